What follows belongs to an exercise in optimizing a design on an open flow for small area; a production flow would make more cautious choices.
RTL that was checked went through simulation tests only; none was proved equivalent to the original.
The runs stand in the order in which they began. Some may have run side by side, so a run need not build on the results above it, and the first need not be the original design.
Some runs may be left out. An edit can pass the tests and still lose a function that they never use.
Only the layout flow was run in runs 2 to 5; the RTL was not checked for function there.
Power and IR drop assume default switching activity.

`design/flow/config.mk`:
```
export PLATFORM = sky130hd
export DESIGN_NAME = icache_intc_top
export DESIGN_NICKNAME = icache_intc_top
export VERILOG_FILES = /design/flow/design.v
export SDC_FILE = /design/flow/constraint.sdc
export NUM_CORES = 8
export LEC_CHECK = 0
export CAP_MARGIN = 20
export CELL_PAD_IN_SITES_DETAIL_PLACEMENT = 2
export CELL_PAD_IN_SITES_GLOBAL_PLACEMENT = 4
export CORE_AREA = 10 10 650 650
export DIE_AREA = 0 0 660 660
export PLACE_DENSITY = 0.3
export SLEW_MARGIN = 20
```
`design/flow/constraint.sdc`:
```
create_clock -name core_clock -period 10.0 [get_ports {clk_i}]
set_input_delay 2.0000 -clock core_clock [delete_from_list [all_inputs] [get_ports {clk_i}]]
set_output_delay 2.0000 -clock core_clock [all_outputs]
set_load 0.01 [all_outputs]
```
`design/flow/design.v`:
```
module Req_Arb_Node_icache_intc
#(
   parameter ADDRESS_WIDTH = 32, 
   parameter UID_WIDTH     = 16
)
(
   input  logic                     request_ch0_i,
   input  logic [ADDRESS_WIDTH-1:0] address_ch0_i,
   input  logic [UID_WIDTH-1:0]     UID_ch0_i,
   output logic                     grant_ch0_o,
   input  logic                     request_ch1_i,
   input  logic [ADDRESS_WIDTH-1:0] address_ch1_i,
   input  logic [UID_WIDTH-1:0]     UID_ch1_i,
   output logic                     grant_ch1_o,
   output logic [ADDRESS_WIDTH-1:0] address_o,
   output logic                     request_o,
   output logic [UID_WIDTH-1:0]     UID_o,
   input  logic                     grant_i,
   input logic                      Flag_i
);
   logic      ch_selector;   
   always_comb
   begin
      request_o   =  request_ch0_i |   request_ch1_i;
      ch_selector = ~request_ch0_i | ( Flag_i & request_ch1_i );
      grant_ch0_o = (( request_ch0_i & ~request_ch1_i) | ( request_ch0_i & ~Flag_i)) & grant_i;
      grant_ch1_o = ((~request_ch0_i &  request_ch1_i) | ( request_ch1_i &  Flag_i)) & grant_i;    
      case(ch_selector)
         1'b1: begin address_o   = address_ch1_i; UID_o    = UID_ch1_i; end
         1'b0: begin address_o   = address_ch0_i; UID_o    = UID_ch0_i; end
      endcase
   end
endmodule
module Resp_Arb_Node_icache_intc #( parameter DATA_WIDTH = 32 )
(
    input  logic                  response_ch0_i,
    input  logic [DATA_WIDTH-1:0] read_data_ch0_i,
    input  logic                  response_ch1_i,
    input  logic [DATA_WIDTH-1:0] read_data_ch1_i,
    output logic [DATA_WIDTH-1:0] read_data_o,
    output logic                  response_o
);
    assign response_o  = response_ch0_i | response_ch1_i;
    assign read_data_o = (response_ch1_i) ? read_data_ch1_i : read_data_ch0_i;
endmodule
module DistributedArbitrationNetwork_Req_icache_intc
#(
    parameter N_CORES       = 16,
    parameter ADDRESS_WIDTH = 32,
    parameter UID_WIDTH     = 20
) 
(
   input  logic                                   clk_i,
   input  logic                                   rst_ni,
   input  logic [N_CORES-1:0]                     request_i,
   input  logic [N_CORES-1:0][ADDRESS_WIDTH-1:0]  address_i,
   input  logic [N_CORES-1:0][UID_WIDTH-1:0]      UID_i,
   output logic [N_CORES-1:0]                     grant_o,
   output logic                                   request_o,
   output logic [ADDRESS_WIDTH-1:0]               address_o,
   output logic [UID_WIDTH-1:0]                   UID_o,
   input  logic                                   grant_i
);
   logic [$clog2(N_CORES)-1:0]                    arb_FLAG_o;
   genvar j,k;
   generate
      if(N_CORES == 2)
      begin : DUAL_MASTER
          Req_Arb_Node_icache_intc 
          #( 
                  .ADDRESS_WIDTH ( ADDRESS_WIDTH ), 
                  .UID_WIDTH     ( UID_WIDTH     )
          )
          Req_Arb_Node_icache_intc_i
          (
            .request_ch0_i   ( request_i [0] ),
            .address_ch0_i   ( address_i [0] ),
            .UID_ch0_i       ( UID_i     [0] ),
            .grant_ch0_o     ( grant_o   [0] ),
            .request_ch1_i   ( request_i [1] ),
            .address_ch1_i   ( address_i [1] ),    
            .UID_ch1_i       ( UID_i     [1] ),
            .grant_ch1_o     ( grant_o   [1] ),
            .request_o       ( request_o     ),
            .address_o       ( address_o     ),
            .UID_o           ( UID_o         ),
            .grant_i         ( grant_i       ),
            .Flag_i          ( arb_FLAG_o    )
         );
      end 
      else
      begin : MULTI_MASTER
          logic [ADDRESS_WIDTH-1:0]   address_int  [N_CORES-3:0];
          logic                       request_int  [N_CORES-3:0];
          logic [UID_WIDTH-1:0]       UID_int      [N_CORES-3:0];
          logic                       grant_int    [N_CORES-3:0];
            for(j=0; j < $clog2(N_CORES); j++)
            begin : HORIZONTAL_INDEX
              for(k=0; k<2**j; k=k+1)
                begin : VERTICAL_INDEX
                  if (j == 0 )
                  begin : OUT_NODE
                    Req_Arb_Node_icache_intc 
                    #( 
                        .ADDRESS_WIDTH ( ADDRESS_WIDTH ), 
                        .UID_WIDTH     ( UID_WIDTH     )
                    )
                    Req_Arb_Node_icache_intc_i
                    (
                        .request_ch0_i   ( request_int [2*k]                ),
                        .address_ch0_i   ( address_int [2*k]                ),
                        .UID_ch0_i       ( UID_int     [2*k]                ),
                        .grant_ch0_o     ( grant_int   [2*k]                ),
                        .request_ch1_i   ( request_int [2*k+1]              ),
                        .address_ch1_i   ( address_int [2*k+1]              ),    
                        .UID_ch1_i       ( UID_int     [2*k+1]              ),
                        .grant_ch1_o     ( grant_int   [2*k+1]              ),
                        .request_o       ( request_o                        ),
                        .address_o       ( address_o                        ),
                        .UID_o           ( UID_o                            ),
                        .grant_i         ( grant_i                          ),
                        .Flag_i          ( arb_FLAG_o[$clog2(N_CORES)-j-1]  )
                    );
                  end 
                  else if ( j < $clog2(N_CORES) - 1 )
                        begin : INTERNAL_NODES
                          Req_Arb_Node_icache_intc 
                          #( 
                              .ADDRESS_WIDTH ( ADDRESS_WIDTH ), 
                              .UID_WIDTH     ( UID_WIDTH     )
                          )
                          Req_Arb_Node_icache_intc_i 
                          (
                              .request_ch0_i   ( request_int [((2**j)*2-2) + 2*k]    ),
                              .address_ch0_i   ( address_int [((2**j)*2-2) + 2*k]    ),
                              .UID_ch0_i       ( UID_int     [((2**j)*2-2) + 2*k]    ),
                              .grant_ch0_o     ( grant_int   [((2**j)*2-2) + 2*k]    ),
                              .request_ch1_i   ( request_int [((2**j)*2-2) + 2*k+1]  ),
                              .address_ch1_i   ( address_int [((2**j)*2-2) + 2*k+1]  ),    
                              .UID_ch1_i       ( UID_int     [((2**j)*2-2) + 2*k+1]  ),
                              .grant_ch1_o     ( grant_int   [((2**j)*2-2) + 2*k+1]  ),
                              .request_o       ( request_int [((2**(j-1))*2-2) + k]  ),
                              .address_o       ( address_int [((2**(j-1))*2-2) + k]  ),
                              .UID_o           ( UID_int     [((2**(j-1))*2-2) + k]  ),
                              .grant_i         ( grant_int   [((2**(j-1))*2-2) + k]  ),
                              .Flag_i          ( arb_FLAG_o  [$clog2(N_CORES)-j-1]   )   
                          );
                        end 
                     else
                        begin : INPUT_NODES
                             Req_Arb_Node_icache_intc 
                             #( 
                                 .ADDRESS_WIDTH ( ADDRESS_WIDTH ), 
                                 .UID_WIDTH     ( UID_WIDTH     )
                             )
                             Req_Arb_Node_icache_intc_i
                             (
                                 .request_ch0_i   ( request_i   [2*k]                   ),
                                 .address_ch0_i   ( address_i   [2*k]                   ),
                                 .UID_ch0_i       ( UID_i       [2*k]                   ),
                                 .grant_ch0_o     ( grant_o     [2*k]                   ),
                                 .request_ch1_i   ( request_i   [2*k+1]                 ),
                                 .address_ch1_i   ( address_i   [2*k+1]                 ),    
                                 .UID_ch1_i       ( UID_i       [2*k+1]                 ),
                                 .grant_ch1_o     ( grant_o     [2*k+1]                 ),
                                 .request_o       ( request_int [((2**(j-1))*2-2) + k]  ),
                                 .address_o       ( address_int [((2**(j-1))*2-2) + k]  ),
                                 .UID_o           ( UID_int     [((2**(j-1))*2-2) + k]  ),
                                 .grant_i         ( grant_int   [((2**(j-1))*2-2) + k]  ),
                                 .Flag_i          ( arb_FLAG_o[$clog2(N_CORES)-j-1]  )
                             );
                        end
                end
            end
    end
    endgenerate
    always_ff @(posedge clk_i or negedge rst_ni)
    begin
        if(rst_ni == 1'b0)
           arb_FLAG_o <= '0;
        else
            if( request_o  & grant_i )
            begin
                    arb_FLAG_o <= arb_FLAG_o + 1'b1;
            end
    end
endmodule
module DistributedArbitrationNetwork_Resp_icache_intc #( parameter N_CACHE_BANKS = 16, parameter DATA_WIDTH    = 32 ) 
(
   input logic [N_CACHE_BANKS-1:0]                 response_i,
   input logic [N_CACHE_BANKS-1:0][DATA_WIDTH-1:0] read_data_i,
   output logic                                    response_o,
   output logic [DATA_WIDTH-1:0]                   read_data_o
);
   genvar j,k;
   generate
      case(N_CACHE_BANKS)
        1: begin
          assign read_data_o = read_data_i;
          assign response_o  = response_i;
        end  
        2:       
        begin : DUAL_CACHE_BANKS
           Resp_Arb_Node_icache_intc 
           #(
              .DATA_WIDTH(DATA_WIDTH)
           )
           Resp_Arb_Node_icache_intc_i
           (
              .response_ch0_i  ( response_i    [0] ),
              .read_data_ch0_i ( read_data_i   [0] ),
              .response_ch1_i  ( response_i    [1] ),
              .read_data_ch1_i ( read_data_i   [1] ),
              .response_o      ( response_o        ),
              .read_data_o     ( read_data_o       )
           );
        end  
        default:
        begin : MULTI_CHACHE_BANKS   
              logic                               response_int   [N_CACHE_BANKS-3:0];
              logic [DATA_WIDTH-1:0]              read_data_int  [N_CACHE_BANKS-3:0];
                for(j=0; j < $clog2(N_CACHE_BANKS); j++)
                  begin : HORIZ_INCR
                    for(k=0; k<2**j; k=k+1)
                      begin : VERT_INCR
                        if (j == 0 )
                        begin : OUT_NODE
                           Resp_Arb_Node_icache_intc 
                           #(
                              .DATA_WIDTH      ( DATA_WIDTH        )
                           )
                           Resp_Arb_Node_icache_intc_i
                           (
                              .response_ch0_i  ( response_int  [2*k]   ),
                              .read_data_ch0_i ( read_data_int [2*k]   ),
                              .response_ch1_i  ( response_int  [2*k+1] ),
                              .read_data_ch1_i ( read_data_int [2*k+1] ),
                              .response_o      ( response_o            ),
                              .read_data_o     ( read_data_o           )
                           );                        
                        end 
                        else    if ( j < $clog2(N_CACHE_BANKS) - 1)
                                begin : INTERNAL_NODES 
                                   Resp_Arb_Node_icache_intc 
                                   #(
                                      .DATA_WIDTH      ( DATA_WIDTH        )
                                   )
                                   Resp_Arb_Node_icache_intc_i
                                   (
                                      .response_ch0_i  ( response_int  [((2**j)*2-2) + 2*k]    ),
                                      .read_data_ch0_i ( read_data_int [((2**j)*2-2) + 2*k]    ),
                                      .response_ch1_i  ( response_int  [((2**j)*2-2) + 2*k +1] ),
                                      .read_data_ch1_i ( read_data_int [((2**j)*2-2) + 2*k +1] ),
                                      .response_o      ( response_int  [((2**(j-1))*2-2) + k]  ),
                                      .read_data_o     ( read_data_int [((2**(j-1))*2-2) + k]  )
                                   );  
                                end
                                else
                                begin : INPUT_NODES
                                   Resp_Arb_Node_icache_intc 
                                   #(
                                      .DATA_WIDTH      ( DATA_WIDTH        )
                                   )
                                   Resp_Arb_Node_icache_intc_i
                                   (
                                      .response_ch0_i  ( response_i    [2*k]                  ),
                                      .read_data_ch0_i ( read_data_i   [2*k]                  ),
                                      .response_ch1_i  ( response_i    [2*k+1]                ),
                                      .read_data_ch1_i ( read_data_i   [2*k+1]                ),
                                      .response_o      ( response_int  [((2**(j-1))*2-2) + k] ),
                                      .read_data_o     ( read_data_int [((2**(j-1))*2-2) + k] )
                                   );
                                end
                      end
                  end
        end  
      endcase  
   endgenerate
endmodule
module RoutingBlock_Req_icache_intc
#(
    parameter int unsigned ADDRESS_WIDTH = 32,
    parameter int unsigned N_CORES       = 16,
    parameter int unsigned UID_WIDTH     = N_CORES,
    parameter int unsigned N_CACHE_BANKS = 8,
    parameter int unsigned DATA_WIDTH    = 32
)
(
    input  logic                                   clk_i,
    input  logic                                   rst_ni,
    output logic                                   request_o,
    output logic [ADDRESS_WIDTH-1:0]               address_o,
    output logic [UID_WIDTH-1:0]                   UID_o,
    input  logic                                   grant_i,
    input  logic [N_CORES-1:0]                     request_i,
    input  logic [N_CORES-1:0][ADDRESS_WIDTH-1:0]  address_i,
    input  logic [N_CORES-1:0][UID_WIDTH-1:0]      UID_i,
    output logic [N_CORES-1:0]                     grant_o,
    input   logic                                  response_i,
    input   logic [UID_WIDTH-1:0]                  response_UID_i,
    output  logic [N_CORES-1:0]                    response_o
);
   assign response_o = {UID_WIDTH{response_i}} & response_UID_i;
   generate
      if(N_CORES > 1)
      begin : MULTI_CORE
         DistributedArbitrationNetwork_Req_icache_intc #( .ADDRESS_WIDTH (ADDRESS_WIDTH), .UID_WIDTH(UID_WIDTH), .N_CORES(N_CORES) )  DistributedArbitrationNetwork_Req_icache_intc_i
         (
            .clk_i        ( clk_i       ),
            .rst_ni       ( rst_ni      ),
            .request_i    ( request_i   ),
            .address_i    ( address_i   ),
            .UID_i        ( UID_i       ),
            .grant_o      ( grant_o     ),
            .request_o    ( request_o   ),
            .address_o    ( address_o   ),
            .UID_o        ( UID_o       ),
            .grant_i      ( grant_i     )
         );
      end
      else
      begin : SINGLE_CORE
         assign request_o   = request_i;
         assign address_o   = address_i;
         assign UID_o       = UID_i;
         assign grant_o     = grant_i;
      end
   endgenerate
endmodule
module RoutingBlock_Resp_icache_intc
#(
   parameter int unsigned UID_WIDTH       = 8,
   parameter int unsigned UID             = 1,
   parameter int unsigned N_CACHE_BANKS   = 16,
   parameter int unsigned DATA_WIDTH      = 32,
   parameter int unsigned DEST_WIDTH      = 1
)
(
   input logic [N_CACHE_BANKS-1:0]                 response_i,
   input logic [N_CACHE_BANKS-1:0][DATA_WIDTH-1:0] read_data_i,
   output logic                                    response_o,
   output logic [DATA_WIDTH-1:0]                   read_data_o,
   input logic                                     request_i,
   input logic [DEST_WIDTH-1:0]                    destination_i,
   output logic                                    grant_o,
   output logic [N_CACHE_BANKS-1:0]                request_o,
   input  logic [N_CACHE_BANKS-1:0]                grant_i,
   output logic [UID_WIDTH-1:0]                    UID_o    
);
   typedef logic [UID_WIDTH-1:0] logic_uid_type;
   DistributedArbitrationNetwork_Resp_icache_intc  #( .N_CACHE_BANKS(N_CACHE_BANKS), .DATA_WIDTH(DATA_WIDTH) )  DistributedArbitrationNetwork_Resp_icache_intc_i
   (
      .response_i  ( response_i  ),
      .read_data_i ( read_data_i ),
      .response_o  ( response_o  ),
      .read_data_o ( read_data_o )
   );
      always @(*)
      begin
         request_o = '0;
         request_o [destination_i] = request_i;
         grant_o                    = grant_i[destination_i];
         UID_o                      = logic_uid_type'(UID);
      end
endmodule
module icache_intc 
#(
    parameter ADDRESS_WIDTH  = 32,
    parameter N_CORES        = 8,
    parameter N_AUX_CHANNEL  = 0,
    parameter UID_WIDTH      = N_CORES+N_AUX_CHANNEL,
    parameter DATA_WIDTH     = 32,
    parameter N_CACHE_BANKS  = 16,
    parameter OFFSET         = $clog2(DATA_WIDTH)-3
)
(
   input  logic                                                      clk_i,
   input  logic                                                      rst_ni,
   input  logic [N_CORES+N_AUX_CHANNEL-1:0]                          request_i,
   input  logic [N_CORES+N_AUX_CHANNEL-1:0][ADDRESS_WIDTH-1:0]       address_i,
   output logic [N_CORES+N_AUX_CHANNEL-1:0]                          grant_o,
   output logic [N_CORES+N_AUX_CHANNEL-1:0]                          response_o,
   output logic [N_CORES+N_AUX_CHANNEL-1:0][DATA_WIDTH-1:0]          read_data_o,
   output logic [N_CACHE_BANKS-1:0]                                  request_o,
   output logic [N_CACHE_BANKS-1:0][ADDRESS_WIDTH-1:0]               address_o,
   output logic [N_CACHE_BANKS-1:0][UID_WIDTH-1:0]                   UID_o,
   input  logic [N_CACHE_BANKS-1:0]                                  grant_i,
   input  logic [N_CACHE_BANKS-1:0][DATA_WIDTH-1:0]                  read_data_i,
   input  logic [N_CACHE_BANKS-1:0]                                  response_i,
   input  logic [N_CACHE_BANKS-1:0][UID_WIDTH-1:0]                   response_UID_i
);
   localparam DEST_WIDTH  = (N_CACHE_BANKS == 1) ? 1'b1 : $clog2(N_CACHE_BANKS);
   logic [N_CORES+N_AUX_CHANNEL-1:0][UID_WIDTH-1:0]   UID_int;
   logic [N_CORES+N_AUX_CHANNEL-1:0]                  grant_from_CB     [N_CACHE_BANKS-1:0];
   logic [N_CACHE_BANKS-1:0]                          request_from_CORE [N_CORES+N_AUX_CHANNEL-1:0];
   logic [N_CORES+N_AUX_CHANNEL-1:0]                  response_from_CB  [N_CACHE_BANKS-1:0];
   logic [N_CACHE_BANKS-1:0]                          response_to_CORE  [N_CORES+N_AUX_CHANNEL-1:0];
   logic [N_CORES+N_AUX_CHANNEL-1:0]                  request_to_CB     [N_CACHE_BANKS-1:0];
   logic [N_CACHE_BANKS-1:0]                          grant_to_CORE     [N_CORES+N_AUX_CHANNEL-1:0];
   logic [N_CORES+N_AUX_CHANNEL-1:0][DEST_WIDTH-1:0]  destination;
   genvar j,k;
   generate
      for (k=0; k<N_CORES+N_AUX_CHANNEL; k++)
      begin : Destination_blk
         if(N_CACHE_BANKS == 1)
            assign destination[k] = 1'b0;
         else
            assign destination[k] = address_i[k][OFFSET+$clog2(N_CACHE_BANKS)-1:OFFSET];
         for (j=0; j<N_CACHE_BANKS; j++)
         begin : Swapping
            assign response_to_CORE[k][j] = response_from_CB[j][k];
            assign request_to_CB[j][k]    = request_from_CORE[k][j];
            assign grant_to_CORE[k][j]    = grant_from_CB[j][k];
         end
      end
      for (j=0; j<N_CACHE_BANKS; j++)
      begin : RoutingRequestNetwork
         if(N_AUX_CHANNEL == 0)
         begin : NO_AUX_CHANNEL
            RoutingBlock_Req_icache_intc #( .ADDRESS_WIDTH(ADDRESS_WIDTH), .N_CORES(N_CORES), .UID_WIDTH(UID_WIDTH), .N_CACHE_BANKS(N_CACHE_BANKS), .DATA_WIDTH(DATA_WIDTH)) RoutingBlock_Req_icache_intc_i
            (
               .clk_i          ( clk_i                ),
               .rst_ni         ( rst_ni               ),
               .request_o      ( request_o        [j] ),
               .address_o      ( address_o        [j] ),
               .UID_o          ( UID_o            [j] ),
               .grant_i        ( grant_i          [j] ),
               .request_i      ( request_to_CB    [j] ),
               .address_i      ( address_i            ),
               .UID_i          ( UID_int              ),
               .grant_o        ( grant_from_CB    [j] ),
               .response_i     ( response_i       [j] ),
               .response_UID_i ( response_UID_i   [j] ),
               .response_o     ( response_from_CB [j] )
            );
         end
         else
         begin : WITH_AUX_CH
               RoutingBlock_2ch_Req_icache_intc #( .ADDRESS_WIDTH(ADDRESS_WIDTH), .N_CORES(N_CORES), .N_AUX_CHANNEL(N_AUX_CHANNEL), .UID_WIDTH(UID_WIDTH), .N_CACHE_BANKS(N_CACHE_BANKS), .DATA_WIDTH(DATA_WIDTH)) RoutingBlock_Req_icache_intc_i
               (
                  .clk_i          ( clk_i                ),
                  .rst_ni         ( rst_ni               ),
                  .request_o      ( request_o        [j] ),
                  .address_o      ( address_o        [j] ),
                  .UID_o          ( UID_o            [j] ),
                  .grant_i        ( grant_i          [j] ),
                  .request_i      ( request_to_CB    [j] ),
                  .address_i      ( address_i            ),
                  .UID_i          ( UID_int              ),
                  .grant_o        ( grant_from_CB    [j] ),
                  .response_i     ( response_i       [j] ),
                  .response_UID_i ( response_UID_i   [j] ),
                  .response_o     ( response_from_CB [j] )
               );
         end
      end
      for (j=0; j<  N_CORES+N_AUX_CHANNEL; j++)
      begin : RoutingResponsetNetwork
         RoutingBlock_Resp_icache_intc #( .UID(2**j), .DEST_WIDTH(DEST_WIDTH), .N_CACHE_BANKS(N_CACHE_BANKS), .DATA_WIDTH(DATA_WIDTH), .UID_WIDTH(UID_WIDTH) ) RoutingBlock_Resp_icache_intc_i
         (
            .response_i    ( response_to_CORE  [j] ),
            .read_data_i   ( read_data_i           ),
            .response_o    ( response_o        [j] ),
            .read_data_o   ( read_data_o       [j] ),
            .request_i     ( request_i         [j] ),
            .destination_i ( destination       [j] ),
            .grant_o       ( grant_o           [j] ),
            .request_o     ( request_from_CORE [j] ),
            .grant_i       ( grant_to_CORE     [j] ),
            .UID_o         ( UID_int           [j] )
         );
      end
    endgenerate
endmodule
module icache_intc_top (
   input  logic          clk_i,
   input  logic          rst_ni,
   input  logic [7:0]    request_i,
   input  logic [255:0]  address_i,
   output logic [7:0]    grant_o,
   output logic [7:0]    response_o,
   output logic [255:0]  read_data_o,
   output logic [15:0]   request_o,
   output logic [511:0]  address_o,
   output logic [127:0]  UID_o,
   input  logic [15:0]   grant_i,
   input  logic [511:0]  read_data_i,
   input  logic [15:0]   response_i,
   input  logic [127:0]  response_UID_i
);
   icache_intc #(
      .ADDRESS_WIDTH ( 32 ),
      .N_CORES       ( 8  ),
      .N_AUX_CHANNEL ( 0  ),
      .DATA_WIDTH    ( 32 ),
      .N_CACHE_BANKS ( 16 )
   ) i_icache_intc (
      .clk_i          ( clk_i          ),
      .rst_ni         ( rst_ni         ),
      .request_i      ( request_i      ),
      .address_i      ( address_i      ),
      .grant_o        ( grant_o        ),
      .response_o     ( response_o     ),
      .read_data_o    ( read_data_o    ),
      .request_o      ( request_o      ),
      .address_o      ( address_o      ),
      .UID_o          ( UID_o          ),
      .grant_i        ( grant_i        ),
      .read_data_i    ( read_data_i    ),
      .response_i     ( response_i     ),
      .response_UID_i ( response_UID_i )
   );
endmodule
```
`design/flow/run.sh`:
```
#!/bin/bash
# synth_recipe.tcl (not shown) runs the flow's synth.tcl, then flattens the netlist and writes it again
# the make line also repeats each setting of config.mk as NAME=value (left out here)
make -C /OpenROAD-flow-scripts/flow DESIGN_CONFIG=/design/flow/config.mk WORK_HOME=/design/flow/orfs CLKGATE_MAP_FILE= SYNTH_SCRIPT=/design/flow/synth_recipe.tcl finish
```
==> results.txt, run 1 <==
DR DRC count=0; drt first pass iters=14; Total Negative Setup Slacks=0 ps; register bit count reported by yosys=48; vias per std cell=7.08; die area=0.436 mm²; post-cts sizing count=0; Area growth syn-to-layout=38.3%; Hold Path Class=register to register; max-slew violations=0; Max clock buf depth=2; commonest non-fill, non-tap cell in the layout=nand2_1; synth unique cells=131; met2 usage=68.2%; Rows=234; unrepaired setup endpoints after global routing=no; remaining antenna violation count=0; FMAX=0.103 GHz; wire per inst=58.8 µm; ys flop type=dfrtp_1; clk sink count=48; Leak Pwr=36.7 nW; drt initial violations=26100; Worst Path Buf+Inv=5; met3 GRT Util=18.3%; core area=0.407 mm²; CTS tree=done; Die Span X=660 µm; PnR worst setup slack=286 ps; Final Hold Vio Count=0; met1 usage=59.2%; largest net degree at the start of global routing=85; number of global-route vias before repair=125000; total CTS buffers=5; crit-path cells=clkdlybuf4s50_1 -> inv_1 -> ha_1 -> or4bb_1 -> a21oi_1 -> nor2b_1 -> nor2_4 -> buf_4 -> a21oi_1 -> a221oi_1 -> buf_4 -> mux2i_1 -> clkdlybuf4s50_1; Crit Path Category=input port to primary output; VDD IR max=0.000162 V; asr flop ratio synth=100%; starting density of the core=18.5%; share of layout cells above drive strength 1=14.4%; Hold WS=506 ps; critical path fanouts, max=25; Worst Skew=16.7 ps; Crit-path slowest cell=clkdlybuf4s50_1; commonest non-fill, non-tap cells in the layout=1943 x nand2_1, 1798 x clkdlybuf4s50_1, 1414 x a21oi_1; fin crit share=97.1%; die height=660 µm; initial antenna violation count=351; Sequential cell area=0.00120 mm²; Multi-input gate area=0.0666 mm²; synthesized area=0.0753 mm²; Vias=134000; fillcell total=48100; Post-synth EDFFs=0; total congestion overflow=0; clk slew on worst S/H paths=110 ps; status=finished clean; Port-buffer cells=1865; crit end category=primary output; Slew Limit Headroom=9.21%; clk root buf=clkbuf_16; Post-Route WL=1120000 µm; CP Data Arrival Time=7710 ps; P per Cell Area=99.6 mW/mm²; sequential share of the synthesized area=1.59%; Top Family by Delay on Critical Path=buffers and inverters; Final Critical Period=9710 ps; worst skew pair latency=360 ps; Max-Cap Viols=0; Mapped Avg Cell Area=5.98 µm²; DP Wirelength=842000 µm; Mapped Cells=12600; GRT busiest layer=met2; first-pass GRT wire length=1410000 µm; H-tree depth=2; boundary pin count=1866; Worst Path Required=8000 ps; RD Place Congestion=1.05; Syn. warnings=27; GRT Overall Usage=47.8%; Setup WS pre-CTS=571 ps; critical path launch point type=input port; final setup fails=0; Slew @ Worst Pin=1360 ps; hold buffers post-CTS=0; setup bufs post-CTS=0; Final nets=14300; slowest cell delay on critical path=630 ps
## cell families after synthesis
logic type / synth area share (%)
AO/OA/AOI/OAI: 47.3
AND/OR/NAND/NOR: 25.8
buffers and inverters: 12.3
multiplexers: 12.1
flip-flops: 1.59
XOR/XNOR: 0.508
adder cells (fa/ha/maj): 0.399
## path summary, 6_finish.rpt
check                                    start             end  slack, ps  depth (start not counted)
worst max-delay path            address_i[162]  address_o[212]        290                         13
worst min-delay path                  register        register        510                          1
worst max register to register        register        register       8250                          2
worst min register to register        register        register        510                          1
max in group asynchronous               rst_ni       async pin       7550                          2
min in group asynchronous               rst_ni       async pin       1780                          2
## worst reg2reg max path, stage by stage, from the launching register on
cell	delay, ps
dfrtp_1	1020
ha_1	370
mux2_2	260
## layout make-up
| class | instances | share of cell area [%] |
|---|---|---|
| multi-input combinational | 10300 | 63.9 |
| timing repair buffer | 2964 | 27.6 |
| tap | 5428 | 6.52 |
| sequential | 48 | 1.15 |
| antenna | 195 | 0.468 |
| inverter | 61 | 0.220 |
| clock buffer | 5 | 0.120 |
| clock inverter | 3 | 0.0660 |
## through the flow
| step | power, mW | cell area [µm²] | util, % | cells |
|---|---|---|---|---|
| 6_report | 10.4 | 104000 | 25.6 | 19000 |
| 4_1_cts | 9.85 | 104000 | 25.4 | 18800 |
| 2_1_floorplan | 3.78 | 75300 | - | 12600 |
| 5_1_grt | 10.3 | 104000 | 25.6 | 18900 |
| 3_3_place_gp | 9.43 | 103000 | 25.4 | 18800 |
| 3_5_place_dp | 9.55 | 103000 | 25.4 | 18800 |
## report_power, final
part / internal (mW) / switching [mW]
logic: 2.94 / 6.43
registers: 0.283 / 0.453
clock network: 0.146 / 0.132
total: 3.37 / 7.02
## synthesized netlist by cell type (all sizes together) (21+ instances only)
cell	number	area, µm²
nand2	1983	7450
clkbuf	1612	6200
a21oi	1468	7430
nor2	982	3700
nand3	647	3240
buf	609	2820
a311oi	579	5080
a211oi	520	3920
a222oi	513	5130
mux2i	492	4920
mux2	367	4170
o21ai	353	1790
a31oi	319	2040
a221oi	293	2580
a22oi	264	1980
nor3	221	1160
and2	207	1290
a221o	183	1830
a22o	146	1280
and3	109	682
inv	59	221
o22ai	52	352
dfrtp	48	1200
nand2b	46	298
xnor2	37	324
nor2b	31	194
o211ai	30	225
ha	24	300
nor3b	24	185
a21o	21	158
o21a	21	159
or2	21	134
## per-layer routing
layer  wire (µm)  share of wire, %  vias up
li1            -                 -    49700
met1      433000                39    70500
met2      447000                40    11400
met3      142000                13     2541
met4       91700               8.2      106
met5         847             0.076        -
==> run 2, diff against run 1 <==
==> design/flow/design.v (replaced) <==
module icache_intc_top (
   input  logic          clk_i,
   input  logic          rst_ni,
   input  logic [7:0]    request_i,
   input  logic [255:0]  address_i,
   output logic [7:0]    grant_o,
   output logic [7:0]    response_o,
   output logic [255:0]  read_data_o,
   output logic [15:0]   request_o,
   output logic [511:0]  address_o,
   output logic [127:0]  UID_o,
   input  logic [15:0]   grant_i,
   input  logic [511:0]  read_data_i,
   input  logic [15:0]   response_i,
   input  logic [127:0]  response_UID_i
);
   logic [15:0][7:0] r;       
   logic [15:0][7:0] win;     
   logic [15:0][2:0] flag_q;  
   for (genvar k = 0; k < 8; k++) begin : g_dec
      for (genvar j = 0; j < 16; j++) begin : g_bank
         assign r[j][k] = request_i[k] & (address_i[32*k+2 +: 4] == j);
      end
   end
   for (genvar j = 0; j < 16; j++) begin : g_req
      logic [3:0] l_req, l_sel;
      logic [1:0] m_req, m_sel;
      logic       t_sel;
      for (genvar p = 0; p < 4; p++) begin : g_leaf
         assign l_req[p] = r[j][2*p] | r[j][2*p+1];
         assign l_sel[p] = ~r[j][2*p] | (flag_q[j][0] & r[j][2*p+1]);
      end
      for (genvar q = 0; q < 2; q++) begin : g_mid
         assign m_req[q] = l_req[2*q] | l_req[2*q+1];
         assign m_sel[q] = ~l_req[2*q] | (flag_q[j][1] & l_req[2*q+1]);
      end
      assign t_sel = ~m_req[0] | (flag_q[j][2] & m_req[1]);
      for (genvar k = 0; k < 8; k++) begin : g_win
         assign win[j][k] = (t_sel == k[2]) & (m_sel[k/4] == k[1]) & (l_sel[k/2] == k[0]);
      end
      assign request_o[j]   = m_req[0] | m_req[1];
      assign UID_o[8*j +: 8] = win[j];
      for (genvar i = 0; i < 32; i++) begin : g_abit
         if (i >= 2 && i < 6) begin : g_const
            assign address_o[32*j+i] = j[i-2];
         end else begin : g_sel
            logic [7:0] d;
            for (genvar k = 0; k < 8; k++) begin : g_d
               assign d[k] = address_i[32*k+i];
            end
            icache_intc_aosel8 i_sel (.s_i(win[j]), .d_i(d), .y_o(address_o[32*j+i]));
         end
      end
      always_ff @(posedge clk_i or negedge rst_ni) begin
         if (!rst_ni)
            flag_q[j] <= '0;
         else if (request_o[j] & grant_i[j])
            flag_q[j] <= flag_q[j] + 3'd1;
      end
   end
   for (genvar k = 0; k < 8; k++) begin : g_core
      logic [15:0] sel;
      logic [15:0] gnt;
      for (genvar j = 0; j < 16; j++) begin : g_bank
         assign sel[j] = response_i[j] & response_UID_i[8*j+k];
         assign gnt[j] = r[j][k] & win[j][k] & grant_i[j];
      end
      assign grant_o[k]    = |gnt;
      assign response_o[k] = |sel;
      for (genvar i = 0; i < 32; i++) begin : g_dbit
         logic [15:0] d;
         for (genvar j = 0; j < 16; j++) begin : g_d
            assign d[j] = read_data_i[32*j+i];
         end
         icache_intc_aosel16 i_sel (.s_i(sel), .d_i(d), .y_o(read_data_o[32*k+i]));
      end
   end
endmodule
module icache_intc_aosel8 (
   input  logic [7:0] s_i,
   input  logic [7:0] d_i,
   output logic       y_o
);
   logic [2:0] n;
   icache_intc_aoi222 i_a (.a_i(s_i[2:0]), .b_i(d_i[2:0]), .y_o(n[0]));
   icache_intc_aoi222 i_b (.a_i(s_i[5:3]), .b_i(d_i[5:3]), .y_o(n[1]));
   icache_intc_aoi22  i_c (.a_i(s_i[7:6]), .b_i(d_i[7:6]), .y_o(n[2]));
   icache_intc_nand3  i_o (.a_i(n), .y_o(y_o));
endmodule
module icache_intc_aosel16 (
   input  logic [15:0] s_i,
   input  logic [15:0] d_i,
   output logic        y_o
);
   logic [4:0] n;
   logic [1:0] m;
   for (genvar g = 0; g < 5; g++) begin : g_aoi
      icache_intc_aoi222 i_a (.a_i(s_i[3*g +: 3]), .b_i(d_i[3*g +: 3]), .y_o(n[g]));
   end
   icache_intc_nand3 i_m0 (.a_i(n[2:0]), .y_o(m[0]));
   icache_intc_nand2 i_m1 (.a_i(n[4:3]), .y_o(m[1]));
   icache_intc_ao211 i_o (.a_i({s_i[15], d_i[15]}), .b_i(m[0]), .c_i(m[1]), .y_o(y_o));
endmodule
module icache_intc_aoi222 (
   input  logic [2:0] a_i,
   input  logic [2:0] b_i,
   output logic       y_o
);
   assign y_o = ~((a_i[0] & b_i[0]) | (a_i[1] & b_i[1]) | (a_i[2] & b_i[2]));
endmodule
module icache_intc_aoi22 (
   input  logic [1:0] a_i,
   input  logic [1:0] b_i,
   output logic       y_o
);
   assign y_o = ~((a_i[0] & b_i[0]) | (a_i[1] & b_i[1]));
endmodule
module icache_intc_nand3 (
   input  logic [2:0] a_i,
   output logic       y_o
);
   assign y_o = ~&a_i;
endmodule
module icache_intc_nand2 (
   input  logic [1:0] a_i,
   output logic       y_o
);
   assign y_o = ~&a_i;
endmodule
module icache_intc_ao211 (
   input  logic [1:0] a_i,
   input  logic       b_i,
   input  logic       c_i,
   output logic       y_o
);
   assign y_o = (&a_i) | b_i | c_i;
endmodule
==> design/flow/flow/run.sh (new file) <==
#!/bin/bash
# Standard ORFS layout, with two changes to how it is made:
#  - port buffers are buf_1 (buffer_ports otherwise picks a 10 um^2 delay buffer),
#  - IO pins may sit on adjacent routing tracks, so a smaller die still has room for all ports.
set -euo pipefail
bash standard.sh \
  "BUFFER_PORTS_ARGS=-buffer_cell sky130_fd_sc_hd__buf_1" \
  "PLACE_PINS_ARGS=-min_distance 1 -min_distance_in_tracks" \
  finish > make_finish.log 2>&1
==> design/flow/standard.sh (new file) <==
#!/bin/bash
# synth_recipe.tcl (not shown) runs the flow's synth.tcl, then flattens the netlist and writes it again
# the make line also repeats each setting of config.mk as NAME=value (left out here)
make -C /OpenROAD-flow-scripts/flow DESIGN_CONFIG=/design/flow/config.mk WORK_HOME=/design/flow/orfs CLKGATE_MAP_FILE= SYNTH_SCRIPT=/design/flow/synth_recipe.tcl "${@:-finish}"
==> design/flow/config.mk (replaced) <==
export PLATFORM = sky130hd
export DESIGN_NAME = icache_intc_top
export DESIGN_NICKNAME = icache_intc_top
export VERILOG_FILES = /design/flow/design.v
export SDC_FILE = /design/flow/constraint.sdc
export NUM_CORES = 8
export LEC_CHECK = 0
export CAP_MARGIN = 20
export CELL_PAD_IN_SITES_DETAIL_PLACEMENT = 0
export CELL_PAD_IN_SITES_GLOBAL_PLACEMENT = 0
export CORE_AREA = 4 4 296 296
export DIE_AREA = 0 0 300 300
export PLACE_DENSITY = 0.7
export SLEW_MARGIN = 20
export SYNTH_HIERARCHICAL = 1
removed: design/flow/run.sh
==> run 2 against run 1 <==
Compared with the run above:
- the flow now stops in global routing (5_1_grt)
- synthesized cell count fell by 59%
- synthesized area down 43%
==> results.txt, run 2 <==
ys flop type=dfrtp_1 (unchanged); starting density of the core=51.0% (was 18.5%); die height=300 µm (was 660 µm); Post-synth EDFFs=0 (unchanged); last step reached=global routing (5_1_grt); synthesized area=0.0429 mm² (was 0.0753 mm²); status=stopped before the end (was finished clean); DP Wirelength=295000 µm (was 842000 µm); total congestion overflow=5574; top post-synthesis cells by area=a222oi_1 51%, a22oi_2 13%, nand3_1 8.7%, a211o_1 5.3%, nand2_1 3.3% (was nand2_1 9.9%, a21oi_1 9.7%, clkbuf_1 7.4%, a222oi_1 6.8%, a311oi_1 6.7%); GRT Overall Usage=105%; placed inst area=0.0534 mm² (was 0.103 mm²); main combinational cell family by area after synthesis=compound AO/OA/AOI/OAI gates (unchanged); Mapped Cells=5123 (was 12600); Port-buffer cells=1801 (was 1865); setup bufs post-CTS=0 (unchanged); asr flop ratio synth=100% (unchanged); XOR/XNOR Fraction of Synth Area=0.653% (was 0.508%); sequential share of the synthesized area=2.80% (was 1.59%); first-pass GRT wire length=725000 µm; synth unique cells=88 (was 131); post-synthesis mux area share=0.420% (was 12.1%); total CTS buffers=5 (unchanged); number of global-route vias before repair=96600; Log Error=[ERROR GRT-0116] Global routing finished with congestion. Check the congestion regions in the DRC Viewer.; RD Place Congestion=1.32 (was 1.05); Mapped Avg Cell Area=8.38 µm² (was 5.98 µm²); largest net degree at the start of global routing=49; Synth top area share=50.8% (was 9.87%); register bit count reported by yosys=48 (unchanged); post-cts sizing count=0 (unchanged); post-synth top area cell=a222oi_1 (was nand2_1); count leader, synth=a222oi_1 (was nand2_1); Syn. warnings=7 (was 27); clk root buf=clkbuf_16 (unchanged); boundary pin count=1866 (unchanged); Die Span X=300 µm (was 660 µm); clk sink count=48 (unchanged); Synth Area in Adders=0.466% (was 0.399%); Rows=106 (was 234); hold buffers post-CTS=0 (unchanged); Compound-Gate Fraction of Synth Area=74.1% (was 47.3%); Max clock buf depth=2 (unchanged); Synth top cells by count=2176 x a222oi_1, 748 x nand3_1, 448 x a22oi_2 (was 1981 x nand2_1, 1493 x clkbuf_1, 1456 x a21oi_1); simple logic cell fraction of the synthesized area=19.7% (was 25.8%); H-tree depth=2 (unchanged)
## run 2: routing by layer
layer	track usage [%]	GRT overflow
met1	99.6	824
met2	113	2499
met3	99.9	759
met4	113	1378
met5	93.7	114
## run 2: cells by family after synthesis
family / Yosys count
xor+xnor: 32
mux: 16
simple gates: 1699
flops: 48
fa+ha+maj: 16
compound gates: 3177
buf+inv: 133
other cells: 2
## run 2: stage by stage
step / hold slack, ps / cells / setup slack, ps / total power [mW]
after CTS: 477 / 8284 / 2310 / 4.47
after detailed placement: 462 / 8276 / 2310 / 4.21
after global placement: 459 / 8273 / 2350 / 4.16
after floorplan: 442 / 5185 / 308 / 2.26
## run 2: modules after synthesis (local to each module, per instance), excerpt
module | copies in the design | area (µm²)
icache_intc_aoi22 | 448 | 12.5
icache_intc_nand2 | 256 | 3.75
icache_intc_nand3 | 704 | 5.00
icache_intc_ao211 | 256 | 8.76
icache_intc_aoi222 | 2176 | 10.0
icache_intc_top | 1 | 8800
## run 2: power groups by stage
| stage | Clock (mW) | Combinational, mW | Sequential [mW] |
|---|---|---|---|
| after floorplan | 0 | 1.88 | 0.375 |
| after global placement | 0 | 3.62 | 0.541 |
| after detailed placement | 0 | 3.67 | 0.541 |
| after CTS | 0.250 | 3.69 | 0.537 |
## run 2: worst min path at each step
stage / startpoint / endpoint / slack [ps] / depth (start not counted)
CTS: flag_q[23] / flag_q[23] / 480 / 1
detailed placement: flag_q[23] / flag_q[23] / 460 / 1
global placement: flag_q[23] / flag_q[23] / 460 / 1
floorplan: flag_q[23] / flag_q[23] / 440 / 1
==> run 3, diff against run 2 <==
--- a/design/flow/config.mk
+++ b/design/flow/config.mk
@@ -10,5 +10,5 @@
 export CELL_PAD_IN_SITES_GLOBAL_PLACEMENT = 0
-export CORE_AREA = 4 4 296 296
-export DIE_AREA = 0 0 300 300
-export PLACE_DENSITY = 0.7
+export CORE_AREA = 4 4 336 336
+export DIE_AREA = 0 0 340 340
+export PLACE_DENSITY = 0.6
 export SLEW_MARGIN = 20
==> run 3 against run 2 <==
Compared with the run above:
- the flow again stops in global routing (5_1_grt)
- synthesized cell count unchanged
- synthesized area did not move
==> results.txt, run 3 <==
status=stopped before the end (unchanged); last step reached=global routing (5_1_grt) (unchanged); Log Error=[ERROR GRT-0116] Global routing finished with congestion. Check the congestion regions in the DRC Viewer. (unchanged); largest net degree at the start of global routing=49; total CTS buffers=5 (unchanged); Synth top area share=50.8% (unchanged); GRT Overall Usage=97.3%; Syn. warnings=7 (unchanged); post-cts sizing count=0 (unchanged); ys flop type=dfrtp_1 (unchanged); synth unique cells=88 (unchanged); first-pass GRT wire length=856000 µm; setup bufs post-CTS=0 (unchanged); die height=340 µm (was 300 µm); Rows=121 (was 106); total congestion overflow=2809; asr flop ratio synth=100% (unchanged); RD Place Congestion=1.28 (was 1.32); clk sink count=48 (unchanged); count leader, synth=a222oi_1 (unchanged); number of global-route vias before repair=99300; sequential share of the synthesized area=2.80% (unchanged); Post-synth EDFFs=0 (unchanged); Mapped Cells=5123 (unchanged); Max clock buf depth=2 (unchanged); H-tree depth=2 (unchanged); DP Wirelength=340000 µm (was 295000 µm); starting density of the core=39.3% (was 51.0%); boundary pin count=1866 (unchanged); post-synth top area cell=a222oi_1 (unchanged); Mapped Avg Cell Area=8.38 µm² (unchanged); hold buffers post-CTS=0 (unchanged); clk root buf=clkbuf_16 (unchanged); synthesized area=0.0429 mm² (unchanged); top post-synthesis cells by area=a222oi_1 51%, a22oi_2 13%, nand3_1 8.7%, a211o_1 5.3%, nand2_1 3.3% (unchanged); Port-buffer cells=1801 (unchanged); Die Span X=340 µm (was 300 µm); Synth top cells by count=2176 x a222oi_1, 748 x nand3_1, 448 x a22oi_2 (unchanged); Setup WS pre-CTS=2010 ps (was 2310 ps); register bit count reported by yosys=48 (unchanged); Inst Count DP=8609 (was 8276); placed inst area=0.0539 mm² (was 0.0534 mm²)
==> run 3: cell counts after synthesis <==
Identical to the previous run, type by type.
==> run 3: power by group through the flow <==
stage / registers (mW) / logic, mW / clock network (mW)
4_1_cts: 0.563 / 3.83 / 0.212
3_3_place_gp: 0.563 / 3.77 / 0
3_5_place_dp: 0.563 / 3.82 / 0
2_1_floorplan: 0.375 / 1.88 / 0
==> run 3: worst max-delay path by stage <==
stage,start,endpoint,slack [ps],cells after the start
2_1_floorplan,address_i[3],grant_o[4],310,8
3_3_place_gp,address_i[132],address_o[350],2090,10
3_5_place_dp,address_i[132],address_o[350],2010,10
4_1_cts,address_i[132],address_o[350],2000,10
==> run 3: cell families after synthesis <==
logic type      after synthesis  synth area share [%]
buf+inv                     133                  1.80
mux                          16                 0.420
compound gates             3177                  74.1
fa+ha+maj                    16                 0.466
simple gates               1699                  19.7
other cells                   2                0.0175
xor+xnor                     32                 0.653
flops                        48                  2.80
==> run 3: per-layer routing <==
metal / overflow / global-route usage [%]
met5: 57 / 81.8
met4: 922 / 103
met3: 352 / 93.2
met2: 1203 / 103
met1: 275 / 94.0
==> run 3: per-module statistics from Yosys (local to each module, per instance), excerpt <==
module	cells inside	area, µm²
icache_intc_nand2	1	3.75
icache_intc_top	1283	8800
icache_intc_ao211	1	8.76
icache_intc_aoi22	1	12.5
icache_intc_nand3	1	5.00
icache_intc_aoi222	1	10.0
==> run 4, diff against run 3 <==
--- a/design/flow/config.mk
+++ b/design/flow/config.mk
@@ -10,4 +10,4 @@
 export CELL_PAD_IN_SITES_GLOBAL_PLACEMENT = 0
-export CORE_AREA = 4 4 336 336
-export DIE_AREA = 0 0 340 340
+export CORE_AREA = 4 4 376 376
+export DIE_AREA = 0 0 380 380
 export PLACE_DENSITY = 0.6
==> run 4 against run 3 <==
Compared with the run above:
- the flow again stops in global routing (5_1_grt)
- synthesized area did not move
- synthesized cell count did not move
==> results.txt, run 4 <==
DP Wirelength=352000 µm (was 340000 µm); Syn. warnings=7 (unchanged); status=stopped before the end (unchanged); die height=380 µm (was 340 µm); total congestion overflow=1253; GRT Overall Usage=83.1%; Die Span X=380 µm (was 340 µm); ys flop type=dfrtp_1 (unchanged); clk root buf=clkbuf_16 (unchanged); largest net degree at the start of global routing=49; Port-buffer cells=1801 (unchanged); Compound-Gate Fraction of Synth Area=74.1% (unchanged); number of global-route vias before repair=97100; first-pass GRT wire length=878000 µm; H-tree depth=2 (unchanged); post-synth top area cell=a222oi_1 (unchanged); register bit count reported by yosys=48 (unchanged); Synth top cells by count=2176 x a222oi_1, 748 x nand3_1, 448 x a22oi_2 (unchanged); clk sink count=48 (unchanged); synthesized area=0.0429 mm² (unchanged); Mapped Cells=5123 (unchanged); Synth top area share=50.8% (unchanged); post-synthesis mux area share=0.420% (unchanged); RD Place Congestion=1.25 (was 1.28); Log Error=[ERROR GRT-0116] Global routing finished with congestion. Check the congestion regions in the DRC Viewer. (unchanged); count leader, synth=a222oi_1 (unchanged); main combinational cell family by area after synthesis=compound AO/OA/AOI/OAI gates (unchanged); boundary pin count=1866 (unchanged); asr flop ratio synth=100% (unchanged); Max clock buf depth=2 (unchanged); hold buffers post-CTS=0 (unchanged); setup bufs post-CTS=0 (unchanged); post-cts sizing count=0 (unchanged); simple logic cell fraction of the synthesized area=19.7% (unchanged); sequential share of the synthesized area=2.80% (unchanged); Mapped Avg Cell Area=8.38 µm² (unchanged); top post-synthesis cells by area=a222oi_1 51%, a22oi_2 13%, nand3_1 8.7%, a211o_1 5.3%, nand2_1 3.3% (unchanged); last step reached=global routing (5_1_grt) (unchanged); Rows=136 (was 121); Synth Area in Adders=0.466% (unchanged); Post-synth EDFFs=0 (unchanged); synth unique cells=88 (unchanged); total CTS buffers=5 (unchanged); starting density of the core=31.2% (was 39.3%); XOR/XNOR Fraction of Synth Area=0.653% (unchanged)
-- run 4: cell counts after synthesis --
Identical to the previous run, type by type.
-- run 4: power groups by stage --
stage               Sequential [mW]  Clock, mW  Combinational (mW)
floorplan                     0.375          0                1.88
global placement              0.561          0                3.88
detailed placement            0.562          0                3.92
CTS                           0.562      0.246                3.93
-- run 4: per-stage QoR --
stage | std cells | area [µm²] | power (mW) | setup WS (ps)
after floorplan | 5185 | 43100 | 2.26 | 308
after CTS | 8971 | 54700 | 4.74 | 2130
after detailed placement | 8963 | 54500 | 4.49 | 2140
after global placement | 8960 | 54400 | 4.44 | 2190
-- run 4: Yosys stat by module (local to each module, per instance), excerpt --
module              copies in the design  area [µm²]  cells  flip-flops and latches
icache_intc_ao211                    256        8.76      1                       0
icache_intc_aoi22                    448        12.5      1                       0
icache_intc_aoi222                  2176        10.0      1                       0
icache_intc_nand2                    256        3.75      1                       0
icache_intc_nand3                    704        5.00      1                       0
icache_intc_top                        1        8800   1283                      48
-- run 4: worst max path at each step --
stage                          to  slack [ps]  depth (start not counted)
CTS                 address_o[31]        2130                          9
detailed placement  address_o[31]        2140                          9
global placement    address_o[17]        2190                          9
floorplan              grant_o[4]         310                          8
-- run 4: logic make-up after synthesis --
logic type      after synthesis
compound gates             3177
simple gates               1699
buf+inv                     133
flops                        48
xor+xnor                     32
fa+ha+maj                    16
mux                          16
other cells                   2
-- run 4: metal layers --
layer  GRT overflow  track usage [%]
met1            178             83.1
met5             29             62.0
met3            167             80.2
met4            330             75.9
met2            549             90.7
==> run 5, diff against run 4 <==
--- a/design/flow/config.mk
+++ b/design/flow/config.mk
@@ -10,5 +10,5 @@
 export CELL_PAD_IN_SITES_GLOBAL_PLACEMENT = 0
-export CORE_AREA = 4 4 376 376
-export DIE_AREA = 0 0 380 380
-export PLACE_DENSITY = 0.6
+export CORE_AREA = 4 4 416 416
+export DIE_AREA = 0 0 420 420
+export PLACE_DENSITY = 0.4
 export SLEW_MARGIN = 20
==> run 5 against run 4 <==
Compared with the run above:
- the run again fails in global routing (5_1_grt)
- synthesized area unchanged
- synthesized cell count unchanged
==> results.txt, run 5 <==
synth unique cells=88 (unchanged); Syn. warnings=7 (unchanged); post-cts sizing count=0 (unchanged); Inst Count DP=9381 (was 8963); synthesized area=0.0429 mm² (unchanged); clk sink count=48 (unchanged); clk root buf=clkbuf_16 (unchanged); status=stopped before the end (unchanged); register bit count reported by yosys=48 (unchanged); Synth top cells by count=2176 x a222oi_1, 748 x nand3_1, 448 x a22oi_2 (unchanged); RD Place Congestion=1.16 (was 1.25); starting density of the core=25.5% (was 31.2%); DP Wirelength=379000 µm (was 352000 µm); boundary pin count=1866 (unchanged); last step reached=global routing (5_1_grt) (unchanged); sequential share of the synthesized area=2.80% (unchanged); Setup WS pre-CTS=2200 ps (was 2140 ps); GRT Overall Usage=69.8%; Mapped Avg Cell Area=8.38 µm² (unchanged); Mapped Cells=5123 (unchanged); first-pass GRT wire length=864000 µm; Post-synth EDFFs=0 (unchanged); H-tree depth=2 (unchanged); ys flop type=dfrtp_1 (unchanged); largest net degree at the start of global routing=49; placed inst area=0.0552 mm² (was 0.0545 mm²); hold buffers post-CTS=0 (unchanged); Log Error=[ERROR GRT-0116] Global routing finished with congestion. Check the congestion regions in the DRC Viewer. (unchanged); top post-synthesis cells by area=a222oi_1 51%, a22oi_2 13%, nand3_1 8.7%, a211o_1 5.3%, nand2_1 3.3% (unchanged); total CTS buffers=5 (unchanged); die height=420 µm (was 380 µm); Rows=150 (was 136); Max clock buf depth=2 (unchanged); post-synth top area cell=a222oi_1 (unchanged); Port-buffer cells=1801 (unchanged); total congestion overflow=10; setup bufs post-CTS=0 (unchanged); count leader, synth=a222oi_1 (unchanged); number of global-route vias before repair=92200; asr flop ratio synth=100% (unchanged); Die Span X=420 µm (was 380 µm); Synth top area share=50.8% (unchanged)
## run 5: cell counts after synthesis
No cell type changed its count.
## run 5: how the worst min path moves through the flow
| stage | to | cells after the start |
|---|---|---|
| 2_1_floorplan | flag_q[23] | 1 |
| 3_3_place_gp | flag_q[23] | 1 |
| 3_5_place_dp | flag_q[23] | 1 |
| 4_1_cts | flag_q[23] | 1 |
## run 5: through the flow
step	total power, mW	utilization, %	hold WS, ps
floorplan	2.26	-	442
global placement	4.60	32.8	488
detailed placement	4.62	32.9	495
CTS	4.89	33.0	509
## run 5: per-module statistics from Yosys (local to each module, per instance), excerpt
module / cell area, µm² / copies in the design
icache_intc_ao211: 8.76 / 256
icache_intc_aoi22: 12.5 / 448
icache_intc_aoi222: 10.0 / 2176
icache_intc_nand2: 3.75 / 256
icache_intc_nand3: 5.00 / 704
icache_intc_top: 8800 / 1
## run 5: cells by family after synthesis
kind of cell | count (synthesis) | synth area share [%]
xor+xnor | 32 | 0.653
fa+ha+maj | 16 | 0.466
buf+inv | 133 | 1.80
other cells | 2 | 0.0175
simple gates | 1699 | 19.7
compound gates | 3177 | 74.1
mux | 16 | 0.420
flops | 48 | 2.80
## run 5: routing by layer
| layer | overflow | GRT usage [%] |
|---|---|---|
| met1 | 0 | 69.9 |
| met2 | 7 | 83.0 |
| met3 | 0 | 59.1 |
| met4 | 3 | 66.4 |
| met5 | 0 | 32.5 |
## run 5: power groups by stage
stage / Clock, mW / Sequential, mW / Combinational (mW)
after CTS: 0.260 / 0.566 / 4.06
after floorplan: 0 / 0.375 / 1.88
after detailed placement: 0 / 0.566 / 4.05
after global placement: 0 / 0.569 / 4.03
==> run 6, diff against run 5 <==
==> design/flow/design.v (replaced) <==
module icache_intc_top (
   input  logic          clk_i,
   input  logic          rst_ni,
   input  logic [7:0]    request_i,
   input  logic [255:0]  address_i,
   output logic [7:0]    grant_o,
   output logic [7:0]    response_o,
   output logic [255:0]  read_data_o,
   output logic [15:0]   request_o,
   output logic [511:0]  address_o,
   output logic [127:0]  UID_o,
   input  logic [15:0]   grant_i,
   input  logic [511:0]  read_data_i,
   input  logic [15:0]   response_i,
   input  logic [127:0]  response_UID_i
);
   logic [15:0][7:0] r;       
   logic [15:0][7:0] win;     
   logic [15:0][7:0] win2;    
   logic [15:0]      bank_en;  
   logic [15:0][2:0] flag_q;  
   for (genvar k = 0; k < 8; k++) begin : g_dec
      logic [3:0] a, an;
      logic [3:0] lo_n, hi_n;
      assign a = address_i[32*k+2 +: 4];
      for (genvar b = 0; b < 4; b++) begin : g_inv
         icache_intc_inv i_inv (.a_i(a[b]), .y_o(an[b]));
      end
      for (genvar x = 0; x < 4; x++) begin : g_pre
         icache_intc_nand2 i_lo (.a_i(x[0] ? a[0] : an[0]), .b_i(x[1] ? a[1] : an[1]), .y_o(lo_n[x]));
         icache_intc_nand3 i_hi (.a_i(request_i[k]), .b_i(x[0] ? a[2] : an[2]),
                                 .c_i(x[1] ? a[3] : an[3]), .y_o(hi_n[x]));
      end
      for (genvar j = 0; j < 16; j++) begin : g_bank
         icache_intc_nor2 i_r (.a_i(lo_n[j%4]), .b_i(hi_n[j/4]), .y_o(r[j][k]));
      end
   end
   for (genvar j = 0; j < 16; j++) begin : g_req
      icache_intc_arb8 i_arb (
         .r_i     ( r[j]         ),
         .flag_i  ( flag_q[j]    ),
         .win_o   ( win[j]       ),
         .win2_o  ( win2[j]      ),
         .req_o   ( request_o[j] )
      );
      assign UID_o[8*j +: 8] = win[j];
      logic [2:0] flag_d;
      icache_intc_and2 i_en  (.a_i(request_o[j]), .b_i(grant_i[j]), .y_o(bank_en[j]));
      icache_intc_inc3 i_inc (.q_i(flag_q[j]), .en_i(bank_en[j]), .d_o(flag_d));
      for (genvar i = 0; i < 32; i++) begin : g_abit
         if (i >= 2 && i < 6) begin : g_const
            assign address_o[32*j+i] = j[i-2];
         end else begin : g_sel
            logic [7:0] d;
            for (genvar k = 0; k < 8; k++) begin : g_d
               assign d[k] = address_i[32*k+i];
            end
            logic [7:0] s;
            assign s = (i < 18) ? win[j] : win2[j];
            icache_intc_aosel8 i_sel (.s_i(s), .d_i(d), .y_o(address_o[32*j+i]));
         end
      end
      always_ff @(posedge clk_i or negedge rst_ni) begin
         if (!rst_ni)
            flag_q[j] <= '0;
         else
            flag_q[j] <= flag_d;
      end
   end
   for (genvar k = 0; k < 8; k++) begin : g_core
      logic [15:0] sel, sel2;    
      logic [15:0] wk;
      for (genvar j = 0; j < 16; j++) begin : g_bank
         icache_intc_and2 i_sel  (.a_i(response_i[j]), .b_i(response_UID_i[8*j+k]), .y_o(sel[j]));
         icache_intc_and2 i_sel2 (.a_i(response_i[j]), .b_i(response_UID_i[8*j+k]), .y_o(sel2[j]));
         assign wk[j] = win2[j][k];
      end
      icache_intc_aosel16 i_gnt (.s_i(wk), .d_i(bank_en), .y_o(grant_o[k]));
      icache_intc_or16    i_rsp (.a_i(sel), .y_o(response_o[k]));
      for (genvar i = 0; i < 32; i++) begin : g_dbit
         logic [15:0] d;
         for (genvar j = 0; j < 16; j++) begin : g_d
            assign d[j] = read_data_i[32*j+i];
         end
         logic [15:0] s;
         assign s = (i < 16) ? sel : sel2;
         icache_intc_aosel16 i_sel (.s_i(s), .d_i(d), .y_o(read_data_o[32*k+i]));
      end
   end
endmodule
module icache_intc_arb8 (
   input  logic [7:0] r_i,
   input  logic [2:0] flag_i,
   output logic [7:0] win_o,
   output logic [7:0] win2_o,
   output logic       req_o
);
   logic [3:0] l_n, l_s, l_sn;    
   logic [1:0] m_r, m_s, m_sn;    
   logic       t_s, t_sn;         
   logic       f1_n;
   for (genvar p = 0; p < 4; p++) begin : g_leaf
      logic u;
      icache_intc_nor2  i_n  (.a_i(r_i[2*p]), .b_i(r_i[2*p+1]), .y_o(l_n[p]));
      icache_intc_nand2 i_u  (.a_i(flag_i[0]), .b_i(r_i[2*p+1]), .y_o(u));
      icache_intc_nand2 i_s  (.a_i(r_i[2*p]), .b_i(u), .y_o(l_s[p]));
      icache_intc_inv   i_sn (.a_i(l_s[p]), .y_o(l_sn[p]));
   end
   icache_intc_inv i_f1n (.a_i(flag_i[1]), .y_o(f1_n));
   for (genvar q = 0; q < 2; q++) begin : g_mid
      icache_intc_nand2  i_r  (.a_i(l_n[2*q]), .b_i(l_n[2*q+1]), .y_o(m_r[q]));
      icache_intc_o21bai i_s  (.a1_i(f1_n), .a2_i(l_n[2*q+1]), .b1n_i(l_n[2*q]), .y_o(m_s[q]));
      icache_intc_inv    i_sn (.a_i(m_s[q]), .y_o(m_sn[q]));
   end
   logic t_u;
   icache_intc_nand2 i_tu  (.a_i(flag_i[2]), .b_i(m_r[1]), .y_o(t_u));
   icache_intc_nand2 i_ts  (.a_i(m_r[0]), .b_i(t_u), .y_o(t_s));
   icache_intc_inv   i_tsn (.a_i(t_s), .y_o(t_sn));
   icache_intc_or2    i_req (.a_i(m_r[0]), .b_i(m_r[1]), .y_o(req_o));
   for (genvar k = 0; k < 8; k++) begin : g_win
      icache_intc_and3 i_w (
         .a_i ( k[2] ? t_s           : t_sn         ),
         .b_i ( k[1] ? m_s[k/4]      : m_sn[k/4]    ),
         .c_i ( k[0] ? l_s[k/2]      : l_sn[k/2]    ),
         .y_o ( win_o[k] )
      );
      icache_intc_and3 i_w2 (
         .a_i ( k[2] ? t_s           : t_sn         ),
         .b_i ( k[1] ? m_s[k/4]      : m_sn[k/4]    ),
         .c_i ( k[0] ? l_s[k/2]      : l_sn[k/2]    ),
         .y_o ( win2_o[k] )
      );
   end
endmodule
module icache_intc_aosel8 (
   input  logic [7:0] s_i,
   input  logic [7:0] d_i,
   output logic       y_o
);
   logic [1:0] n;
   logic       m;
   icache_intc_aoi222 i_a (.a_i(s_i[2:0]), .b_i(d_i[2:0]), .y_o(n[0]));
   icache_intc_aoi222 i_b (.a_i(s_i[5:3]), .b_i(d_i[5:3]), .y_o(n[1]));
   icache_intc_nand2  i_m (.a_i(n[0]), .b_i(n[1]), .y_o(m));
   icache_intc_ao221  i_o (.a_i(s_i[7:6]), .b_i(d_i[7:6]), .c_i(m), .y_o(y_o));
endmodule
module icache_intc_aosel16 (
   input  logic [15:0] s_i,
   input  logic [15:0] d_i,
   output logic        y_o
);
   logic [4:0] n;
   logic [1:0] m;
   for (genvar g = 0; g < 5; g++) begin : g_aoi
      icache_intc_aoi222 i_a (.a_i(s_i[3*g +: 3]), .b_i(d_i[3*g +: 3]), .y_o(n[g]));
   end
   icache_intc_nand3 i_m0 (.a_i(n[0]), .b_i(n[1]), .c_i(n[2]), .y_o(m[0]));
   icache_intc_nand2 i_m1 (.a_i(n[3]), .b_i(n[4]), .y_o(m[1]));
   icache_intc_ao211 i_o  (.a_i({s_i[15], d_i[15]}), .b_i(m[0]), .c_i(m[1]), .y_o(y_o));
endmodule
module icache_intc_or16 (
   input  logic [15:0] a_i,
   output logic        y_o
);
   logic [3:0] n;
   for (genvar g = 0; g < 4; g++) begin : g_or
      icache_intc_or4 i_n (.a_i(a_i[4*g +: 4]), .y_o(n[g]));
   end
   icache_intc_or4 i_o (.a_i(n), .y_o(y_o));
endmodule
module icache_intc_inc3 (
   input  logic [2:0] q_i,
   input  logic       en_i,
   output logic [2:0] d_o
);
   logic c1_n, c2_n;
   icache_intc_xor2  i_d0 (.a_i(q_i[0]), .b_i(en_i), .y_o(d_o[0]));
   icache_intc_nand2 i_c1 (.a_i(en_i), .b_i(q_i[0]), .y_o(c1_n));
   icache_intc_xnor2 i_d1 (.a_i(q_i[1]), .b_i(c1_n), .y_o(d_o[1]));
   icache_intc_nand3 i_c2 (.a_i(en_i), .b_i(q_i[0]), .c_i(q_i[1]), .y_o(c2_n));
   icache_intc_xnor2 i_d2 (.a_i(q_i[2]), .b_i(c2_n), .y_o(d_o[2]));
endmodule
module icache_intc_aoi222 (
   input  logic [2:0] a_i,
   input  logic [2:0] b_i,
   output logic       y_o
);
   assign y_o = ~((a_i[0] & b_i[0]) | (a_i[1] & b_i[1]) | (a_i[2] & b_i[2]));
endmodule
module icache_intc_ao221 (
   input  logic [1:0] a_i,
   input  logic [1:0] b_i,
   input  logic       c_i,
   output logic       y_o
);
   assign y_o = (a_i[0] & b_i[0]) | (a_i[1] & b_i[1]) | c_i;
endmodule
module icache_intc_ao211 (
   input  logic [1:0] a_i,
   input  logic       b_i,
   input  logic       c_i,
   output logic       y_o
);
   assign y_o = (&a_i) | b_i | c_i;
endmodule
module icache_intc_o21bai (
   input  logic a1_i,
   input  logic a2_i,
   input  logic b1n_i,
   output logic y_o
);
   assign y_o = ~((a1_i | a2_i) & ~b1n_i);
endmodule
module icache_intc_or4 (
   input  logic [3:0] a_i,
   output logic       y_o
);
   assign y_o = |a_i;
endmodule
module icache_intc_xor2 (
   input  logic a_i,
   input  logic b_i,
   output logic y_o
);
   assign y_o = a_i ^ b_i;
endmodule
module icache_intc_xnor2 (
   input  logic a_i,
   input  logic b_i,
   output logic y_o
);
   assign y_o = ~(a_i ^ b_i);
endmodule
module icache_intc_nand3 (
   input  logic a_i,
   input  logic b_i,
   input  logic c_i,
   output logic y_o
);
   assign y_o = ~(a_i & b_i & c_i);
endmodule
module icache_intc_and3 (
   input  logic a_i,
   input  logic b_i,
   input  logic c_i,
   output logic y_o
);
   assign y_o = a_i & b_i & c_i;
endmodule
module icache_intc_nand2 (
   input  logic a_i,
   input  logic b_i,
   output logic y_o
);
   assign y_o = ~(a_i & b_i);
endmodule
module icache_intc_nor2 (
   input  logic a_i,
   input  logic b_i,
   output logic y_o
);
   assign y_o = ~(a_i | b_i);
endmodule
module icache_intc_and2 (
   input  logic a_i,
   input  logic b_i,
   output logic y_o
);
   assign y_o = a_i & b_i;
endmodule
module icache_intc_or2 (
   input  logic a_i,
   input  logic b_i,
   output logic y_o
);
   assign y_o = a_i | b_i;
endmodule
module icache_intc_inv (
   input  logic a_i,
   output logic y_o
);
   assign y_o = ~a_i;
endmodule
==> design/flow/flow/run.sh (replaced) <==
#!/bin/bash
# Layout flow: the standard ORFS flow (standard.sh), run in steps, with these changes to
# how the layout is made:
#  - the synthesis is standard.sh's, unchanged;
#  - after the floorplan (flow/fp_post.tcl), the buffers that synthesis put between tie cells
#    and constant outputs are removed (the timing-driven placement that would remove them is
#    off), and the constant outputs share one tie cell per value;
#  - port buffers are buf_1 (buffer_ports otherwise picks a 10 um^2 delay buffer);
#  - IO pins may sit on adjacent routing tracks, except near the clock port, which is placed
#    in the middle of the left edge (flow/clk_pin.tcl).
# Each step's full output goes to a log file of its own in this folder; ORFS's own logs are
# under orfs/logs.
set -euo pipefail
HERE=$(pwd)
RES=orfs/results/$FLOW_PLATFORM/icache_intc_top/base
DIE_H=$(sed -n 's/^export DIE_AREA = [0-9.]* [0-9.]* [0-9.]* \([0-9.]*\).*/\1/p' config.mk)
YMID=$(python3 -c "print(float('$DIE_H')/2)")
EXCL=$(python3 -c "print('left:%g-%g' % ($YMID-5, $YMID+5))")
EXTRA=(
  "BUFFER_PORTS_ARGS=-buffer_cell sky130_fd_sc_hd__buf_1"
  "PLACE_PINS_ARGS=-min_distance 1 -min_distance_in_tracks -exclude $EXCL"
  "PRE_IO_PLACEMENT_TCL=$HERE/flow/clk_pin.tcl"
)

bash standard.sh synth > log_synth.log 2>&1
bash standard.sh "${EXTRA[@]}" floorplan > log_floorplan.log 2>&1

ODB=$RES/2_floorplan.odb LIB=$FLOW_HOME/platforms/sky130hd/lib/sky130_fd_sc_hd__tt_025C_1v80.lib \
  openroad -no_init -exit flow/fp_post.tcl > log_fp_post.log 2>&1

bash standard.sh "${EXTRA[@]}" "${@:-finish}" > log_finish.log 2>&1
==> design/flow/flow/clk_pin.tcl (new file) <==
# Runs before IO placement: put the clock port in the middle of the left edge. run.sh keeps
# the other pins a few um away from it, since they may otherwise sit on the adjacent tracks.
set die [[ord::get_db_block] getDieArea]
set ymid [expr {([$die yMin] + [$die yMax]) / 2000.0}]
place_pin -pin_name clk_i -layer met3 -location [list 0.4 $ymid] -pin_size {0.8 0.3}
==> design/flow/flow/fp_post.tcl (new file) <==
# Runs on the floorplan before placement (run.sh passes the odb in $::env(ODB)):
#  - removes the buffers synthesis put between tie cells and constant outputs;
#  - drives all constant-1 outputs from one tie cell and all constant-0 outputs from one
#    (the floorplan gave each its own tie cell).
read_liberty $::env(LIB)
read_db $::env(ODB)
set block [ord::get_db_block]
set bufs {}
foreach inst [$block getInsts] {
  if {[string match "sky130_fd_sc_hd__buf_*" [[$inst getMaster] getName]]} { lappend bufs $inst }
}
puts "buffers before placement: [llength $bufs]"
remove_buffers
set keep(HI) ""; set keep(LO) ""
foreach inst [$block getInsts] {
  if {[[$inst getMaster] getName] ne "sky130_fd_sc_hd__conb_1"} continue
  foreach p {HI LO} {
    set n [[$inst findITerm $p] getNet]
    if {$n eq "NULL"} continue
    if {$keep($p) eq ""} { set keep($p) $n; continue }
    foreach bt [$n getBTerms] { $bt disconnect; $bt connect $keep($p) }
    foreach it [$n getITerms] { if {[$it getInst] ne $inst} { $it disconnect; $it connect $keep($p) } }
  }
}
set removed 0
foreach inst [$block getInsts] {
  if {[[$inst getMaster] getName] ne "sky130_fd_sc_hd__conb_1"} continue
  set used 0
  foreach p {HI LO} {
    set n [[$inst findITerm $p] getNet]
    if {$n ne "NULL" && ($n eq $keep(HI) || $n eq $keep(LO))} { set used 1 }
  }
  if {!$used} {
    foreach p {HI LO} { set n [[$inst findITerm $p] getNet]; if {$n ne "NULL"} { odb::dbNet_destroy $n } }
    odb::dbInst_destroy $inst
    incr removed
  }
}
puts "removed $removed tie cells"
write_db $::env(ODB)
--- a/design/flow/config.mk
+++ b/design/flow/config.mk
@@ -8,7 +8,8 @@
 export CAP_MARGIN = 20
-export CELL_PAD_IN_SITES_DETAIL_PLACEMENT = 0
-export CELL_PAD_IN_SITES_GLOBAL_PLACEMENT = 0
-export CORE_AREA = 4 4 416 416
-export DIE_AREA = 0 0 420 420
-export PLACE_DENSITY = 0.4
+export CELL_PAD_IN_SITES_DETAIL_PLACEMENT = 1
+export CELL_PAD_IN_SITES_GLOBAL_PLACEMENT = 2
+export CORE_AREA = 4 4 516 516
+export DIE_AREA = 0 0 520 520
+export GPL_TIMING_DRIVEN = 0
+export PLACE_DENSITY = 0.3
 export SLEW_MARGIN = 20
==> run 6 against run 5 <==
Compared with the run above:
- the run now finishes clean
- synthesized cell count is 3.9% higher
- synthesized area fell by 3.3%
==> results.txt, run 6 <==
CP Data Arrival Time=5700 ps; Worst Skew=1.82 ps; Synth top cells by count=2216 x a222oi_1, 952 x nand2_1, 448 x a221o_1 (was 2176 x a222oi_1, 748 x nand3_1, 448 x a22oi_2); share of layout cells above drive strength 1=4.45%; Multi-input gate area=0.0395 mm²; Post-synth EDFFs=0 (unchanged); Hold Path Class=register to register; status=finished clean (was stopped before the end); Compound-Gate Fraction of Synth Area=70.4% (was 74.1%); critical path launch point type=input port; clk slew on worst S/H paths=80 ps; worst skew pair latency=320 ps; Die Span X=520 µm (was 420 µm); total CTS buffers=5 (unchanged); VDD IR max=0.0000640 V; largest net degree at the start of global routing=33; count leader, synth=a222oi_1 (unchanged); Slew @ Worst Pin=1370 ps; Vias=83200; Leak Pwr=18.6 nW; simple logic cell fraction of the synthesized area=23.0% (was 19.7%); RD Place Congestion=0.978 (was 1.16); biggest regs=flag_q (48); register bit count reported by yosys=48 (unchanged); CTS tree=done; Worst Path Required=8000 ps; XOR/XNOR Fraction of Synth Area=1.01% (was 0.653%); Final Hold Vio Count=0; Mapped Avg Cell Area=7.80 µm² (was 8.38 µm²); most flop-heavy register=flag_q; worst r2r path cells=2; max FFs per register=48; Synth top area share=53.5% (was 50.8%); critical path fanouts, max=15; Post-Route WL=605000 µm; hold_sp=flag_q[2]; wire per inst=56.3 µm; commonest non-fill, non-tap cell in the layout=a222oi_1; top post-synthesis cells by area=a222oi_1 53%, a221o_1 11%, nand2_1 8.6%, a211o_1 5.6%, and2_1 4.1% (was a222oi_1 51%, a22oi_2 13%, nand3_1 8.7%, a211o_1 5.3%, nand2_1 3.3%); GRT Overall Usage=41.5%; max-slew violations=0; r2r startpoint=flag_q[42]; Rows=187 (was 150); initial antenna violation count=197; Crit Path Category=input port to primary output; remaining antenna violation count=0; crit end category=primary output; drt first pass iters=22; fillcell total=31900; unrepaired setup endpoints after global routing=no; fin crit share=77.0%; first-pass GRT wire length=785000 µm; hold buffers post-CTS=0 (unchanged); worst r2r dst=flag_q[44]; DP Wirelength=438000 µm (was 379000 µm); Final Critical Period=7700 ps; Reg2Reg Setup Slack=9010 ps; hold path cells=1; core area=0.260 mm²; Syn. warnings=7 (unchanged); number of global-route vias before repair=77100; Sequential cell area=0.00120 mm²; starting density of the core=15.9% (was 25.5%); total congestion overflow=0; H-tree depth=2 (unchanged); vias per std cell=7.74; Slew Limit Headroom=8.55%; clk root buf=clkbuf_16 (unchanged); Final nets=8041; synth unique cells=17 (was 88); Max-Cap Viols=0; sequential share of the synthesized area=2.90% (was 2.80%); setup bufs post-CTS=0 (unchanged); synthesized area=0.0415 mm² (was 0.0429 mm²); die height=520 µm (was 420 µm); post-cts sizing count=0 (unchanged); main combinational cell family by area after synthesis=compound AO/OA/AOI/OAI gates (unchanged); worst hold path endpoint=flag_q[2]; Max clock buf depth=2 (unchanged); commonest non-fill, non-tap cells in the layout=2216 x a222oi_1, 1746 x buf_1, 952 x nand2_1; DR DRC count=0; post-synth top area cell=a222oi_1 (unchanged); FMAX=0.130 GHz; Mapped Cells=5322 (was 5123); drt initial violations=27800; P per Cell Area=87.6 mW/mm²; Total Negative Setup Slacks=0 ps; asr flop ratio synth=100% (unchanged); final setup fails=0; boundary pin count=1865 (was 1866); Area growth syn-to-layout=29.4%; Port-buffer cells=1801 (unchanged); clk sink count=48 (unchanged); Synth Area in Adders=0% (was 0.466%); post-synthesis mux area share=0% (was 0.420%); final core occ=20.6%; die area=0.270 mm²; ys flop type=dfrtp_1 (unchanged)
==> run 6: cell count changes after synthesis, sizes merged, moves of 129 or more <==
cell   delta
and3    +230
a221o   +445
nand3   -436
and2    +129
inv     +139
nand2   +580
a22oi   -457
==> run 6: metrics by stage <==
step | hold slack, ps | power, mW | setup slack (ps) | instance area (µm²) | instances
floorplan | 438 | 2.02 | 4230 | 41700 | 5384
global placement | 456 | 4.24 | 2570 | 52100 | 10600
detailed placement | 458 | 4.28 | 2540 | 53000 | 10600
CTS | 473 | 4.49 | 2540 | 53100 | 10600
global route | 489 | 4.77 | 2290 | 53600 | 10700
finish | 469 | 4.70 | 2300 | 53700 | 10800
==> run 6: layout make-up <==
type	instances	share of cell area [%]
multi-input cells	5050	73.6
repair buffers	1838	14.0
well taps	3496	8.15
flip-flops and latches	48	2.24
inverters	160	1.12
diodes	151	0.704
clock buffers	5	0.233
clock inverters	2	0.0233
==> run 6: per-layer routing <==
metal / vias to the layer above / routed length (µm) / global-route usage (%)
met5: - / 612 / 2.56
met4: 54 / 44600 / 24.6
met3: 1313 / 78700 / 13.8
met2: 7968 / 246000 / 59.5
met1: 42900 / 235000 / 53.3
li1: 30900 / - / -
==> run 6: cell families (layout without fill, tap and decap cells) <==
group / Yosys count / after routing
buffers and inverters: 224 / 2005
flip-flops: 48 / 48
AO/OA/AOI/OAI: 2960 / 2960
XOR/XNOR: 48 / 48
AND/OR/NAND/NOR: 2040 / 2040
other: 2 / 153
==> run 6: power breakdown <==
group	total (mW)	switching, mW	internal, mW	leakage [nW]
clock	0.192	0.0998	0.0919	0.0666
sequential	0.434	0.141	0.293	0.572
combinational	4.08	3.01	1.06	18.0
==> run 6: worst max-delay path by stage <==
stage | startpoint | end | cells past startpoint
global placement | request_i[0] | address_o[79] | 12
floorplan | address_i[165] | address_o[0] | 12
finish | request_i[0] | address_o[170] | 12
global route | request_i[0] | address_o[80] | 12
CTS | request_i[0] | address_o[79] | 12
detailed placement | request_i[0] | address_o[79] | 12
==> run 6: per-module statistics from Yosys, one instance, submodules excluded, a selection <==
module | cells | copies in the design
icache_intc_top | 114 | 1
icache_intc_aoi222 | 1 | 2216
icache_intc_ao221 | 1 | 448
icache_intc_xor2 | 1 | 16
icache_intc_xnor2 | 1 | 32
icache_intc_ao211 | 1 | 264
icache_intc_or4 | 1 | 40
icache_intc_o21bai | 1 | 32
icache_intc_or2 | 1 | 16
icache_intc_and3 | 1 | 256
icache_intc_nand3 | 1 | 312
icache_intc_inv | 1 | 160
icache_intc_nor2 | 1 | 192
icache_intc_nand2 | 1 | 952
==> run 6: critical path, stage by stage <==
cell	delay (ps)
buf_1	210
nand3_1	470
nor2_1	370
nor2_1	90
nand2_1	100
nand2_1	160
inv_1	200
and3_1	1030
a222oi_1	320
nand2_1	140
a221o_1	120
buf_1	420
==> run 7, diff against run 6 <==
--- a/design/flow/flow/run.sh
+++ b/design/flow/flow/run.sh
@@ -7,5 +7,3 @@
 #    off), and the constant outputs share one tie cell per value;
-#  - port buffers are buf_1 (buffer_ports otherwise picks a 10 um^2 delay buffer);
-#  - IO pins may sit on adjacent routing tracks, except near the clock port, which is placed
-#    in the middle of the left edge (flow/clk_pin.tcl).
+#  - port buffers are buf_1 (buffer_ports otherwise picks a 10 um^2 delay buffer).
 # Each step's full output goes to a log file of its own in this folder; ORFS's own logs are
@@ -15,9 +13,4 @@
 RES=orfs/results/$FLOW_PLATFORM/icache_intc_top/base
-DIE_H=$(sed -n 's/^export DIE_AREA = [0-9.]* [0-9.]* [0-9.]* \([0-9.]*\).*/\1/p' config.mk)
-YMID=$(python3 -c "print(float('$DIE_H')/2)")
-EXCL=$(python3 -c "print('left:%g-%g' % ($YMID-5, $YMID+5))")
 EXTRA=(
   "BUFFER_PORTS_ARGS=-buffer_cell sky130_fd_sc_hd__buf_1"
-  "PLACE_PINS_ARGS=-min_distance 1 -min_distance_in_tracks -exclude $EXCL"
-  "PRE_IO_PLACEMENT_TCL=$HERE/flow/clk_pin.tcl"
 )
--- a/design/flow/config.mk
+++ b/design/flow/config.mk
@@ -10,4 +10,4 @@
 export CELL_PAD_IN_SITES_GLOBAL_PLACEMENT = 2
-export CORE_AREA = 4 4 516 516
-export DIE_AREA = 0 0 520 520
+export CORE_AREA = 4 4 556 556
+export DIE_AREA = 0 0 560 560
 export GPL_TIMING_DRIVEN = 0
removed: design/flow/flow/clk_pin.tcl
==> run 7 against run 6 <==
Compared with the run above:
- highest routed layer unchanged
- synthesized area did not move
- core utilization fell by 2.1 points
- setup slack got worse by 170 ps
- via count rose by 6.4%
- combinational power rose by 13%
- maximum frequency fell by 2.2%
- clock skew rose by 4.0 ps
- hold slack improved by 3.9 ps
- critical path type unchanged
==> results.txt, run 7 <==
status=finished clean (unchanged); crit path launch=request_i[3] (was request_i[0]); first-pass GRT wire length=966000 µm (was 785000 µm); GRT Overall Usage=45.9% (was 41.5%); Mapped Avg Cell Area=7.80 µm² (unchanged); commonest non-fill, non-tap cells in the layout=2216 x a222oi_1, 1687 x buf_1, 952 x nand2_1 (was 2216 x a222oi_1, 1746 x buf_1, 952 x nand2_1); sequential share of the synthesized area=2.90% (unchanged); ys flop type=dfrtp_1 (unchanged); number of global-route vias before repair=80700 (was 77100); top post-synthesis cells by area=a222oi_1 53%, a221o_1 11%, nand2_1 8.6%, a211o_1 5.6%, and2_1 4.1% (unchanged); Crit Path Category=input port to primary output (unchanged); crit end category=primary output (unchanged); die area=0.314 mm² (was 0.270 mm²); share of layout cells above drive strength 1=8.08% (was 4.45%); DP Wirelength=576000 µm (was 438000 µm); CTS tree=done (unchanged); total CTS buffers=5 (unchanged); Metal-1 WL=291000 µm (was 235000 µm); WL met2=325000 µm (was 246000 µm); Hold Path Class=register to register (unchanged); post-cts sizing count=0 (unchanged); Synth top area share=53.5% (unchanged); met3 routed WL=92900 µm (was 78700 µm); Area growth syn-to-layout=35.6% (was 29.4%); critical path fanouts, max=15 (unchanged); Final Hold Vio Count=0 (unchanged); final setup fails=0 (unchanged); DR DRC count=0 (unchanged); Max-Cap Viols=0 (unchanged); post-synth top area cell=a222oi_1 (unchanged); clk sink count=48 (unchanged); Reg2Reg Setup Slack=8960 ps (was 9010 ps); worst r2r path cells=2 (unchanged); fin cells=11400 (was 10800); most flop-heavy register=flag_q (unchanged); Worst Skew=5.85 ps (was 1.82 ps); Final Critical Period=7870 ps (was 7700 ps); Vias=88500 (was 83200); hold path cells=1 (unchanged); hold_sp=flag_q[41] (was flag_q[2]); main combinational cell family by area after synthesis=compound AO/OA/AOI/OAI gates (unchanged); Rows=202 (was 187); Syn. warnings=7 (unchanged); asr flop ratio synth=100% (unchanged); Die Span X=560 µm (was 520 µm); register bit count reported by yosys=48 (unchanged); simple logic cell fraction of the synthesized area=23.0% (unchanged); uppermost routed layer=met5 (unchanged); remaining antenna violation count=0 (unchanged); Slew Limit Headroom=8.22% (was 8.55%); initial antenna violation count=334 (was 197); P per Cell Area=93.7 mW/mm² (was 87.6 mW/mm²); worst skew pair latency=340 ps (was 320 ps); critical path launch point type=input port (unchanged); clk slew on worst S/H paths=80 ps (about the same); drt initial violations=30000 (was 27800); FMAX=0.127 GHz (was 0.130 GHz); count leader, synth=a222oi_1 (unchanged); Inst Count DP=11100 (was 10600); Total Negative Setup Slacks=0 ps (unchanged); r2r startpoint=flag_q[30] (was flag_q[42]); core area=0.303 mm² (was 0.260 mm²); largest net degree at the start of global routing=33 (unchanged); worst r2r dst=flag_q[32] (was flag_q[44]); RD Place Congestion=0.977 (was 0.978); Worst Path Required=8000 ps (about the same); Slew @ Worst Pin=1380 ps (was 1370 ps); Max clock buf depth=2 (unchanged); synthesized area=0.0415 mm² (unchanged); max FFs per register=48 (unchanged); total congestion overflow=0 (unchanged); hold buffers post-CTS=0 (unchanged); Port-buffer cells=1801 (unchanged); vias per std cell=7.77 (was 7.74); Synth Area in Adders=0% (unchanged); Post-Route WL=775000 µm (was 605000 µm); synth unique cells=17 (unchanged); XOR/XNOR Fraction of Synth Area=1.01% (unchanged); setup bufs post-CTS=0 (unchanged); boundary pin count=1866 (was 1865); Final nets=8112 (was 8041); commonest non-fill, non-tap cell in the layout=a222oi_1 (unchanged); Synth top cells by count=2216 x a222oi_1, 952 x nand2_1, 448 x a221o_1 (unchanged); Mapped Cells=5322 (unchanged); wire per inst=68.1 µm (was 56.3 µm); Post-synth EDFFs=0 (unchanged); worst hold path endpoint=flag_q[41] (was flag_q[2]); Compound-Gate Fraction of Synth Area=70.4% (unchanged); clk root buf=clkbuf_16 (unchanged); starting density of the core=13.7% (was 15.9%); unrepaired setup endpoints after global routing=no (unchanged); fillcell total=36800 (was 31900); VDD IR max=0.0000678 V (was 0.0000640 V); fin crit share=78.7% (was 77.0%); CP Data Arrival Time=5870 ps (was 5700 ps); H-tree depth=2 (unchanged); post-synthesis mux area share=0% (unchanged); drt first pass iters=17 (was 22); die height=560 µm (was 520 µm); biggest regs=flag_q (48) (unchanged); max-slew violations=0 (unchanged); Leak Pwr=19.4 nW (was 18.6 nW)
run 7: power by group:
group	switching [mW]	internal (mW)	total [mW]
logic	3.48	1.12	4.61
registers	0.159	0.293	0.452
clock network	0.122	0.0948	0.217
total	3.76	1.51	5.27
run 7: metal layers:
metal | vias up | global-route usage, %
met5 | - | 0.0305
met2 | 9275 | 68.9
li1 | 31200 | -
met1 | 46000 | 55.8
met4 | 62 | 31.7
met3 | 1933 | 14.2
run 7: cell type report:
cell class / count / area (µm²) / share of cell area [%]
antenna: 231 / 578 / 1.03
clock buffer: 5 / 125 / 0.222
clock inverter: 3 / 21.3 / 0.0378
inverter: 160 / 601 / 1.07
multi-input combinational: 5050 / 39600 / 70.5
sequential: 48 / 1200 / 2.13
tap: 3978 / 4980 / 8.85
timing repair buffer: 1909 / 9120 / 16.2
run 7: kinds of logic after synthesis:
group,after synthesis
compound gates,2960
simple gates,2040
buf+inv,224
xor+xnor,48
flops,48
other cells,2
run 7: worst max-delay path by stage:
| stage | endpoint | slack, ps | depth (start not counted) |
|---|---|---|---|
| finish | address_o[63] | 2130 | 12 |
| global route | address_o[63] | 2150 | 12 |
| CTS | address_o[59] | 2200 | 12 |
| detailed placement | address_o[59] | 2210 | 12 |
| global placement | address_o[59] | 2100 | 12 |
| floorplan | address_o[0] | 4230 | 12 |
run 7: critical path, stage by stage:
cell and delay [ps]:
buf_1 210, nand3_1 430, nor2_1 530, nor2_1 130, nand2_1 100, nand2_1 160, inv_1 200, and3_2 690
a222oi_1 250, nand2_1 120, a221o_1 150, buf_1 830
run 7: per-module statistics from Yosys (local to each module, per instance), a selection:
| module | cells | cell area (µm²) | copies in the design | flops+latches |
|---|---|---|---|---|
| icache_intc_xor2 | 1 | 8.76 | 16 | 0 |
| icache_intc_ao221 | 1 | 10.0 | 448 | 0 |
| icache_intc_and2 | 1 | 6.26 | 272 | 0 |
| icache_intc_nor2 | 1 | 3.75 | 192 | 0 |
| icache_intc_xnor2 | 1 | 8.76 | 32 | 0 |
| icache_intc_o21bai | 1 | 7.51 | 32 | 0 |
| icache_intc_aoi222 | 1 | 10.0 | 2216 | 0 |
| icache_intc_nand3 | 1 | 5.00 | 312 | 0 |
| icache_intc_or2 | 1 | 6.26 | 16 | 0 |
| icache_intc_inv | 1 | 3.75 | 160 | 0 |
run 7: stage by stage:
stage          total power, mW  hold slack [ps]  util, %  setup WS [ps]  cell area (µm²)
4_1_cts                   5.02              478     18.3           2200            55500
6_report                  5.27              473     18.6           2130            56300
3_3_place_gp              4.68              458     17.4           2100            52700
5_1_grt                   5.25              490     18.5           2150            56100
3_5_place_dp              4.78              462     18.3           2210            55400
2_1_floorplan             2.02              438        -           4230            41700
==> run 8, diff against run 7 <==
--- a/design/flow/flow/run.sh
+++ b/design/flow/flow/run.sh
@@ -7,3 +7,5 @@
 #    off), and the constant outputs share one tie cell per value;
-#  - port buffers are buf_1 (buffer_ports otherwise picks a 10 um^2 delay buffer).
+#  - port buffers are buf_1 (buffer_ports otherwise picks a 10 um^2 delay buffer);
+#  - IO pins may sit on adjacent routing tracks, except near the clock port, which is placed
+#    in the middle of the left edge (flow/clk_pin.tcl).
 # Each step's full output goes to a log file of its own in this folder; ORFS's own logs are
@@ -13,4 +15,9 @@
 RES=orfs/results/$FLOW_PLATFORM/icache_intc_top/base
+DIE_H=$(sed -n 's/^export DIE_AREA = [0-9.]* [0-9.]* [0-9.]* \([0-9.]*\).*/\1/p' config.mk)
+YMID=$(python3 -c "print(float('$DIE_H')/2)")
+EXCL=$(python3 -c "print('left:%g-%g' % ($YMID-5, $YMID+5))")
 EXTRA=(
   "BUFFER_PORTS_ARGS=-buffer_cell sky130_fd_sc_hd__buf_1"
+  "PLACE_PINS_ARGS=-min_distance 1 -min_distance_in_tracks -exclude $EXCL"
+  "PRE_IO_PLACEMENT_TCL=$HERE/flow/clk_pin.tcl"
 )
==> design/flow/flow/clk_pin.tcl (new file) <==
# Runs before IO placement: put the clock port in the middle of the left edge. run.sh keeps
# the other pins a few um away from it, since they may otherwise sit on the adjacent tracks.
set die [[ord::get_db_block] getDieArea]
set ymid [expr {([$die yMin] + [$die yMax]) / 2000.0}]
place_pin -pin_name clk_i -layer met3 -location [list 0.4 $ymid] -pin_size {0.8 0.3}
--- a/design/flow/config.mk
+++ b/design/flow/config.mk
@@ -10,6 +10,6 @@
 export CELL_PAD_IN_SITES_GLOBAL_PLACEMENT = 2
-export CORE_AREA = 4 4 556 556
-export DIE_AREA = 0 0 560 560
+export CORE_AREA = 4 4 466 466
+export DIE_AREA = 0 0 470 470
 export GPL_TIMING_DRIVEN = 0
-export PLACE_DENSITY = 0.3
+export PLACE_DENSITY = 0.36
 export SLEW_MARGIN = 20
==> run 8 against run 7 <==
Compared with the run above:
- clock skew is 3.7 ps lower
- core utilization is 6.3 points higher
- synthesized area stayed put
- setup slack better by 320 ps
- non-clock buffer count is 64 lower
- cell count is 11% lower
- first-iteration DRC count is 1.8% higher
- critical path type unchanged
- largest power group unchanged
- highest routed layer unchanged
==> results.txt, run 8 <==
status=finished clean (unchanged); Reg2Reg Setup Slack=9050 ps (was 8960 ps); worst r2r path cells=2 (unchanged); max FFs per register=48 (unchanged); GRT Overall Usage=48.5% (was 45.9%); number of global-route vias before repair=78400 (was 80700); VDD IR max=0.0000633 V (was 0.0000678 V); fin cells=10100 (was 11400); Worst Path Required=8000 ps (about the same); Max clock buf depth=2 (unchanged); unrepaired setup endpoints after global routing=no (unchanged); synth unique cells=17 (unchanged); Port-buffer cells=1801 (unchanged); Synth top cells by count=2216 x a222oi_1, 952 x nand2_1, 448 x a221o_1 (unchanged); starting density of the core=19.5% (was 13.7%); commonest non-fill, non-tap cells in the layout=2216 x a222oi_1, 1780 x buf_1, 952 x nand2_1 (was 2216 x a222oi_1, 1687 x buf_1, 952 x nand2_1); remaining antenna violation count=0 (unchanged); post-synth top area cell=a222oi_1 (unchanged); uppermost routed layer=met5 (unchanged); biggest regs=flag_q (48) (unchanged); clk sink count=48 (unchanged); hold buffers post-CTS=0 (unchanged); H-tree depth=2 (unchanged); DP Wirelength=400000 µm (was 576000 µm); vias per std cell=8.44 (was 7.77); max-slew violations=0 (unchanged); clk root buf=clkbuf_16 (unchanged); sequential share of the synthesized area=2.90% (unchanged); Total Negative Setup Slacks=0 ps (unchanged); die area=0.221 mm² (was 0.314 mm²); Final Hold Vio Count=0 (unchanged); drt first pass iters=23 (was 17); initial antenna violation count=223 (was 334); Inst Count DP=9912 (was 11100); Slew Limit Headroom=6.59% (was 8.22%); first-pass GRT wire length=760000 µm (was 966000 µm); commonest non-fill, non-tap cell in the layout=a222oi_1 (unchanged); worst r2r dst=flag_q[35] (was flag_q[32]); post-cts sizing count=0 (unchanged); total CTS buffers=5 (unchanged); register bit count reported by yosys=48 (unchanged); worst skew pair latency=330 ps (was 340 ps); Hold Path Class=register to register (unchanged); ys flop type=dfrtp_1 (unchanged); synthesized area=0.0415 mm² (unchanged); Vias=85300 (was 88500); Die Span X=470 µm (was 560 µm); Area growth syn-to-layout=27.4% (was 35.6%); critical path fanouts, max=15 (unchanged); Worst Skew=2.12 ps (was 5.85 ps); share of layout cells above drive strength 1=3.30% (was 8.08%); die height=470 µm (was 560 µm); r2r startpoint=flag_q[33] (was flag_q[30]); Final nets=8048 (was 8112); crit path launch=request_i[3] (unchanged); critical path launch point type=input port (unchanged); largest net degree at the start of global routing=33 (unchanged); Crit Path Category=input port to primary output (unchanged); fillcell total=26400 (was 36800); Final Critical Period=7540 ps (was 7870 ps); count leader, synth=a222oi_1 (unchanged); clk slew on worst S/H paths=80 ps (about the same); drt initial violations=30500 (was 30000); Post-synth EDFFs=0 (unchanged); setup bufs post-CTS=0 (unchanged); Power Total=4.67 mW (was 5.27 mW); hold_sp=flag_q[44] (was flag_q[41]); top post-synthesis cells by area=a222oi_1 53%, a221o_1 11%, nand2_1 8.6%, a211o_1 5.6%, and2_1 4.1% (unchanged); DR DRC count=0 (unchanged); total congestion overflow=0 (unchanged); met3 routed WL=88500 µm (was 92900 µm); Final Cell Area=0.0528 mm² (was 0.0563 mm²); P per Cell Area=88.4 mW/mm² (was 93.7 mW/mm²); CTS tree=done (unchanged); Post-Route WL=572000 µm (was 775000 µm); core area=0.212 mm² (was 0.303 mm²); Rows=169 (was 202); Slew @ Worst Pin=1400 ps (was 1380 ps); crit end category=primary output (unchanged); Mapped Avg Cell Area=7.80 µm² (unchanged); Synth top area share=53.5% (unchanged); Mapped Cells=5322 (unchanged); final setup fails=0 (unchanged); Leak Pwr=18.6 nW (was 19.4 nW); fin crit share=75.4% (was 78.7%); Critical Path End=address_o[18] (was address_o[63]); most flop-heavy register=flag_q (unchanged); Syn. warnings=7 (unchanged); Metal-1 WL=210000 µm (was 291000 µm); FMAX=0.133 GHz (was 0.127 GHz); placed inst area=0.0521 mm² (was 0.0554 mm²); Max-Cap Viols=0 (unchanged); RD Place Congestion=1.00 (was 0.977); WL met2=226000 µm (was 325000 µm); wire per inst=56.7 µm (was 68.1 µm); boundary pin count=1865 (was 1866); CP Data Arrival Time=5540 ps (was 5870 ps); asr flop ratio synth=100% (unchanged)
## run 8: cell counts after synthesis
No cell type changed its count.
## run 8: layout make-up
type	count	area, µm²	area share, %
Multi-Input combinational cell	5050	39400	74.6
Tap cell	2821	3530	6.68
Clock buffer	5	125	0.237
Clock inverter	3	18.8	0.0355
Antenna cell	170	425	0.805
Sequential cell	48	1200	2.27
Inverter	160	601	1.14
Timing Repair Buffer	1845	7530	14.3
## run 8: worst max-delay path: stages
cell and delay [ps]:
buf_1 300, nand3_1 310, nor2_1 280, nor2_1 100, nand2_1 100, nand2_1 190
inv_1 210, and3_1 1060, a222oi_1 310, nand2_1 110, a221o_1 110, buf_1 420
## run 8: worst min-delay path by stage
stage	to	slack [ps]	cells after the start
after floorplan	flag_q[11]	440	1
after global placement	flag_q[44]	460	1
after detailed placement	flag_q[32]	460	1
after CTS	flag_q[47]	470	1
after global routing	flag_q[35]	490	1
final	flag_q[44]	470	1
## run 8: where the power goes
group | total, mW | internal (mW) | switching, mW
registers | 0.435 | 0.293 | 0.141
logic | 4.04 | 1.06 | 2.98
clock network | 0.193 | 0.0932 | 0.0995
total | 4.67 | 1.45 | 3.22
## run 8: kinds of logic (layout without fill, tap and decap cells)
kind of cell	Yosys count	count (layout)	synth area share [%]
compound gates	2960	2960	70.4
xor+xnor	48	48	1.01
buf+inv	224	2013	2.61
flops	48	48	2.90
other cells	2	172	0.0181
simple gates	2040	2040	23.0
## run 8: Yosys stat by module (local to each module, per instance), a selection
module | area, µm² | cells inside | flip-flops and latches
icache_intc_top | 1690 | 114 | 48
icache_intc_ao211 | 8.76 | 1 | 0
icache_intc_or2 | 6.26 | 1 | 0
icache_intc_xor2 | 8.76 | 1 | 0
icache_intc_and2 | 6.26 | 1 | 0
icache_intc_inv | 3.75 | 1 | 0
icache_intc_ao221 | 10.0 | 1 | 0
icache_intc_o21bai | 7.51 | 1 | 0
## run 8: layer usage
metal | GRT usage, % | vias to the layer above
met5 | 4.35 | -
met4 | 30.0 | 80
met3 | 22.6 | 1896
met2 | 67.3 | 9102
met1 | 59.8 | 43200
li1 | - | 31000
## run 8: metrics by stage
step	hold WS, ps	worst slack [ps]	utilization, %
3_3_place_gp	455	2700	24.2
2_1_floorplan	438	4230	-
4_1_cts	470	2620	24.6
5_1_grt	492	2400	24.8
6_report	470	2460	24.9
3_5_place_dp	458	2630	24.5
==> run 9, diff against run 8 <==
--- a/design/flow/design.v
+++ b/design/flow/design.v
@@ -70,2 +70,3 @@
    for (genvar k = 0; k < 8; k++) begin : g_core
+      logic [15:0] sel_n;        
       logic [15:0] sel, sel2;    
@@ -73,4 +74,5 @@
       for (genvar j = 0; j < 16; j++) begin : g_bank
-         icache_intc_and2 i_sel  (.a_i(response_i[j]), .b_i(response_UID_i[8*j+k]), .y_o(sel[j]));
-         icache_intc_and2 i_sel2 (.a_i(response_i[j]), .b_i(response_UID_i[8*j+k]), .y_o(sel2[j]));
+         icache_intc_nand2 i_seln (.a_i(response_i[j]), .b_i(response_UID_i[8*j+k]), .y_o(sel_n[j]));
+         icache_intc_inv   i_sel  (.a_i(sel_n[j]), .y_o(sel[j]));
+         icache_intc_inv   i_sel2 (.a_i(sel_n[j]), .y_o(sel2[j]));
          assign wk[j] = win2[j][k];
@@ -78,3 +80,3 @@
       icache_intc_aosel16 i_gnt (.s_i(wk), .d_i(bank_en), .y_o(grant_o[k]));
-      icache_intc_or16    i_rsp (.a_i(sel), .y_o(response_o[k]));
+      icache_intc_nand16  i_rsp (.a_i(sel_n), .y_o(response_o[k]));
       for (genvar i = 0; i < 32; i++) begin : g_dbit
@@ -160,3 +162,3 @@
 endmodule
-module icache_intc_or16 (
+module icache_intc_nand16 (
    input  logic [15:0] a_i,
@@ -165,4 +167,4 @@
    logic [3:0] n;
-   for (genvar g = 0; g < 4; g++) begin : g_or
-      icache_intc_or4 i_n (.a_i(a_i[4*g +: 4]), .y_o(n[g]));
+   for (genvar g = 0; g < 4; g++) begin : g_nand
+      icache_intc_nand4 i_n (.a_i(a_i[4*g +: 4]), .y_o(n[g]));
    end
@@ -213,2 +215,8 @@
 endmodule
+module icache_intc_nand4 (
+   input  logic [3:0] a_i,
+   output logic       y_o
+);
+   assign y_o = ~&a_i;
+endmodule
 module icache_intc_or4 (
--- a/design/flow/config.mk
+++ b/design/flow/config.mk
@@ -10,6 +10,6 @@
 export CELL_PAD_IN_SITES_GLOBAL_PLACEMENT = 2
-export CORE_AREA = 4 4 466 466
-export DIE_AREA = 0 0 470 470
+export CORE_AREA = 4 4 436 436
+export DIE_AREA = 0 0 440 440
 export GPL_TIMING_DRIVEN = 0
-export PLACE_DENSITY = 0.36
+export PLACE_DENSITY = 0.4
 export SLEW_MARGIN = 20
==> run 9 against run 8 <==
Compared with the run above:
- combinational power shrank 1%
- power fell by 0.98%
- synthesized area is 0.48% lower
- non-clock buffer count shrank 33
- flip-flop and latch count is the same
- core utilization increased by 2.8 points
- largest cell class unchanged
==> results.txt, run 9 <==
fin cells=9845 (was 10100); hold buffers post-CTS=0 (unchanged); Leak Pwr=19.8 nW (was 18.6 nW); Area growth syn-to-layout=24.5% (was 27.4%); Rows=158 (was 169); VDD IR max=0.0000718 V (was 0.0000633 V); drt initial violations=30400 (was 30500); post-cts sizing count=0 (unchanged); Sequential cell area=0.00120 mm² (unchanged); Multi-input gate area=0.0380 mm² (was 0.0394 mm²); main combinational cell family by area after synthesis=compound AO/OA/AOI/OAI gates (unchanged); Total Negative Setup Slacks=0 ps (unchanged); setup bufs post-CTS=0 (unchanged); Vias=85000 (was 85300); worst r2r dst=flag_q[8] (was flag_q[35]); worst hold path endpoint=flag_q[20] (was flag_q[44]); sequential power share=9.4% (was 9.3%); unrepaired setup endpoints after global routing=no (unchanged); Mapped Cells=5450 (was 5322); critical path launch point type=input port (unchanged); total congestion overflow=0 (unchanged); starting density of the core=22.3% (was 19.5%); slowest cell delay on critical path=820 ps (was 1060 ps); Inst Count DP=9671 (was 9912); Crit Path Category=input port to primary output (unchanged); count leader, synth=a222oi_1 (unchanged); worst skew pair latency=330 ps (about the same); Final Critical Period=7530 ps (was 7540 ps); Die Span X=440 µm (was 470 µm); Max-Cap Viols=0 (unchanged); die area=0.194 mm² (was 0.221 mm²); remaining antenna violation count=0 (unchanged); Crit-path slowest cell=and3_1 (unchanged); XOR/XNOR Fraction of Synth Area=1.02% (was 1.01%); synthesized area=0.0413 mm² (was 0.0415 mm²); part of the power in the clock network=4.2% (was 4.1%); die height=440 µm (was 470 µm); Int Power=1.40 mW (was 1.45 mW); PnR worst setup slack=2470 ps (was 2460 ps); post-synth top area cell=a222oi_1 (unchanged); register bit count reported by yosys=48 (unchanged); Final Hold Vio Count=0 (unchanged); fillcell total=23500 (was 26400); status=finished clean (unchanged); Worst Skew=13.9 ps (was 2.12 ps); Syn. warnings=7 (unchanged); DR DRC count=0 (unchanged); commonest non-fill, non-tap cell in the layout=a222oi_1 (unchanged); Most common cell on crit path=nand2_1 (unchanged); H-tree depth=2 (unchanged); P per Cell Area=90.0 mW/mm² (was 88.4 mW/mm²); share of layout cells above drive strength 1=0.555% (was 3.30%); largest net degree at the start of global routing=33 (unchanged); fin crit share=75.3% (was 75.4%); Hold WS=470 ps (about the same); FMAX=0.133 GHz (about the same); r2r startpoint=flag_q[6] (was flag_q[33]); first-pass GRT wire length=708000 µm (was 760000 µm); Setup WS pre-CTS=2860 ps (was 2630 ps); sw frac=69.7% (was 69.0%); boundary pin count=1865 (unchanged); combinational share of power=86.5% (was 86.6%); clk root buf=clkbuf_16 (unchanged); Slew Limit Headroom=7.77% (was 6.59%); wire per inst=54.7 µm (was 56.7 µm); critical path fanouts, max=15 (unchanged); max-slew violations=0 (unchanged); commonest non-fill, non-tap cells in the layout=2216 x a222oi_1, 1778 x buf_1, 1080 x nand2_1 (was 2216 x a222oi_1, 1780 x buf_1, 952 x nand2_1); Post-Route WL=539000 µm (was 572000 µm); biggest regs=flag_q (48) (unchanged); drt first pass iters=30 (was 23); simple logic cell fraction of the synthesized area=20.3% (was 23.0%); number of global-route vias before repair=77600 (was 78400); Max clock buf depth=2 (unchanged); RD Place Congestion=1.10 (was 1.00); asr flop ratio synth=100% (unchanged); final setup fails=0 (unchanged); crit-path cells=buf_1 -> nand3_1 -> nor2_1 -> nor2_1 -> nand2_1 -> nand2_1 -> inv_1 -> and3_1 -> a222oi_1 -> nand2_1 -> a221o_1 -> buf_1 (unchanged); Final nets=8143 (was 8048); Port-buffer cells=1801 (unchanged); synth unique cells=18 (was 17); sequential share of the synthesized area=2.91% (was 2.90%); initial antenna violation count=196 (was 223); clk sink count=48 (unchanged); DP Wirelength=388000 µm (was 400000 µm); Post-synth EDFFs=0 (unchanged); Synth top area share=53.7% (was 53.5%); Worst Path Required=8000 ps (about the same); Compound-Gate Fraction of Synth Area=70.8% (was 70.4%); Synth Area in Adders=0% (unchanged); ys flop type=dfrtp_1 (unchanged); Mapped Avg Cell Area=7.58 µm² (was 7.80 µm²); worst r2r path cells=2 (unchanged); most flop-heavy register=flag_q (unchanged); GRT Overall Usage=51.1% (was 48.5%); max FFs per register=48 (unchanged); clk slew on worst S/H paths=80 ps (about the same); crit end category=primary output (unchanged); top post-synthesis cells by area=a222oi_1 54%, a221o_1 11%, nand2_1 9.8%, a211o_1 5.6%, and3_1 3.9% (was a222oi_1 53%, a221o_1 11%, nand2_1 8.6%, a211o_1 5.6%, and2_1 4.1%); hold path cells=1 (unchanged); core area=0.185 mm² (was 0.212 mm²); total CTS buffers=5 (unchanged); NetSw=3.22 mW (about the same); Reg2Reg Setup Slack=9050 ps (about the same); CTS tree=done (unchanged); Slew @ Worst Pin=1380 ps (was 1400 ps); vias per std cell=8.63 (was 8.44); Hold Path Class=register to register (unchanged); CP Data Arrival Time=5530 ps (was 5540 ps); hold_sp=flag_q[20] (was flag_q[44]); post-synthesis mux area share=0% (unchanged); Synth top cells by count=2216 x a222oi_1, 1080 x nand2_1, 448 x a221o_1 (was 2216 x a222oi_1, 952 x nand2_1, 448 x a221o_1)
run 9: cell count changes in the layout (fill, tap and decap cells not counted), sizes merged:
cell	before	now
clkbuf	11	22
inv	160	416
diode	170	160
or4	40	8
nand2	952	1080
and2	272	16
clkinv	3	1
buf	1839	1796
nand4	0	32
run 9: metrics by stage:
stage / util (%) / power (mW) / instance area [µm²]
2_1_floorplan: - / 2.01 / 41500
3_3_place_gp: 27.3 / 4.06 / 50700
3_5_place_dp: 27.4 / 4.08 / 50700
4_1_cts: 27.4 / 4.28 / 50900
5_1_grt: 27.6 / 4.62 / 51200
6_report: 27.7 / 4.63 / 51400
run 9: per-module statistics from Yosys, one instance, submodules excluded, a selection:
module	cells inside	cell area [µm²]	times used
icache_intc_top	114	1690	1
icache_intc_xnor2	1	8.76	32
icache_intc_or4	1	7.51	8
icache_intc_and3	1	6.26	256
icache_intc_inv	1	3.75	416
icache_intc_o21bai	1	7.51	32
run 9: worst max-delay path: cells and delay by family:
kind	cells	cell delay, ps
and+or+nand+nor	7	1900
buffers and inverters	3	1200
AOI/OAI and AO/OA	2	390
run 9: worst max-delay path by stage:
stage | from | endpoint | depth (start not counted)
after floorplan | address_i[165] | address_o[0] | 12
after global placement | request_i[5] | grant_o[0] | 13
after detailed placement | request_i[4] | grant_o[2] | 13
after CTS | request_i[6] | grant_o[2] | 13
after global routing | address_i[228] | address_o[78] | 14
final | request_i[3] | address_o[78] | 12
run 9: area by class of cell:
type	instances	area share [%]
Timing Repair Buffer	1812	13.5
Tap cell	2480	6.04
Clock buffer	6	0.251
Multi-Input combinational cell	4922	74.0
Inverter	416	3.04
Antenna cell	160	0.779
Clock inverter	1	0.00974
Sequential cell	48	2.34
run 9: cells by family (layout without fill, tap and decap cells):
group / count (synthesis) / count (layout)
compound gates: 2960 / 2960
buf+inv: 480 / 2235
simple gates: 1912 / 1912
xor+xnor: 48 / 48
other cells: 2 / 162
flops: 48 / 48
run 9: power by group through the flow:
stage          Sequential, mW  Clock [mW]  Combinational (mW)
2_1_floorplan           0.390           0                1.62
3_5_place_dp            0.431           0                3.65
3_3_place_gp            0.432           0                3.63
5_1_grt                 0.451       0.205                3.96
4_1_cts                 0.432       0.197                3.66
6_report                0.434       0.193                4.00
run 9: layer usage:
metal  GRT usage [%]  part of all wire, %  vias to the layer above
met5            2.47                 0.15                        -
met2            74.9                   40                     9463
met3            22.7                   15                     2427
met1            59.2                   35                    42000
met4            35.2                  9.6                       72
li1                -                    -                    31000
==> run 10, diff against run 9 <==
--- a/design/flow/design.v
+++ b/design/flow/design.v
@@ -153,10 +153,10 @@
 );
-   logic [4:0] n;
-   logic [1:0] m;
-   for (genvar g = 0; g < 5; g++) begin : g_aoi
+   logic [3:0] n;
+   logic       m, p;
+   for (genvar g = 0; g < 4; g++) begin : g_aoi
       icache_intc_aoi222 i_a (.a_i(s_i[3*g +: 3]), .b_i(d_i[3*g +: 3]), .y_o(n[g]));
    end
-   icache_intc_nand3 i_m0 (.a_i(n[0]), .b_i(n[1]), .c_i(n[2]), .y_o(m[0]));
-   icache_intc_nand2 i_m1 (.a_i(n[3]), .b_i(n[4]), .y_o(m[1]));
-   icache_intc_ao211 i_o  (.a_i({s_i[15], d_i[15]}), .b_i(m[0]), .c_i(m[1]), .y_o(y_o));
+   icache_intc_nand4 i_m  (.a_i(n), .y_o(m));
+   icache_intc_ao221 i_p  (.a_i(s_i[13:12]), .b_i(d_i[13:12]), .c_i(m), .y_o(p));
+   icache_intc_ao221 i_o  (.a_i(s_i[15:14]), .b_i(d_i[15:14]), .c_i(p), .y_o(y_o));
 endmodule
@@ -199,10 +199,2 @@
 endmodule
-module icache_intc_ao211 (
-   input  logic [1:0] a_i,
-   input  logic       b_i,
-   input  logic       c_i,
-   output logic       y_o
-);
-   assign y_o = (&a_i) | b_i | c_i;
-endmodule
 module icache_intc_o21bai (
--- a/design/flow/config.mk
+++ b/design/flow/config.mk
@@ -10,6 +10,6 @@
 export CELL_PAD_IN_SITES_GLOBAL_PLACEMENT = 2
-export CORE_AREA = 4 4 436 436
-export DIE_AREA = 0 0 440 440
+export CORE_AREA = 4 4 516 516
+export DIE_AREA = 0 0 520 520
 export GPL_TIMING_DRIVEN = 0
-export PLACE_DENSITY = 0.4
+export PLACE_DENSITY = 0.3
 export SLEW_MARGIN = 20
==> run 10 against run 9 <==
Compared with the run above:
- largest power group unchanged
- still clean
- routed wire length up 10%
- global-route usage fell by 11 points
- flip-flop and latch count did not move
- synthesized area is 0.80% lower
- maximum frequency shrank 8.8%
- cell count is 7.5% higher
- hold slack lost 0.99 ps
- register-to-register slack hardly changed
- largest cell class unchanged
- clock power rose by 7%
- via count fell by 3.6%
- combinational power barely moved
==> results.txt, run 10 <==
die area=0.270 mm² (was 0.194 mm²); DR DRC count=0 (unchanged); Synth top area share=47.7% (was 53.7%); largest net degree at the start of global routing=33 (unchanged); clk root buf=clkbuf_16 (unchanged); core area=0.260 mm² (was 0.185 mm²); die height=520 µm (was 440 µm); final setup fails=0 (unchanged); fillcell total=31900 (was 23500); P per Cell Area=87.7 mW/mm² (was 90.0 mW/mm²); CP Data Arrival Time=6250 ps (was 5530 ps); Mapped Cells=5186 (was 5450); Final Hold Vio Count=0 (unchanged); Post-synth EDFFs=0 (unchanged); post-synth top area cell=a222oi_1 (unchanged); asr flop ratio synth=100% (unchanged); Vias=81900 (was 85000); DP Wirelength=433000 µm (was 388000 µm); Final nets=7904 (was 8143); top post-synthesis cells by area=a222oi_1 48%, a221o_1 24%, nand2_1 7.5%, nand4_1 4.5%, and3_1 3.9% (was a222oi_1 54%, a221o_1 11%, nand2_1 9.8%, a211o_1 5.6%, and3_1 3.9%); Slew Limit Headroom=9.59% (was 7.77%); boundary pin count=1865 (unchanged); Power Total=4.64 mW (was 4.63 mW); CTS tree=done (unchanged); total congestion overflow=0 (unchanged); commonest non-fill, non-tap cell in the layout=a222oi_1 (unchanged); share of layout cells above drive strength 1=3.22% (was 0.555%); Mapped Avg Cell Area=7.90 µm² (was 7.58 µm²); remaining antenna violation count=0 (unchanged); synthesized area=0.0410 mm² (was 0.0413 mm²); r2r startpoint=flag_q[15] (was flag_q[6]); setup bufs post-CTS=0 (unchanged); Rows=187 (was 158); max FFs per register=48 (unchanged); Leak Pwr=19.0 nW (was 19.8 nW); synth unique cells=17 (was 18); drt initial violations=25300 (was 30400); Max clock buf depth=2 (unchanged); GRT Overall Usage=40.6% (was 51.1%); Die Span X=520 µm (was 440 µm); clk sink count=48 (unchanged); critical path launch point type=input port (unchanged); wire per inst=56.2 µm (was 54.7 µm); H-tree depth=2 (unchanged); Synth top cells by count=1952 x a222oi_1, 976 x a221o_1, 816 x nand2_1 (was 2216 x a222oi_1, 1080 x nand2_1, 448 x a221o_1); drt first pass iters=27 (was 30); crit-path cells=buf_1 -> nand3_1 -> nor2_1 -> nor2_1 -> nand2_1 -> nand2_1 -> and3_1 -> a222oi_1 -> nand4_1 -> a221o_1 -> a221o_1 -> buf_1 (was buf_1 -> nand3_1 -> nor2_1 -> nor2_1 -> nand2_1 -> nand2_1 -> inv_1 -> and3_1 -> a222oi_1 -> nand2_1 -> a221o_1 -> buf_1); starting density of the core=15.7% (was 22.3%); Post-Route WL=595000 µm (was 539000 µm); RD Place Congestion=0.967 (was 1.10); biggest regs=flag_q (48) (unchanged); worst skew pair latency=330 ps (about the same); Max-Cap Viols=0 (unchanged); hold buffers post-CTS=0 (unchanged); Port-buffer cells=1801 (unchanged); first-pass GRT wire length=770000 µm (was 708000 µm); crit path launch=request_i[0] (was request_i[3]); VDD IR max=0.0000589 V (was 0.0000718 V); Area growth syn-to-layout=29.1% (was 24.5%); Final Critical Period=8250 ps (was 7530 ps); sequential share of the synthesized area=2.93% (was 2.91%); slowest cell delay on critical path=790 ps (was 820 ps); post-cts sizing count=0 (unchanged); fin crit share=82.5% (was 75.3%); count leader, synth=a222oi_1 (unchanged); Slew @ Worst Pin=1350 ps (was 1380 ps); clk slew on worst S/H paths=80 ps (about the same); Crit-path slowest cell=a222oi_1 (was and3_1); commonest non-fill, non-tap cells in the layout=1952 x a222oi_1, 1732 x buf_1, 976 x a221o_1 (was 2216 x a222oi_1, 1778 x buf_1, 1080 x nand2_1); hold_sp=flag_q[38] (was flag_q[20]); max-slew violations=0 (unchanged); register bit count reported by yosys=48 (unchanged); Syn. warnings=7 (unchanged); number of global-route vias before repair=77300 (was 77600); Hold Path Class=register to register (unchanged); ys flop type=dfrtp_1 (unchanged); initial antenna violation count=181 (was 196); unrepaired setup endpoints after global routing=no (unchanged); Crit Path Category=input port to primary output (unchanged); status=finished clean (unchanged); most flop-heavy register=flag_q (unchanged); total CTS buffers=5 (unchanged); crit end category=primary output (unchanged); vias per std cell=7.74 (was 8.63); Worst Skew=5.33 ps (was 13.9 ps); Worst Path Required=8000 ps (about the same); final core occ=20.3% (was 27.7%); critical path fanouts, max=15 (unchanged); FMAX=0.121 GHz (was 0.133 GHz); Total Negative Setup Slacks=0 ps (unchanged)
run 10: changes by cell type after synthesis, sizes merged:
| cell | previous run | this run |
|---|---|---|
| nand3 | 312 | 48 |
| a222oi | 2216 | 1952 |
| a211o | 264 | 0 |
| a221o | 448 | 976 |
| nand4 | 32 | 296 |
| nand2 | 1080 | 816 |
run 10: worst paths after layout:
| check | slack, ps | cells after the start | to |
|---|---|---|---|
| worst max register to register | 9060 | 2 | flag_q[17] |
| worst max-delay path | 1750 | 12 | grant_o[5] |
| max in group asynchronous | 7720 | 3 | flag_q[2] |
| min in group asynchronous | 1600 | 1 | flag_q[26] |
| worst min-delay path | 470 | 1 | flag_q[38] |
| worst min register to register | 470 | 1 | flag_q[38] |
run 10: where the power goes:
| group | switching [mW] | internal, mW |
|---|---|---|
| Clock | 0.106 | 0.0998 |
| Sequential | 0.143 | 0.293 |
| Combinational | 2.96 | 1.04 |
run 10: metal layers:
layer	vias up	wire length, µm	track usage (%)
li1	30500	-	-
met1	41900	225000	48.9
met2	7762	248000	60.9
met3	1701	77200	16.3
met4	100	43000	22.8
met5	-	764	1.05
run 10: final cells by class:
type                       count  area (µm²)  share of cell area, %
antenna                      122         305                  0.578
clock buffer                   6         139                  0.263
clock inverter                 1        8.76                 0.0166
inverter                     416        1560                   2.95
multi-input combinational   4658       37700                   71.4
sequential                    48        1200                   2.27
tap                         3496        4370                   8.27
timing repair buffer        1837        7550                   14.3
run 10: cell families (layout without fill, tap and decap cells):
group           Yosys count  in the layout  synth area share [%]
compound gates         2960           2960                  72.1
flops                    48             48                  2.93
other cells               2            124                0.0183
xor+xnor                 48             48                  1.03
simple gates           1648           1648                  18.9
buf+inv                 480           2260                  4.99
run 10: Yosys stat by module (local to each module, per instance), a selection:
module	cells	area, µm²	flip-flops and latches	times used
icache_intc_or2	1	6.26	0	16
icache_intc_xor2	1	8.76	0	16
icache_intc_ao221	1	10.0	0	976
icache_intc_aoi222	1	10.0	0	1952
icache_intc_nor2	1	3.75	0	192
icache_intc_and3	1	6.26	0	256
run 10: metrics by stage:
stage	hold slack (ps)	cell area (µm²)	cells	worst slack, ps
final	469	52900	10600	1750
after global placement	458	51600	10400	2070
after CTS	479	52400	10500	2000
after detailed placement	458	52300	10400	2000
after global routing	489	52700	10500	1620
after floorplan	438	41200	5248	3970
run 10: worst max-delay path, delay by kind of cell:
| kind | cells | cell delay, ps |
|---|---|---|
| AND/OR/NAND/NOR | 7 | 2230 |
| AO/OA/AOI/OAI | 3 | 1450 |
| buffers and inverters | 2 | 550 |
==> run 11, diff against run 10 <==
--- a/design/flow/config.mk
+++ b/design/flow/config.mk
@@ -10,6 +10,6 @@
 export CELL_PAD_IN_SITES_GLOBAL_PLACEMENT = 2
-export CORE_AREA = 4 4 516 516
-export DIE_AREA = 0 0 520 520
+export CORE_AREA = 4 4 466 466
+export DIE_AREA = 0 0 470 470
 export GPL_TIMING_DRIVEN = 0
-export PLACE_DENSITY = 0.3
+export PLACE_DENSITY = 0.36
 export SLEW_MARGIN = 20
==> run 11 against run 10 <==
Compared with the run above:
- still clean
- flip-flop and latch count unchanged
- combinational power about the same
- synthesized cell count unchanged
- synthesized area unchanged
- largest power group unchanged
- highest routed layer unchanged
==> results.txt, run 11 <==
status=finished clean (unchanged); clk sink count=48 (unchanged); Vias=84100 (was 81900); Mapped Cells=5186 (unchanged); simple logic cell fraction of the synthesized area=18.9% (unchanged); DR DRC count=0 (unchanged); die area=0.221 mm² (was 0.270 mm²); register bit count reported by yosys=48 (unchanged); post-synth top area cell=a222oi_1 (unchanged); Worst Path Required=8000 ps (about the same); Worst Skew=7.70 ps (was 5.33 ps); Slew Limit Headroom=7.14% (was 9.59%); fin crit share=82.1% (was 82.5%); Synth top cells by count=1952 x a222oi_1, 976 x a221o_1, 816 x nand2_1 (unchanged); clk root buf=clkbuf_16 (unchanged); commonest non-fill, non-tap cells in the layout=1952 x a222oi_1, 1753 x buf_1, 976 x a221o_1 (was 1952 x a222oi_1, 1732 x buf_1, 976 x a221o_1); top post-synthesis cells by area=a222oi_1 48%, a221o_1 24%, nand2_1 7.5%, nand4_1 4.5%, and3_1 3.9% (unchanged); critical path fanouts, max=16 (was 15); number of global-route vias before repair=78400 (was 77300); wire per inst=57.3 µm (was 56.2 µm); final core occ=24.4% (was 20.3%); most flop-heavy register=flag_q (unchanged); ys flop type=dfrtp_1 (unchanged); Compound-Gate Fraction of Synth Area=72.1% (unchanged); DP Wirelength=397000 µm (was 433000 µm); first-pass GRT wire length=746000 µm (was 770000 µm); remaining antenna violation count=0 (unchanged); Max-Cap Viols=0 (unchanged); sequential share of the synthesized area=2.93% (unchanged); Rows=169 (was 187); crit-path cells=buf_1 -> nand2_1 -> clkinv_1 -> a222oi_1 -> nand4_1 -> a221o_1 -> a221o_1 -> buf_1 (was buf_1 -> nand3_1 -> nor2_1 -> nor2_1 -> nand2_1 -> nand2_1 -> and3_1 -> a222oi_1 -> nand4_1 -> a221o_1 -> a221o_1 -> buf_1); initial antenna violation count=132 (was 181); post-synthesis mux area share=0% (unchanged); Post-synth EDFFs=0 (unchanged); starting density of the core=19.3% (was 15.7%); crit end category=primary output (unchanged); max FFs per register=48 (unchanged); drt initial violations=27600 (was 25300); max-slew violations=0 (unchanged); Synth top area share=47.7% (unchanged); count leader, synth=a222oi_1 (unchanged); Hold Path Class=register to register (unchanged); core area=0.212 mm² (was 0.260 mm²); post-cts sizing count=0 (unchanged); VDD IR max=0.0000640 V (was 0.0000589 V); boundary pin count=1865 (unchanged); largest net degree at the start of global routing=33 (unchanged); vias per std cell=8.50 (was 7.74); Leak Pwr=18.9 nW (was 19.0 nW); final setup fails=0 (unchanged); total CTS buffers=5 (unchanged); synth unique cells=17 (unchanged); worst skew pair latency=330 ps (about the same); Syn. warnings=7 (unchanged); synthesized area=0.0410 mm² (unchanged); XOR/XNOR Fraction of Synth Area=1.03% (unchanged); hold buffers post-CTS=0 (unchanged); main combinational cell family by area after synthesis=compound AO/OA/AOI/OAI gates (unchanged); CTS tree=done (unchanged); GRT Overall Usage=47.6% (was 40.6%); die height=470 µm (was 520 µm); worst r2r dst=flag_q[8] (was flag_q[17]); critical path launch point type=input port (unchanged); CP Data Arrival Time=6210 ps (was 6250 ps); Mapped Avg Cell Area=7.90 µm² (unchanged); drt first pass iters=21 (was 27); setup bufs post-CTS=0 (unchanged); Total Negative Setup Slacks=0 ps (unchanged); biggest regs=flag_q (48) (unchanged); Max clock buf depth=2 (unchanged); hold_sp=flag_q[11] (was flag_q[38]); Worst Path Buf+Inv=3 (was 2); worst hold path endpoint=flag_q[11] (was flag_q[38]); Final Hold Vio Count=0 (unchanged); commonest non-fill, non-tap cell in the layout=a222oi_1 (unchanged); Post-Route WL=568000 µm (was 595000 µm); r2r startpoint=flag_q[6] (was flag_q[15]); unrepaired setup endpoints after global routing=no (unchanged); Final Critical Period=8210 ps (was 8250 ps); FMAX=0.122 GHz (was 0.121 GHz); asr flop ratio synth=100% (unchanged); hold path cells=1 (unchanged); slowest cell delay on critical path=1190 ps (was 790 ps); Area growth syn-to-layout=26.7% (was 29.1%); Final nets=7903 (was 7904); Reg2Reg Setup Slack=9050 ps (was 9060 ps); H-tree depth=2 (unchanged); Die Span X=470 µm (was 520 µm); RD Place Congestion=1.02 (was 0.967); total congestion overflow=0 (unchanged); clk slew on worst S/H paths=80 ps (about the same); worst r2r path cells=2 (unchanged); P per Cell Area=89.6 mW/mm² (was 87.7 mW/mm²); Crit Path Category=input port to primary output (unchanged); Slew @ Worst Pin=1390 ps (was 1350 ps); Synth Area in Adders=0% (unchanged); Top Family by Delay on Critical Path=buffers and inverters (was simple AND/OR/NAND/NOR gates); Crit-path slowest cell=clkinv_1 (was a222oi_1); share of layout cells above drive strength 1=2.47% (was 3.22%); Port-buffer cells=1801 (unchanged)
-- run 11: cell types whose count changed in the layout (fill, tap and decap cells not counted), sizes merged --
cell and delta:
bufinv +1, inv -2, clkinv +2, buf -9
clkbuf +8, diode -12
-- run 11: routing by layer --
| metal | up-vias | GRT usage [%] | share of wire [%] |
|---|---|---|---|
| li1 | 30500 | - | - |
| met1 | 42500 | 55.3 | 36 |
| met2 | 8836 | 68.9 | 40 |
| met3 | 2208 | 22.4 | 15 |
| met4 | 58 | 31.7 | 8.9 |
| met5 | - | 2.64 | 0.15 |
-- run 11: cell type report --
cell class	count	area, µm²
diodes	110	275
clock buffers	6	129
clock inverters	2	35.0
fillers	26200	160000
inverters	416	1560
multi-input cells	4658	37700
flip-flops and latches	48	1200
well taps	2821	3530
repair buffers	1836	7440
-- run 11: worst max path at each step --
stage / start / cells after the start / to
floorplan: address_i[165] / 13 / grant_o[0]
global placement: request_i[2] / 12 / grant_o[6]
detailed placement: request_i[2] / 12 / grant_o[0]
CTS: request_i[2] / 12 / grant_o[1]
global route: address_i[98] / 14 / grant_o[2]
finish: response_i[0] / 8 / read_data_o[43]
-- run 11: cells by family (layout without fill, tap and decap cells) --
kind of cell / count (synthesis) / after routing
AO/OA/AOI/OAI: 2960 / 2960
AND/OR/NAND/NOR: 1648 / 1648
other: 2 / 112
buffers and inverters: 480 / 2260
XOR/XNOR: 48 / 48
flip-flops: 48 / 48
-- run 11: stage by stage --
stage          std cells  power, mW  cell area (µm²)  setup slack, ps  hold WS (ps)
6_report            9897       4.65            51900             1790           468
5_1_grt             9840       4.66            51700             1890           485
4_1_cts             9778       4.33            51400             2310           473
3_5_place_dp        9770       4.09            51300             2330           457
3_3_place_gp        9744       4.06            50800             2310           458
2_1_floorplan       5248       1.98            41200             3970           438
-- run 11: modules after synthesis (local to each module, per instance), excerpt --
module	copies in the design	cell area [µm²]	flip-flops and latches	cells
icache_intc_top	1	1690	48	114
icache_intc_xor2	16	8.76	0	1
icache_intc_xnor2	32	8.76	0	1
icache_intc_nand4	296	6.26	0	1
icache_intc_nand3	48	5.00	0	1
icache_intc_inv	416	3.75	0	1
-- run 11: where the power goes --
part / internal [mW] / switching, mW
clock: 0.119 / 0.101
sequential: 0.293 / 0.144
combinational: 1.03 / 2.96
total: 1.44 / 3.21

-- re-timing with driven ports --
The flow's constraints put no driver on any port. The routed layouts listed below were extracted and timed again, unchanged, in two steps. Step 1 (the two cells are an assumption about what drives the block):
set clk [get_ports {clk_i}]
set_driving_cell -lib_cell sky130_fd_sc_hd__clkbuf_16 $clk
set_driving_cell -lib_cell sky130_fd_sc_hd__buf_2 [delete_from_list [all_inputs] $clk]
Step 2 adds t to the input delays and takes it off the output delays; t is the mean of the earliest and latest rising clock arrival at the registers after step 1. Input paths then give back, and output paths get back, about the clock's delay inside the block. Slacks: no drivers / after step 1 / after step 2; pairs: no drivers / after step 1.
run	t, ns	setup slack, ns	hold slack, ns	latest minus earliest clock arrival (ns)	worst register clock-pin slew, ns
run 1	0.413	0.286 / 0.226 / 0.226	0.506 / 0.506 / 0.506	0.022 / 0.022	0.11 / 0.11
run 6	0.406	2.302 / 2.274 / 2.274	0.469 / 0.469 / 0.469	0.009 / 0.010	0.08 / 0.08
run 7	0.404	2.131 / 2.079 / 2.079	0.473 / 0.473 / 0.473	0.026 / 0.025	0.11 / 0.11
run 8	0.401	2.456 / 2.424 / 2.424	0.470 / 0.470 / 0.470	0.014 / 0.013	0.09 / 0.09
run 9	0.372	2.474 / 2.446 / 2.446	0.470 / 0.470 / 0.470	0.018 / 0.018	0.09 / 0.09
run 10	0.377	1.751 / 1.717 / 1.717	0.469 / 0.469 / 0.469	0.013 / 0.012	0.09 / 0.09
run 11	0.371	1.791 / 1.754 / 1.754	0.468 / 0.468 / 0.468	0.013 / 0.013	0.09 / 0.09
After both steps setup and hold are still met in every run listed. The setup slack of run 1, which loses most, moves by -0.060 ns with the drivers and by -0.060 ns with both steps.
